From an optimization exercise on the open Yosys and OpenROAD flow, aimed at small area, a short achievable clock period and few clock cycles per item; shortcuts taken in it are not production practice. Function was checked by simulation only, so behaviour that the tests miss may differ from the original. Runs are listed by start time; runs that overlapped did not see each other's results, and the first one shown may already differ from the original design. Not every run is shown, and edits may drop behaviour that the tests do not exercise. Power and IR drop assume default switching activity.

## flow/constraint.sdc

```tcl
create_clock -name core_clock -period 12.5 [get_ports {clk_i}]
set_input_delay 2.5000 -clock core_clock [delete_from_list [all_inputs] [get_ports {clk_i}]]
set_output_delay 2.5000 -clock core_clock [all_outputs]
set_load 0.01 [all_outputs]
```

## flow/run.sh

```bash
#!/bin/bash
# synth_recipe.tcl (not shown) runs the flow's synth.tcl, then flattens the netlist and writes it again
# the make line also repeats each setting of config.mk as NAME=value (left out here)
make -C /OpenROAD-flow-scripts/flow DESIGN_CONFIG=/design/flow/config.mk WORK_HOME=/design/flow/orfs CLKGATE_MAP_FILE= SYNTH_SCRIPT=/design/flow/synth_recipe.tcl finish
```

## flow/config.mk

```make
export PLATFORM = sky130hd
export DESIGN_NAME = md5_ctl
export DESIGN_NICKNAME = md5_ctl
export VERILOG_FILES = /design/flow/design.v
export SDC_FILE = /design/flow/constraint.sdc
export NUM_CORES = 4
export LEC_CHECK = 0
export CAP_MARGIN = 20
export CORE_MARGIN = 2
export CORE_UTILIZATION = 30
export SLEW_MARGIN = 20
```

## flow/design.v

```verilog
module md5_core(a_i, b_i, c_i, d_i, round_i, m_i, s_i, t_i, a_o);
	input [0:31] a_i, b_i, c_i, d_i;
	input [0:1] round_i;	 
	input [0:31] m_i;	 
	input [0:4] s_i;	 
	input [0:31] t_i;	 
	output [0:31] a_o;	 
	wire [0:31] a_i, b_i, c_i, d_i;
	wire [0:1] round_i;
	wire [0:31] a_o, tmp;
	reg [0:31] f;
	function [0:31] F;
	input [0:31] x, y, z;
	begin
		F = (x & y) | ((~x) & z);
	end
	endfunction
	function [0:31] G;
	input [0:31] x, y, z;
	begin
		G = (x & z) | ((~z) & y);
	end
	endfunction
	function [0:31] H;
	input [0:31] x, y, z;
	begin
		H = (x ^ y ^ z);
	end
	endfunction
	function [0:31] I;
	input [0:31] x, y, z;
	begin
		I = (y ^ (x | (~z)));
	end
	endfunction
	assign tmp = a_i + f + m_i + t_i;
	assign a_o = b_i + ((tmp << s_i) | (tmp >> (32 - s_i)));
	always @ (a_i, b_i, c_i, d_i, round_i, m_i, s_i, t_i)
	begin
		case (round_i)
		2'b00:
		begin
			f = F(b_i, c_i, d_i);
		end
		2'b01:
		begin
			f = G(b_i, c_i, d_i);
		end
		2'b10:
		begin
			f = H(b_i, c_i, d_i);
		end
		2'b11:
		begin
			f = I(b_i, c_i, d_i);
		end
		endcase
	end
endmodule
module slut(round_i, s_o);
	input [0:5] round_i;	 
	output [0:4] s_o;	 
	reg [0:4] s_o;
	always @ (round_i)
	begin
		case (round_i)
		00: s_o = 5'd7;
		01: s_o = 5'd12;
		02: s_o = 5'd17;
		03: s_o = 5'd22;
		04: s_o = 5'd7;
		05: s_o = 5'd12;
		06: s_o = 5'd17;
		07: s_o = 5'd22;
		08: s_o = 5'd7;
		09: s_o = 5'd12;
		10: s_o = 5'd17;
		11: s_o = 5'd22;
		12: s_o = 5'd7;
		13: s_o = 5'd12;
		14: s_o = 5'd17;
		15: s_o = 5'd22;
		16: s_o = 5'd5;
		17: s_o = 5'd9;
		18: s_o = 5'd14;
		19: s_o = 5'd20;
		20: s_o = 5'd5;
		21: s_o = 5'd9;
		22: s_o = 5'd14;
		23: s_o = 5'd20;
		24: s_o = 5'd5;
		25: s_o = 5'd9;
		26: s_o = 5'd14;
		27: s_o = 5'd20;
		28: s_o = 5'd5;
		29: s_o = 5'd9;
		30: s_o = 5'd14;
		31: s_o = 5'd20;
		32: s_o = 5'd4;
		33: s_o = 5'd11;
		34: s_o = 5'd16;
		35: s_o = 5'd23;
		36: s_o = 5'd4;
		37: s_o = 5'd11;
		38: s_o = 5'd16;
		39: s_o = 5'd23;
		40: s_o = 5'd4;
		41: s_o = 5'd11;
		42: s_o = 5'd16;
		43: s_o = 5'd23;
		44: s_o = 5'd4;
		45: s_o = 5'd11;
		46: s_o = 5'd16;
		47: s_o = 5'd23;
		48: s_o = 5'd6;
		49: s_o = 5'd10;
		50: s_o = 5'd15;
		51: s_o = 5'd21;
		52: s_o = 5'd6;
		53: s_o = 5'd10;
		54: s_o = 5'd15;
		55: s_o = 5'd21;
		56: s_o = 5'd6;
		57: s_o = 5'd10;
		58: s_o = 5'd15;
		59: s_o = 5'd21;
		60: s_o = 5'd6;
		61: s_o = 5'd10;
		62: s_o = 5'd15;
		63: s_o = 5'd21;
		endcase
	end
endmodule
module tlut(round_i, t_o);
	input [0:5] round_i;	 
	output [0:31] t_o;	 
	reg [0:31] t_o;
	always @ (round_i)
	begin
		case (round_i)
		00: t_o = 32'hd76aa478  ;
		01: t_o = 32'he8c7b756  ;
		02: t_o = 32'h242070db  ;
		03: t_o = 32'hc1bdceee  ;
		04: t_o = 32'hf57c0faf  ;
		05: t_o = 32'h4787c62a  ;
		06: t_o = 32'ha8304613  ;
		07: t_o = 32'hfd469501  ;
		08: t_o = 32'h698098d8  ;
		09: t_o = 32'h8b44f7af  ;
		10: t_o = 32'hffff5bb1  ;
		11: t_o = 32'h895cd7be  ;
		12: t_o = 32'h6b901122  ;
		13: t_o = 32'hfd987193  ;
		14: t_o = 32'ha679438e  ;
		15: t_o = 32'h49b40821  ;
		16: t_o = 32'hf61e2562  ;
		17: t_o = 32'hc040b340  ;
		18: t_o = 32'h265e5a51  ;
		19: t_o = 32'he9b6c7aa  ;
		20: t_o = 32'hd62f105d  ;
		21: t_o = 32'h02441453  ;
		22: t_o = 32'hd8a1e681  ;
		23: t_o = 32'he7d3fbc8  ;
		24: t_o = 32'h21e1cde6  ;
		25: t_o = 32'hc33707d6  ;
		26: t_o = 32'hf4d50d87  ;
		27: t_o = 32'h455a14ed  ;
		28: t_o = 32'ha9e3e905  ;
		29: t_o = 32'hfcefa3f8  ;
		30: t_o = 32'h676f02d9  ;
		31: t_o = 32'h8d2a4c8a  ;
		32: t_o = 32'hfffa3942  ;
		33: t_o = 32'h8771f681  ;
		34: t_o = 32'h6d9d6122  ;
		35: t_o = 32'hfde5380c  ;
		36: t_o = 32'ha4beea44  ;
		37: t_o = 32'h4bdecfa9  ;
		38: t_o = 32'hf6bb4b60  ;
		39: t_o = 32'hbebfbc70  ;
		40: t_o = 32'h289b7ec6  ;
		41: t_o = 32'heaa127fa  ;
		42: t_o = 32'hd4ef3085  ;
		43: t_o = 32'h04881d05  ;
		44: t_o = 32'hd9d4d039  ;
		45: t_o = 32'he6db99e5  ;
		46: t_o = 32'h1fa27cf8  ;
		47: t_o = 32'hc4ac5665  ;
		48: t_o = 32'hf4292244  ;
		49: t_o = 32'h432aff97  ;
		50: t_o = 32'hab9423a7  ;
		51: t_o = 32'hfc93a039  ;
		52: t_o = 32'h655b59c3  ;
		53: t_o = 32'h8f0ccc92  ;
		54: t_o = 32'hffeff47d  ;
		55: t_o = 32'h85845dd1  ;
		56: t_o = 32'h6fa87e4f  ;
		57: t_o = 32'hfe2ce6e0  ;
		58: t_o = 32'ha3014314  ;
		59: t_o = 32'h4e0811a1  ;
		60: t_o = 32'hf7537e82  ;
		61: t_o = 32'hbd3af235  ;
		62: t_o = 32'h2ad7d2bb  ;
		63: t_o = 32'heb86d391  ;
		endcase
	end
endmodule
module ilut(round_i, i_o);
	input [0:5] round_i;	 
	output [0:3] i_o;	 
	reg [0:3] i_o;
	always @*
	begin
		case (round_i)
		00: i_o = 00;
		01: i_o = 01;
		02: i_o = 02;
		03: i_o = 03;
		04: i_o = 04;
		05: i_o = 05;
		06: i_o = 06;
		07: i_o = 07;
		08: i_o = 08;
		09: i_o = 09;
		10: i_o = 10;
		11: i_o = 11;
		12: i_o = 12;
		13: i_o = 13;
		14: i_o = 14;
		15: i_o = 15;
		16: i_o = 01;
		17: i_o = 06;
		18: i_o = 11;
		19: i_o = 00;
		20: i_o = 05;
		21: i_o = 10;
		22: i_o = 15;
		23: i_o = 04;
		24: i_o = 09;
		25: i_o = 14;
		26: i_o = 03;
		27: i_o = 08;
		28: i_o = 13;
		29: i_o = 02;
		30: i_o = 07;
		31: i_o = 12;
		32: i_o = 05;
		33: i_o = 08;
		34: i_o = 11;
		35: i_o = 14;
		36: i_o = 01;
		37: i_o = 04;
		38: i_o = 07;
		39: i_o = 10;
		40: i_o = 13;
		41: i_o = 00;
		42: i_o = 03;
		43: i_o = 06;
		44: i_o = 09;
		45: i_o = 12;
		46: i_o = 15;
		47: i_o = 02;
		48: i_o = 00;
		49: i_o = 07;
		50: i_o = 14;
		51: i_o = 05;
		52: i_o = 12;
		53: i_o = 03;
		54: i_o = 10;
		55: i_o = 01;
		56: i_o = 08;
		57: i_o = 15;
		58: i_o = 06;
		59: i_o = 13;
		60: i_o = 04;
		61: i_o = 11;
		62: i_o = 02;
		63: i_o = 09;
		endcase
	end
endmodule
module sram(clk_i, rst_i, en_i, we_i, addr_i, data_i, data_o);
	parameter aw = 6;	 
	parameter dw = 32;	 
	parameter readdelay = 1;	 
	parameter writedelay = 1;	 
	input clk_i;
	input rst_i;
	input en_i;		 
	input we_i;		 
	input [0:aw - 1] addr_i;
	input [0:dw - 1] data_i;
	output [0:dw - 1] data_o;
	wire clk_i, rst_i, en_i, we_i;
	wire [0:aw - 1] addr_i;
	wire [0:dw - 1] data_o, data_i;
	reg [0:dw - 1] mem [0:(1 << aw) - 1];
	reg [0:dw - 1] out;
	reg [0:dw - 1] wrbuf0;
	reg [0:aw - 1] wraddr0;
	reg wr;
	assign data_o = out;
	always @ (posedge clk_i)
	begin
		if (rst_i == 1) begin
			wr <= 0;
		end else if (en_i != 0) begin
			out <= mem[addr_i];
			if (we_i != 0)
			begin
				wrbuf0 <= data_i;
				wraddr0 <= addr_i;
				wr <= 1;
			end else begin
				wr <= 0;
			end
		   if (wr != 0) begin
				mem[wraddr0] <= wrbuf0;
		   end
		end
	end
	task dump;
		input [0:aw - 1] from;
		input [0:aw - 1] to;
		integer i;
		begin
			for (i = from; i <= to; i = i + 1)
			begin
				$display("%h:\t%h", i, mem[i]);
			end
		end
	endtask
endmodule
module md5_fsm(clk_i, rdy_i, msg_i, rst_i, hash_o);
	input clk_i;
	input rdy_i;
	input [0:31] msg_i;
	input rst_i;
	output [0:127] hash_o;
	wire clk_i;
	wire rdy_i, rst_i;
	wire [0:31] msg_i;
	wire [0:127] hash_o;
	reg [0:31] core_a, core_b, core_c, core_d;
	reg [0:1] core_round;
	wire [0:31] core_m, core_t;
	wire [0:4] core_s;
	wire [0:31] core_out;
	reg [0:5] round;
	wire [0:4] s_o;
	wire [0:31] t_o;
	reg [0:31] h0, h1, h2, h3;
	reg [0:31] a;
	reg [0:31] b;
	reg [0:31] c;
	reg [0:31] d;
	assign core_m = {msg_i[24:31], msg_i[16:23], msg_i[8:15], msg_i[0:7]};
	assign core_s = s_o;
	assign core_t = t_o;
	assign hash_o = {h0[24:31], h0[16:23], h0[8:15], h0[0:7],
	    h1[24:31], h1[16:23], h1[8:15], h1[0:7],
	    h2[24:31], h2[16:23], h2[8:15], h2[0:7],
	    h3[24:31], h3[16:23], h3[8:15], h3[0:7]};  
	always @ (posedge clk_i)
	begin
		if (rst_i == 1) begin
			round <= 0;
			h0 <= 32'h67452301;
			h1 <= 32'hefcdab89;
			h2 <= 32'h98badcfe;
			h3 <= 32'h10325476;
			a <= 32'h67452301;
			b <= 32'hefcdab89;
			c <= 32'h98badcfe;
			d <= 32'h10325476;
		end else begin
			if (rdy_i == 1) begin
				round <= round + 1;
				case (round)
				0: begin
					a <= core_out;
				end
				1: begin
					d <= core_out;
				end
				2: begin
					c <= core_out;
				end
				3: begin
					b <= core_out;
				end
				4: begin
					a <= core_out;
				end
				5: begin
					d <= core_out;
				end
				6: begin
					c <= core_out;
				end
				7: begin
					b <= core_out;
				end
				8: begin
					a <= core_out;
				end
				9: begin
					d <= core_out;
				end
				10: begin
					c <= core_out;
				end
				11: begin
					b <= core_out;
				end
				12: begin
					a <= core_out;
				end
				13: begin
					d <= core_out;
				end
				14: begin
					c <= core_out;
				end
				15: begin
					b <= core_out;
				end
				16: begin
					a <= core_out;
				end
				17: begin
					d <= core_out;
				end
				18: begin
					c <= core_out;
				end
				19: begin
					b <= core_out;
				end
				20: begin
					a <= core_out;
				end
				21: begin
					d <= core_out;
				end
				22: begin
					c <= core_out;
				end
				23: begin
					b <= core_out;
				end
				24: begin
					a <= core_out;
				end
				25: begin
					d <= core_out;
				end
				26: begin
					c <= core_out;
				end
				27: begin
					b <= core_out;
				end
				28: begin
					a <= core_out;
				end
				29: begin
					d <= core_out;
				end
				30: begin
					c <= core_out;
				end
				31: begin
					b <= core_out;
				end
				32: begin
					a <= core_out;
				end
				33: begin
					d <= core_out;
				end
				34: begin
					c <= core_out;
				end
				35: begin
					b <= core_out;
				end
				36: begin
					a <= core_out;
				end
				37: begin
					d <= core_out;
				end
				38: begin
					c <= core_out;
				end
				39: begin
					b <= core_out;
				end
				40: begin
					a <= core_out;
				end
				41: begin
					d <= core_out;
				end
				42: begin
					c <= core_out;
				end
				43: begin
					b <= core_out;
				end
				44: begin
					a <= core_out;
				end
				45: begin
					d <= core_out;
				end
				46: begin
					c <= core_out;
				end
				47: begin
					b <= core_out;
				end
				48: begin
					a <= core_out;
				end
				49: begin
					d <= core_out;
				end
				50: begin
					c <= core_out;
				end
				51: begin
					b <= core_out;
				end
				52: begin
					a <= core_out;
				end
				53: begin
					d <= core_out;
				end
				54: begin
					c <= core_out;
				end
				55: begin
					b <= core_out;
				end
				56: begin
					a <= core_out;
				end
				57: begin
					d <= core_out;
				end
				58: begin
					c <= core_out;
				end
				59: begin
					b <= core_out;
				end
				60: begin
					a <= core_out;
				end
				61: begin
					d <= core_out;
				end
				62: begin
					c <= core_out;
				end
				63: begin
					h0 <= h0 + a;
					h1 <= h1 + core_out;
					h2 <= h2 + c;
					h3 <= h3 + d;
					a <= h0 + a;
					b <= h1 + core_out;
					c <= h2 + c;
					d <= h3 + d;
				end
				endcase
			end
		end
	end
	always @*
	begin
		case (round)
		0: begin
			core_a = a;
			core_b = b;
			core_c = c;
			core_d = d;
		end
		1: begin
			core_a = d;
			core_b = a;
			core_c = b;
			core_d = c;
		end
		2: begin
			core_a = c;
			core_b = d;
			core_c = a;
			core_d = b;
		end
		3: begin
			core_a = b;
			core_b = c;
			core_c = d;
			core_d = a;
		end
		4: begin
			core_a = a;
			core_b = b;
			core_c = c;
			core_d = d;
		end
		5: begin
			core_a = d;
			core_b = a;
			core_c = b;
			core_d = c;
		end
		6: begin
			core_a = c;
			core_b = d;
			core_c = a;
			core_d = b;
		end
		7: begin
			core_a = b;
			core_b = c;
			core_c = d;
			core_d = a;
		end
		8: begin
			core_a = a;
			core_b = b;
			core_c = c;
			core_d = d;
		end
		9: begin
			core_a = d;
			core_b = a;
			core_c = b;
			core_d = c;
		end
		10: begin
			core_a = c;
			core_b = d;
			core_c = a;
			core_d = b;
		end
		11: begin
			core_a = b;
			core_b = c;
			core_c = d;
			core_d = a;
		end
		12: begin
			core_a = a;
			core_b = b;
			core_c = c;
			core_d = d;
		end
		13: begin
			core_a = d;
			core_b = a;
			core_c = b;
			core_d = c;
		end
		14: begin
			core_a = c;
			core_b = d;
			core_c = a;
			core_d = b;
		end
		15: begin
			core_a = b;
			core_b = c;
			core_c = d;
			core_d = a;
		end
		16: begin
			core_a = a;
			core_b = b;
			core_c = c;
			core_d = d;
		end
		17: begin
			core_a = d;
			core_b = a;
			core_c = b;
			core_d = c;
		end
		18: begin
			core_a = c;
			core_b = d;
			core_c = a;
			core_d = b;
		end
		19: begin
			core_a = b;
			core_b = c;
			core_c = d;
			core_d = a;
		end
		20: begin
			core_a = a;
			core_b = b;
			core_c = c;
			core_d = d;
		end
		21: begin
			core_a = d;
			core_b = a;
			core_c = b;
			core_d = c;
		end
		22: begin
			core_a = c;
			core_b = d;
			core_c = a;
			core_d = b;
		end
		23: begin
			core_a = b;
			core_b = c;
			core_c = d;
			core_d = a;
		end
		24: begin
			core_a = a;
			core_b = b;
			core_c = c;
			core_d = d;
		end
		25: begin
			core_a = d;
			core_b = a;
			core_c = b;
			core_d = c;
		end
		26: begin
			core_a = c;
			core_b = d;
			core_c = a;
			core_d = b;
		end
		27: begin
			core_a = b;
			core_b = c;
			core_c = d;
			core_d = a;
		end
		28: begin
			core_a = a;
			core_b = b;
			core_c = c;
			core_d = d;
		end
		29: begin
			core_a = d;
			core_b = a;
			core_c = b;
			core_d = c;
		end
		30: begin
			core_a = c;
			core_b = d;
			core_c = a;
			core_d = b;
		end
		31: begin
			core_a = b;
			core_b = c;
			core_c = d;
			core_d = a;
		end
		32: begin
			core_a = a;
			core_b = b;
			core_c = c;
			core_d = d;
		end
		33: begin
			core_a = d;
			core_b = a;
			core_c = b;
			core_d = c;
		end
		34: begin
			core_a = c;
			core_b = d;
			core_c = a;
			core_d = b;
		end
		35: begin
			core_a = b;
			core_b = c;
			core_c = d;
			core_d = a;
		end
		36: begin
			core_a = a;
			core_b = b;
			core_c = c;
			core_d = d;
		end
		37: begin
			core_a = d;
			core_b = a;
			core_c = b;
			core_d = c;
		end
		38: begin
			core_a = c;
			core_b = d;
			core_c = a;
			core_d = b;
		end
		39: begin
			core_a = b;
			core_b = c;
			core_c = d;
			core_d = a;
		end
		40: begin
			core_a = a;
			core_b = b;
			core_c = c;
			core_d = d;
		end
		41: begin
			core_a = d;
			core_b = a;
			core_c = b;
			core_d = c;
		end
		42: begin
			core_a = c;
			core_b = d;
			core_c = a;
			core_d = b;
		end
		43: begin
			core_a = b;
			core_b = c;
			core_c = d;
			core_d = a;
		end
		44: begin
			core_a = a;
			core_b = b;
			core_c = c;
			core_d = d;
		end
		45: begin
			core_a = d;
			core_b = a;
			core_c = b;
			core_d = c;
		end
		46: begin
			core_a = c;
			core_b = d;
			core_c = a;
			core_d = b;
		end
		47: begin
			core_a = b;
			core_b = c;
			core_c = d;
			core_d = a;
		end
		48: begin
			core_a = a;
			core_b = b;
			core_c = c;
			core_d = d;
		end
		49: begin
			core_a = d;
			core_b = a;
			core_c = b;
			core_d = c;
		end
		50: begin
			core_a = c;
			core_b = d;
			core_c = a;
			core_d = b;
		end
		51: begin
			core_a = b;
			core_b = c;
			core_c = d;
			core_d = a;
		end
		52: begin
			core_a = a;
			core_b = b;
			core_c = c;
			core_d = d;
		end
		53: begin
			core_a = d;
			core_b = a;
			core_c = b;
			core_d = c;
		end
		54: begin
			core_a = c;
			core_b = d;
			core_c = a;
			core_d = b;
		end
		55: begin
			core_a = b;
			core_b = c;
			core_c = d;
			core_d = a;
		end
		56: begin
			core_a = a;
			core_b = b;
			core_c = c;
			core_d = d;
		end
		57: begin
			core_a = d;
			core_b = a;
			core_c = b;
			core_d = c;
		end
		58: begin
			core_a = c;
			core_b = d;
			core_c = a;
			core_d = b;
		end
		59: begin
			core_a = b;
			core_b = c;
			core_c = d;
			core_d = a;
		end
		60: begin
			core_a = a;
			core_b = b;
			core_c = c;
			core_d = d;
		end
		61: begin
			core_a = d;
			core_b = a;
			core_c = b;
			core_d = c;
		end
		62: begin
			core_a = c;
			core_b = d;
			core_c = a;
			core_d = b;
		end
		63: begin
			core_a = b;
			core_b = c;
			core_c = d;
			core_d = a;
		end
		endcase
	end
	always @* begin
		if (round < 16) begin
			core_round = 0;
		end else if (round < 32) begin
			core_round = 1;
		end else if (round < 48) begin
			core_round = 2;
		end else begin
			core_round = 3;
		end
	end
	md5_core md5_core0(core_a, core_b, core_c, core_d, core_round, core_m,
	    core_s, core_t, core_out);
	slut slut0(round, s_o);
	tlut tlut0(round, t_o);
endmodule
module md5_ctl(clk_i, rdy_i, msg_i, rst_i, hash_o, rdy_o, busy_o);
	input clk_i;
	input rdy_i;
	input [0:31] msg_i;
	input rst_i;
	output [0:127] hash_o;
	output rdy_o;
	output busy_o;
	wire clk_i;
	wire rdy_i, rst_i;
	wire [0:31] msg_i;
	wire [0:127] hash_o;
	reg busy_o;
	reg rdy_o;
	reg msgram0_en;
	reg msgram0_we;
	reg [0:3] msgram0_addr;
	wire [0:31] msgram0_data_i, msgram0_data_o;
	reg [0:31] rambuf, msgreg;
	reg md5fsm_rdy;
	reg [0:31] md5fsm_msg;
	wire [0:127] md5fsm_hash;
	wire [0:3] i_o;
	reg [0:5] md5_round;
	reg [0:5] ilut_md5_round;
	reg rrr;
	assign msgram0_data_i = rambuf;
	assign hash_o = md5fsm_hash;
	always @ (posedge clk_i)
	begin
		if (rst_i == 1) begin
			md5_round <= 0;
			ilut_md5_round <= 0;
			msgram0_addr <= 0;
			msgram0_we <= 0;
			msgram0_en <= 1;
			rrr <= 0;
			rdy_o <= 0;
			busy_o <= 0;
			md5fsm_rdy <= 0;
		end else begin
			if (md5_round == 0)
				rdy_o <= 1;
			else if (md5_round == 1)
				rdy_o <= 0;
			if (md5_round < 15)
				busy_o <= 0;
			else
				busy_o <= 1;
			if (md5_round < 16) begin
				if (rdy_i == 1) begin
					msgram0_we <= 1;
					msgram0_addr <= i_o;
					rambuf <= msg_i;
					msgreg <= msg_i;
					md5fsm_rdy <= 1;
					md5_round <= md5_round + 1;
					ilut_md5_round <= ilut_md5_round + 1;
				end else begin
					msgram0_we <= 0;
					md5fsm_rdy <= 0;
				end
			end else if (md5_round == 16 && rrr == 0) begin
					msgram0_addr <= i_o;
					msgram0_we <= 0;
					md5fsm_rdy <= 0;
					rrr <= 1;
					ilut_md5_round <= ilut_md5_round + 1;
			end else begin
					msgram0_addr <= i_o;
					md5fsm_rdy <= 1;
					msgreg <= msgram0_data_o;
					md5_round <= md5_round + 1;
					ilut_md5_round <= ilut_md5_round + 1;
			end
			if (md5_round == 63)
					ilut_md5_round <= 0;
			if (md5_round == 0)
					rrr <= 0;
		end
	end
	always @*
	begin
		if (rrr == 0)
			md5fsm_msg = msgreg;
		else
			md5fsm_msg = msgram0_data_o;
	end
	md5_fsm md5_fsm0(clk_i, md5fsm_rdy, md5fsm_msg, rst_i, md5fsm_hash);
	sram msgram0(clk_i, rst_i, msgram0_en, msgram0_we, msgram0_addr, msgram0_data_i, msgram0_data_o);
	defparam msgram0.aw = 4;
	ilut ilut0(ilut_md5_round, i_o);
endmodule
```

==> flow_metrics.py, run 1 <==
metrics = {
    "status": {
        "outcome": "timing/DRC/antenna clean",
    },
    "synthesis": {
        "synth_nets": 5861,
        "synth_area_mm2": 0.05716,
        "yosysWarningCount": 7,
        "netlist_top_cells_area": "edfxtp_1 (34%), dfxtp_1 (11%), mux4_2 (6.5%), a21oi_1 (4.9%), ha_1 (4.8%)",
        "yosysTopAreaCell": "edfxtp_1",
        "synth_top_area_share_pct": 33.83,
        "synth-edff-count": 644,
        "synth_top_flop_cell": "edfxtp_1",
        "synth_common_cells": "edfxtp_1 (644), a21oi_1 (565), nor2_1 (523)",
        "avgSynthCellArea_um2": 10.32,
        "ys_seq_area_share_pct": 45.22,
        "synth_most_common_cell": "edfxtp_1",
        "ys_async_sr_fraction_pct": 0,
        "ys_ff_latch": 969,
        "synth_cells": 5541,
        "synth.distinct_cells": 92,
    },
    "setup_path": {
        "worst_path_max_delay_cell": "or3_4",
        "crit_type": "reg2reg",
        "crit_fanout": 48,
        "worstPathArrival_ns": 12.71,
        "r2r_start": "md5_fsm0.round[5]",
        "endpoint_kind": "flop",
        "start_kind": "flop",
        "path_common_cell": "inv_1",
        "worst_path_largest_cell_delay_ns": 0.51,
        "worstPathRequired_ns": 13.16,
        "reg2regPathDepth": 49,
        "crit_start": "md5_fsm0.round[5]",
    },
    "timing": {
        "fin_skew_ns": 0.03726,
        "tightest_slew_ns": 1.038,
        "max-slew-margin-rel_pct": 28.83,
        "period_share_pct": 96.37,
        "slew_violations": 0,
        "holdWs_ns": 0.4107,
        "finalSetupViolations": 0,
        "fmax_mhz": 83.02,
        "period_minus_slack_ns": 12.05,
        "hold_viol_final": 0,
    },
    "floorplan": {
        "die_area_mm2": 0.1940,
        "ios": 165,
        "core_region_area_mm2": 0.1898,
        "std_cell_rows": 160,
        "start_util_pct": 30.12,
        "die_x_um": 440.5,
        "dieHeight_um": 440.5,
    },
    "worst_hold_path": {
        "hold_start": "rambuf[28]",
        "min_path_type": "reg2reg",
        "hold-path-cell-count": 0,
    },
    "route": {
        "drtAntennaViolNets": 0,
        "drt_wl_total_mm": 200.6,
        "firstDrtPassIters": 15,
        "drc": 0,
        "vias": 46540,
        "routedWlPerCell_um": 24.47,
        "drtIter0Drc": 6389,
        "via_per_inst": 5.678,
    },
    "cells_and_area": {
        "fin_util_pct": 34.65,
        "area_delta_synth_final_pct": 15.03,
        "nFillCells": 18880,
        "drive_gt1_share_pct": 12.39,
        "nNetsFinal": 5918,
    },
    "place": {
        "place_congestion": 0.9654,
        "dp_hpwl_mm": 141.7,
        "portBuffers": 164,
    },
    "clock_network": {
        "clk_latency_ns": 0.75,
        "cts_made_buffers": 97,
        "cts_tree": "done",
        "htreeDepth": 3,
        "clock_sinks": 969,
        "cts_buffer_depth": 3,
        "cts.reportedPaths.clkPinSlew_ns": 0.06,
        "clockRootBuffer": "clkbuf_16",
    },
    "global_route": {
        "grt_max_degree": 133,
        "grt-ovfl-total": 0,
        "antenna_found_initial": 9,
        "grt_usage_pct": 19.95,
        "grt_pass1_vias": 43170,
        "grt_pass1_wl_mm": 290.9,
    },
    "flow_run": {
        "maxCapViolations": 0,
    },
}
## per-layer routing
layer / GRT usage [%] / routed length (um) / vias up
met5: 0 / 34 / -
met4: 8.323 / 9362 / 4
li1: - / - / 21060
met3: 3.299 / 16760 / 360
met1: 26.67 / 82940 / 22880
met2: 31.95 / 91460 / 2242
## cell families after synthesis
logic type / after synthesis / share of synthesized area (%)
compound gates: 1665 / 19.33
simple gates: 1439 / 10.93
flops: 969 / 45.22
buf+inv: 604 / 3.982
mux: 324 / 9.428
fa+ha+maj: 316 / 7.662
xor+xnor: 224 / 3.446
## cell type report
cell class	instances	area [um^2]	share of cell area, %
clock buffer	124	2610	3.970
clock inverter	60	784.5	1.193
multi-input combinational	3969	29470	44.82
tap	2511	3142	4.778
sequential	969	25860	39.34
antenna	2	5.005	0.007612
inverter	229	864.6	1.315
timing repair buffer	332	3012	4.580
## worst max-delay path, delay by kind of cell (launching register included)
kind | cells | cell delay [ns]
mux | 3 | 0.79
simple gates | 11 | 2.40
compound gates | 20 | 4.70
xor+xnor | 2 | 0.33
fa+ha+maj | 7 | 2.59
flops | 1 | 0.40
buf+inv | 6 | 0.69
## layout by cell type, fill, tap and decap left out, types with 23 or more instances in the layout
cell type and n:
o21bai_1 25, o211ai_1 116, mux2i_1 101, o21ai_0 289, xnor2_1 120, ha_1 215
a21o_1 61, o221a_2 34, a21oi_2 38, and3_1 34, clkbuf_16 98, o22a_1 34
mux4_2 166, mux2_2 55, a211oi_1 72, dfxtp_1 316, nor2b_1 27, nand3_1 106
a311oi_1 26, nor2_1 508, nand2_1 498, nor3_1 84, clkdlybuf4s50_1 163, o21a_1 47
inv_1 221, xor2_1 100, nand2b_1 42, a21oi_1 527, or3_1 23, buf_4 159
a31oi_1 70, and2_1 32, edfxtp_1 644, fa_1 67, maj3_1 31, a222oi_1 129
## what timing repair did
| action | 4_1_cts | 5_1_grt |
|---|---|---|
| buffers inserted | 0 | 4 |
| endpoints found under the hold margin | 0 | 0 |
| hold buffers | 0 | 0 |
| resized for setup | 0 | 58 |
| endpoints found under the setup margin | 0 | 19 |
## final timing paths
| check | to | slack, ns |
|---|---|---|
| worst min register to register | msgram0.wrbuf0[28] | 0.41 |
| worst min-delay path | msgram0.wrbuf0[28] | 0.41 |
| worst max register to register | md5_fsm0.b[0] | 0.45 |
| worst max-delay path | md5_fsm0.b[0] | 0.45 |
## registers in the layout, indices dropped and copies added, names as in the netlist, 5 cells and up
register / count
md5_fsm0.md5_core0.t_i: 32
md5_fsm0.md5_core0.s_i: 5
msgram0.mem: 512
md5_fsm0.h1: 32
md5_fsm0.h3: 32
msgram0.out: 32
msgram0.wrbuf0: 32
md5_fsm0.b: 32
md5_fsm0.h0: 32
rambuf: 32
md5_fsm0.a: 32
ilut_md5_round: 6
md5_round: 6
msgreg: 32
md5_fsm0.d: 32
md5_fsm0.h2: 32
md5_fsm0.round: 6
md5_fsm0.c: 32
## metrics by stage
stage                     setup WS [ns]  setup TNS, ns  cells  area, um^2
after floorplan                   1.166              0   5541       57160
after global placement           0.3580              0   8004       62060
after detailed placement         0.1283              0   8004       62060
after CTS                       0.07578              0   8188       65450
after global routing            -0.1173        -0.2935   8196       65750
final                            0.4540              0   8196       65750
Testbench counts, summed over its fixed seeds: cycles 30,084, blocks 450.
Power of run 1 is not shown: default switching activity piles up to over one toggle a cycle in this logic, so the estimate is an artifact.
==> inputs of run 2 (changes only) <==
==> flow/design.v (replaced) <==
module md5_ctl(clk_i, rdy_i, msg_i, rst_i, hash_o, rdy_o, busy_o);
	input clk_i;
	input rdy_i;
	input [0:31] msg_i;
	input rst_i;
	output [0:127] hash_o;
	output rdy_o;
	output busy_o;
	reg idle, run, last, fin;
	reg [5:0] k;		 
	reg go;			 
	reg [4:0] sh;		 
	reg [2:0] rsel;		 
	reg [31:0] pre;
	reg [31:0] a, b, c, d;
	reg [31:0] h0, h1, h2, h3;
	reg [511:0] mq;		 
	wire [31:0] msg = msg_i;
	wire [31:0] m_in = {msg[7:0], msg[15:8], msg[23:16], msg[31:24]};
	wire accept = rdy_i & ~run & ~last & ~fin;
	wire do_pre = accept | run;
	wire [5:0] k_n = do_pre ? k + 6'd1 : k;
	wire shift = accept | (run & (k != 6'd47));
	wire [63:0] kdec = 64'd1 << k;
	wire [31:0] tk;
	assign tk[0] = |(kdec & 64'he9debc225c74a6d4);
	assign tk[1] = |(kdec & 64'h5136030587297a7e);
	assign tk[2] = |(kdec & 64'h2547ad181f104a1a);
	assign tk[3] = |(kdec & 64'h41485228e8984b3d);
	assign tk[4] = |(kdec & 64'he4ea528062342d47);
	assign tk[5] = |(kdec & 64'h6a4cf2e429099e39);
	assign tk[6] = |(kdec & 64'h03d1e3d16bb7010f);
	assign tk[7] = |(kdec & 64'hdab66722efc86f1c);
	assign tk[8] = |(kdec & 64'h8c962a65378b7e92);
	assign tk[9] = |(kdec & 64'hf707837262ce4e7a);
	assign tk[10] = |(kdec & 64'h13e2cba28f690afb);
	assign tk[11] = |(kdec & 64'h11b269f995848518);
	assign tk[12] = |(kdec & 64'hf9d2fd8b08b63f86);
	assign tk[13] = |(kdec & 64'h334f479f30c32207);
	assign tk[14] = |(kdec & 64'hf7f2d17691cc6e6c);
	assign tk[15] = |(kdec & 64'he26a30b231ca0bab);
	assign tk[16] = |(kdec & 64'h545927ce77d0442a);
	assign tk[17] = |(kdec & 64'hf05a65f1fa9d04a3);
	assign tk[18] = |(kdec & 64'hc2e494bc663d8eba);
	assign tk[19] = |(kdec & 64'h2b73adf5e8156c19);
	assign tk[20] = |(kdec & 64'h701c31f70e8dfc58);
	assign tk[21] = |(kdec & 64'h2343c6dbf358c45d);
	assign tk[22] = |(kdec & 64'h5050342b7da64e93);
	assign tk[23] = |(kdec & 64'hc1ccfffd35c8b52a);
	assign tk[24] = |(kdec & 64'hb5f6502fdb88bfb9);
	assign tk[25] = |(kdec & 64'hdf6662e342b55621);
	assign tk[26] = |(kdec & 64'h3bf9ecdfec9564b5);
	assign tk[27] = |(kdec & 64'heb6c53adb048bfc2);
	assign tk[28] = |(kdec & 64'h324954c924512491);
	assign tk[29] = |(kdec & 64'hf75d23dd758d75d6);
	assign tk[30] = |(kdec & 64'h9b5bb66d6edbb5bb);
	assign tk[31] = |(kdec & 64'hb6edb6dbb6db6edb);
	reg [2:0] rn;
	always @* begin
		case (k_n)
		6'd0: rn = 3'd0;
		6'd1: rn = 3'd0;
		6'd2: rn = 3'd0;
		6'd3: rn = 3'd0;
		6'd4: rn = 3'd0;
		6'd5: rn = 3'd0;
		6'd6: rn = 3'd0;
		6'd7: rn = 3'd0;
		6'd8: rn = 3'd0;
		6'd9: rn = 3'd0;
		6'd10: rn = 3'd0;
		6'd11: rn = 3'd0;
		6'd12: rn = 3'd0;
		6'd13: rn = 3'd0;
		6'd14: rn = 3'd0;
		6'd15: rn = 3'd0;
		6'd16: rn = 3'd0;
		6'd17: rn = 3'd2;
		6'd18: rn = 3'd4;
		6'd19: rn = 3'd6;
		6'd20: rn = 3'd0;
		6'd21: rn = 3'd2;
		6'd22: rn = 3'd4;
		6'd23: rn = 3'd6;
		6'd24: rn = 3'd0;
		6'd25: rn = 3'd2;
		6'd26: rn = 3'd4;
		6'd27: rn = 3'd6;
		6'd28: rn = 3'd0;
		6'd29: rn = 3'd2;
		6'd30: rn = 3'd4;
		6'd31: rn = 3'd6;
		6'd32: rn = 3'd2;
		6'd33: rn = 3'd3;
		6'd34: rn = 3'd4;
		6'd35: rn = 3'd5;
		6'd36: rn = 3'd6;
		6'd37: rn = 3'd7;
		6'd38: rn = 3'd0;
		6'd39: rn = 3'd1;
		6'd40: rn = 3'd2;
		6'd41: rn = 3'd3;
		6'd42: rn = 3'd4;
		6'd43: rn = 3'd5;
		6'd44: rn = 3'd6;
		6'd45: rn = 3'd7;
		6'd46: rn = 3'd0;
		6'd47: rn = 3'd1;
		6'd48: rn = 3'd0;
		6'd49: rn = 3'd3;
		6'd50: rn = 3'd6;
		6'd51: rn = 3'd1;
		6'd52: rn = 3'd4;
		6'd53: rn = 3'd7;
		6'd54: rn = 3'd2;
		6'd55: rn = 3'd5;
		6'd56: rn = 3'd0;
		6'd57: rn = 3'd3;
		6'd58: rn = 3'd6;
		6'd59: rn = 3'd1;
		6'd60: rn = 3'd4;
		6'd61: rn = 3'd7;
		6'd62: rn = 3'd2;
		6'd63: rn = 3'd5;
		endcase
	end
	reg [4:0] sk;
	always @* begin
		case ({k[5:4], k[1:0]})
		4'd0: sk = 5'd7;
		4'd1: sk = 5'd12;
		4'd2: sk = 5'd17;
		4'd3: sk = 5'd22;
		4'd4: sk = 5'd5;
		4'd5: sk = 5'd9;
		4'd6: sk = 5'd14;
		4'd7: sk = 5'd20;
		4'd8: sk = 5'd4;
		4'd9: sk = 5'd11;
		4'd10: sk = 5'd16;
		4'd11: sk = 5'd23;
		4'd12: sk = 5'd6;
		4'd13: sk = 5'd10;
		4'd14: sk = 5'd15;
		4'd15: sk = 5'd21;
		endcase
	end
	reg [31:0] mr;
	always @* begin
		case (rsel)
		3'd0: mr = mq[63:32];
		3'd1: mr = mq[127:96];
		3'd2: mr = mq[191:160];
		3'd3: mr = mq[255:224];
		3'd4: mr = mq[319:288];
		3'd5: mr = mq[383:352];
		3'd6: mr = mq[447:416];
		3'd7: mr = mq[511:480];
		endcase
	end
	wire [31:0] msel = run ? mr : m_in;
	wire [31:0] asel = go ? d : a;
	wire [31:0] pre_n = asel + msel + tk;
	reg [31:0] x1, x0;
	reg [31:0] x1_n, x0_n;
	wire [31:0] c_n, d_n;
	always @* begin
		case (k[5:4])
		2'd0: begin x1_n = c_n; x0_n = d_n; end
		2'd1: begin x1_n = c_n | d_n; x0_n = c_n & ~d_n; end
		2'd2: begin x1_n = ~(c_n ^ d_n); x0_n = c_n ^ d_n; end
		default: begin x1_n = ~c_n; x0_n = ~(c_n ^ d_n); end
		endcase
	end
	wire [31:0] f = (b & x1) | (~b & x0);
	wire [31:0] x = pre + f;
	wire [31:0] r0 = sh[0] ? {x[30:0], x[31]} : x;
	wire [31:0] r1 = sh[1] ? {r0[29:0], r0[31:30]} : r0;
	wire [31:0] r2 = sh[2] ? {r1[27:0], r1[31:28]} : r1;
	wire [31:0] r3 = sh[3] ? {r2[23:0], r2[31:24]} : r2;
	wire [31:0] r4 = sh[4] ? {r3[15:0], r3[31:16]} : r3;
	wire [31:0] nb = b + r4;
	wire hstep = (run & (k[5:1] == 5'b11111)) | last | fin;
	wire [31:0] hsum = h0 + b;
	always @(posedge clk_i) begin
		if (shift)
			mq <= {run ? mq[31:0] : m_in, mq[511:32]};
	end
	always @(posedge clk_i) begin
		if (rst_i) begin
			idle <= 1'b1;
			run <= 1'b0;
			last <= 1'b0;
			fin <= 1'b0;
			k <= 6'd0;
			go <= 1'b0;
		end else begin
			if (accept)
				idle <= 1'b0;
			else if (fin)
				idle <= 1'b1;
			if (accept && k == 6'd15)
				run <= 1'b1;
			else if (k == 6'd63)
				run <= 1'b0;
			last <= run && k == 6'd63;
			fin <= last;
			go <= do_pre;
			k <= k_n;
		end
	end
	always @(posedge clk_i) begin
		pre <= pre_n;
		sh <= sk;
		rsel <= rn;
	end
	assign c_n = rst_i ? 32'h98badcfe : go ? b : fin ? h3 : c;
	assign d_n = rst_i ? 32'h10325476 : go ? c : fin ? h2 : d;
	always @(posedge clk_i) begin
		if (rst_i) begin
			a <= 32'h67452301;
			b <= 32'hefcdab89;
		end else if (go) begin
			a <= d;
			b <= nb;
		end else if (fin) begin
			a <= h1;
			b <= hsum;
		end
		c <= c_n;
		d <= d_n;
		x1 <= x1_n;
		x0 <= x0_n;
	end
	always @(posedge clk_i) begin
		if (rst_i) begin
			h0 <= 32'h67452301;
			h1 <= 32'h10325476;
			h2 <= 32'h98badcfe;
			h3 <= 32'hefcdab89;
		end else if (hstep) begin
			h0 <= h1;
			h1 <= h2;
			h2 <= h3;
			h3 <= hsum;
		end
	end
	assign hash_o = {h0[7:0], h0[15:8], h0[23:16], h0[31:24],
	    h3[7:0], h3[15:8], h3[23:16], h3[31:24],
	    h2[7:0], h2[15:8], h2[23:16], h2[31:24],
	    h1[7:0], h1[15:8], h1[23:16], h1[31:24]};
	assign rdy_o = idle;
	assign busy_o = ~idle;
endmodule
--- a/flow/config.mk
+++ b/flow/config.mk
@@ -5,7 +5,9 @@
 export SDC_FILE = /design/flow/constraint.sdc
 export NUM_CORES = 4
 export LEC_CHECK = 0
+export ABC_AREA = 1
 export CAP_MARGIN = 20
 export CORE_MARGIN = 2
 export CORE_UTILIZATION = 30
+export SETUP_SLACK_MARGIN = 5
 export SLEW_MARGIN = 20
==> run 2 against run 1 <==
Effect of this change: setup slack better by 5.8 ns; fmax increased by 92%; register-to-register slack improved by 5.8 ns; critical path depth down 33; hold slack lost 0.021 ns; wire length down 10%; first-iteration DRC count shrank 30%; non-clock buffer count is 98 lower; critical path type unchanged; critical endpoint is now pre[30]; largest cell class is now flip-flops and latches.
==> flow_metrics.py, run 2 <==
metrics = {
    "status": {
        "outcome": "timing/DRC/antenna clean",
    },
    "setup_path": {
        "crit_fanout": 54,
        "crit_type": "reg2reg",
        "r2r_start": "k[5]",
        "start_kind": "flop",
        "worst_path_largest_cell_delay_ns": 1.00,
        "worstPathRequired_ns": 13.10,
        "critical_path.top_delay_family": "simple AND/OR/NAND/NOR gates",
        "worstPathArrival_ns": 6.89,
        "worst_path_max_delay_cell": "nor4b_1",
        "critPathBufInv": 3,
        "endpoint_kind": "flop",
        "r2r-end": "pre[30]",
        "reg2regPathDepth": 16,
        "path_common_cell": "inv_1",
        "path_depth": 16,
        "crit_chain": "nand2_4 -> inv_2 -> nand2_2 -> inv_1 -> nor2_1 -> nand3_1 -> nor4b_1 -> nand4_1 -> fa_1 -> ha_1 -> inv_1 -> nor3_1 -> nor3b_1 -> nand2_1 -> o21ai_0 -> xor2_1",
        "rrSetupSlack_ns": 6.21,
    },
    "synthesis": {
        "ys_async_sr_fraction_pct": 0,
        "synth-edff-count": 512,
        "synth_most_common_cell": "nand2_1",
        "synth_common_cells": "nand2_1 (1290), inv_1 (561), edfxtp_1 (512)",
        "ys_seq_area_share_pct": 49.66,
        "synth_top_area_share_pct": 33.49,
        "netlist_top_cells_area": "edfxtp_1 (33%), dfxtp_1 (16%), nand2_1 (11%), ha_1 (5.4%), inv_1 (4.6%)",
        "synth_area_mm2": 0.04592,
        "synth_nets": 5596,
        "synth.distinct_cells": 67,
        "ys_ff_latch": 883,
        "avgSynthCellArea_um2": 8.619,
        "synth_cells": 5327,
        "yosysTopAreaCell": "edfxtp_1",
        "yosysWarningCount": 1,
        "synth_top_flop_cell": "edfxtp_1",
    },
    "place": {
        "placed_area_mm2": 0.04986,
        "portBuffers": 164,
        "place_ws_ns": 6.161,
        "dp_hpwl_mm": 132.4,
        "place_congestion": 1.002,
    },
    "worst_hold_path": {
        "hold_start": "mq[394]",
        "min_path_type": "reg2reg",
        "hold-path-cell-count": 0,
        "holdPathEnd": "mq[362]",
    },
    "timing": {
        "period_minus_slack_ns": 6.288,
        "setup_tns_ns": 0,
        "max-slew-margin-rel_pct": 19.19,
        "finalSetupViolations": 0,
        "fin_skew_ns": 0.08136,
        "tightest_slew_ns": 1.195,
        "grt_setup_unrepaired": "false",
        "hold_viol_final": 0,
        "fmax_mhz": 159.0,
        "period_share_pct": 50.30,
        "setup_ws_ns": 6.212,
        "slew_violations": 0,
    },
    "cells_and_area": {
        "drive_gt1_share_pct": 7.368,
        "final_area_mm2": 0.05326,
        "nFillCells": 15540,
        "largest_reg_flops": 512,
        "max_flop_register": "mq",
        "nNetsFinal": 5710,
        "antenna_cells": 0,
        "final_common_cell": "nand2_1",
        "final_cell_mix": "nand2_1 (1289), inv_1 (557), edfxtp_1 (512)",
        "area_delta_synth_final_pct": 16.00,
    },
    "clock_network": {
        "cts_buffer_depth": 3,
        "cts_made_buffers": 96,
        "clk_latency_ns": 0.75,
        "ctsResizeCount": 0,
        "cts.reportedPaths.clkPinSlew_ns": 0.07,
        "clockRootBuffer": "clkbuf_16",
        "cts_tree": "done",
        "post_cts_buffers": 0,
        "clock_sinks": 883,
        "htreeDepth": 3,
        "cts_hold_buf": 0,
    },
    "route": {
        "via_per_inst": 5.233,
        "vias": 39530,
        "firstDrtPassIters": 6,
        "drc": 0,
        "drtIter0Drc": 4469,
        "drtAntennaViolNets": 0,
        "routedWlPerCell_um": 23.79,
        "drt_wl_total_mm": 179.7,
    },
    "global_route": {
        "grt_pass1_vias": 37050,
        "grt-ovfl-total": 0,
        "antenna_found_initial": 3,
        "grt_pass1_wl_mm": 258.1,
        "grt_max_degree": 188,
        "grt_usage_pct": 22.27,
    },
    "floorplan": {
        "dieHeight_um": 395.2,
        "std_cell_rows": 143,
        "ios": 165,
        "die_area_mm2": 0.1562,
        "core_region_area_mm2": 0.1519,
        "die_x_um": 395.2,
        "start_util_pct": 30.23,
    },
    "power": {
        "power.leakage_nw": 23.00,
        "vdd_drop_max_uv": 127.4,
        "power_density_mw_per_mm2": 190.9,
    },
    "flow_run": {
        "maxCapViolations": 0,
    },
}
[run 2: changes by cell type after synthesis, sizes merged, moves of 129 or more]
cell	delta
a222oi	-129
inv	+352
edfxtp	-132
clkbuf	-169
nand2	+822
a21oi	-341
nand3	+307
mux4	-166
[run 2: worst max path at each step]
stage,start,endpoint
CTS,b[17],b[28]
floorplan,rdy_i,mq[0]
detailed placement,msg_i[6],pre[27]
finish,k[5],pre[30]
global route,b[17],b[28]
global placement,msg_i[6],pre[27]
[run 2: layout make-up]
cell class | instances | area [um^2] | share of cell area (%)
Clock inverter | 57 | 747.0 | 1.402
Multi-Input combinational cell | 3643 | 20110 | 37.76
Tap cell | 2030 | 2540 | 4.769
Timing Repair Buffer | 234 | 2187 | 4.106
Clock buffer | 124 | 2658 | 4.990
Inverter | 583 | 2206 | 4.142
Sequential cell | 883 | 22810 | 42.83
[run 2: cells by family (layout without fill, tap and decap cells)]
| group | count (synthesis) | after routing | share of synthesized area [%] |
|---|---|---|---|
| buffers and inverters | 801 | 998 | 6.714 |
| multiplexers | 36 | 36 | 0.8529 |
| flip-flops | 883 | 883 | 49.66 |
| adder cells (fa/ha/maj) | 234 | 234 | 6.949 |
| AND/OR/NAND/NOR | 2466 | 2466 | 23.14 |
| XOR/XNOR | 82 | 82 | 1.581 |
| AO/OA/AOI/OAI | 825 | 825 | 11.11 |
[run 2: layer usage]
metal,routed length [um],up-vias,track usage [%]
met4,8219,4,9.508
met2,79580,1674,34.38
li1,-,18360,-
met1,79190,19160,30.76
met3,12710,324,3.621
met5,25,-,0
[run 2: power by group]
part	internal (mW)	leakage, nW	switching [mW]	total (mW)
sequential	3.31	8.06	0.154	3.46
clock	1.77	1.66	1.27	3.04
combinational	1.17	13.3	2.49	3.66
[run 2: through the flow]
| step | total power, mW | instances | util, % | hold WS [ns] |
|---|---|---|---|---|
| floorplan | 5.970 | 5327 | - | 0.4003 |
| global placement | 7.074 | 7373 | 32.82 | 0.4011 |
| detailed placement | 7.075 | 7373 | 32.82 | 0.4045 |
| CTS | 10.14 | 7554 | 35.06 | 0.3875 |
| global route | 10.70 | 7554 | 35.06 | 0.3995 |
| finish | 10.17 | 7554 | 35.06 | 0.3896 |
Testbench counts for the RTL of run 2, summed over its fixed seeds: cycles 29,892, blocks 450.
==> inputs of run 3 (changes only) <==
==> flow/flow/run.sh (new file) <==
#!/bin/bash
set -euo pipefail
bash standard.sh SETUP_SLACK_MARGIN=8 finish > make_finish.log 2>&1
==> flow/standard.sh (new file) <==
#!/bin/bash
# synth_recipe.tcl (not shown) runs the flow's synth.tcl, then flattens the netlist and writes it again
# the make line also repeats each setting of config.mk as NAME=value (left out here)
make -C /OpenROAD-flow-scripts/flow DESIGN_CONFIG=/design/flow/config.mk WORK_HOME=/design/flow/orfs CLKGATE_MAP_FILE= SYNTH_SCRIPT=/design/flow/synth_recipe.tcl "${@:-finish}"
--- a/flow/config.mk
+++ b/flow/config.mk
@@ -9,5 +9,4 @@
 export CAP_MARGIN = 20
 export CORE_MARGIN = 2
 export CORE_UTILIZATION = 30
-export SETUP_SLACK_MARGIN = 5
 export SLEW_MARGIN = 20
removed: flow/run.sh
==> run 3 against run 2 <==
Effect of this change: synthesized area did not move; largest cell class is now multi-input gates; critical endpoint is now b[12]; final area is 12% higher; critical path depth grew 20; clock-buffer cell count shrank 6; fmax grew 26%; still clean on timing, DRC and antenna.
==> flow_metrics.py, run 3 <==
metrics = {
    "global_route": {
        "grt_usage_pct": 23.64,
        "grt_pass1_wl_mm": 272.3,
        "antenna_found_initial": 8,
        "grt-ovfl-total": 0,
        "grt_max_degree": 99,
        "grt_pass1_vias": 38830,
    },
    "synthesis": {
        "synth_area_mm2": 0.04592,
        "ys_ff_latch": 883,
        "synth.distinct_cells": 67,
        "yosysWarningCount": 1,
        "synth_common_cells": "nand2_1 (1290), inv_1 (561), edfxtp_1 (512)",
        "ys_seq_area_share_pct": 49.66,
        "synth-edff-count": 512,
        "synth_cells": 5327,
        "synth_nets": 5596,
        "synth_top_flop_cell": "edfxtp_1",
        "netlist_top_cells_area": "edfxtp_1 (33%), dfxtp_1 (16%), nand2_1 (11%), ha_1 (5.4%), inv_1 (4.6%)",
        "avgSynthCellArea_um2": 8.619,
        "ys_async_sr_fraction_pct": 0,
        "synth_top_area_share_pct": 33.49,
        "synth_most_common_cell": "nand2_1",
        "yosysTopAreaCell": "edfxtp_1",
    },
    "worst_hold_path": {
        "min_path_type": "reg2reg",
        "holdPathEnd": "mq[358]",
        "hold_start": "mq[390]",
        "hold-path-cell-count": 0,
    },
    "clock_network": {
        "clock_sinks": 883,
        "cts_buffer_depth": 3,
        "cts_made_buffers": 95,
        "clockRootBuffer": "clkbuf_16",
        "cts.reportedPaths.clkPinSlew_ns": 0.06,
        "clk_latency_ns": 0.78,
        "htreeDepth": 3,
        "cts_tree": "done",
        "cts_hold_buf": 0,
    },
    "place": {
        "placed_area_mm2": 0.05001,
        "portBuffers": 164,
        "place_congestion": 1.033,
        "dp_hpwl_mm": 136.1,
    },
    "cells_and_area": {
        "nNetsFinal": 5907,
        "area_delta_synth_final_pct": 29.68,
        "multi_input_area_mm2": 0.02442,
        "nFillCells": 14920,
        "max_flop_register": "mq",
        "largest_reg_flops": 512,
        "drive_gt1_share_pct": 22.62,
        "final_cell_mix": "nand2_1 (1111), inv_1 (514), edfxtp_1 (512)",
        "final_area_mm2": 0.05954,
        "seq_area_mm2": 0.02293,
        "final_common_cell": "nand2_1",
    },
    "floorplan": {
        "die_x_um": 395.2,
        "die_area_mm2": 0.1562,
        "dieHeight_um": 395.2,
        "start_util_pct": 30.23,
        "std_cell_rows": 143,
        "core_region_area_mm2": 0.1519,
        "ios": 165,
    },
    "timing": {
        "period_minus_slack_ns": 4.976,
        "period_share_pct": 39.81,
        "fin_skew_ns": 0.1026,
        "fmax_mhz": 201.0,
        "slew_violations": 0,
        "setup_tns_ns": 0,
        "finalSetupViolations": 0,
        "hold_viol_final": 0,
        "tightest_slew_ns": 1.084,
        "max-slew-margin-rel_pct": 27.64,
        "grt_setup_unrepaired": "true",
    },
    "setup_path": {
        "critical_path.top_delay_family": "simple AND/OR/NAND/NOR gates",
        "start_kind": "flop",
        "crit_fanout": 3,
        "worstPathRequired_ns": 13.11,
        "worstPathArrival_ns": 5.59,
        "reg2regPathDepth": 36,
        "rrSetupSlack_ns": 7.52,
        "worst_path_max_delay_cell": "fa_2",
        "crit_type": "reg2reg",
        "r2r-end": "b[12]",
        "critPathBufInv": 4,
        "r2r_start": "b[0]",
        "worst_path_largest_cell_delay_ns": 0.39,
        "endpoint_kind": "flop",
        "path_common_cell": "nand2_1",
    },
    "route": {
        "vias": 41590,
        "firstDrtPassIters": 7,
        "routedWlPerCell_um": 24.94,
        "drtIter0Drc": 4648,
        "drc": 0,
        "via_per_inst": 5.369,
        "drtAntennaViolNets": 0,
        "drt_wl_total_mm": 193.2,
    },
    "power": {
        "combPwrFrac_pct": 45.8,
        "power.leakage_nw": 24.98,
        "power_density_mw_per_mm2": 199.0,
        "vdd_drop_max_uv": 124.4,
        "pwr-share-seq_pct": 29.4,
        "pwr-share-clk_pct": 24.8,
        "switching_share_pct": 39.98,
        "switching_power_mw": 4.738,
        "p_int_mw": 7.113,
    },
    "status": {
        "outcome": "timing/DRC/antenna clean",
    },
    "flow_run": {
        "maxCapViolations": 0,
    },
}
-- run 3: cell types whose count changed in the layout (fill, tap and decap cells not counted), moves of 60 or more --
cell     change
buf_4      +140
ha_1        -88
ha_4        +80
nand2_1    -178
nand2_2    +112
nand2_4     +61
nor2_1     -113
nor2_4      +60
o21ai_0     -66
-- run 3: logic make-up (layout without fill, tap and decap cells) --
logic type                 after synthesis  count (layout)  share of synthesized area (%)
and+or+nand+nor                       2466            2471                          23.14
xor gates and xnor gates                82              82                          1.581
buffers and inverters                  801            1182                          6.714
AOI/OAI and AO/OA                      825             825                          11.11
other                                    0               4                              0
DFF                                    883             883                          49.66
adders and majority gates              234             234                          6.949
muxes                                   36              36                         0.8529
-- run 3: how the worst max path moves through the flow --
stage	to	cells after the start	startpoint
global route	b[29]	34	b[4]
finish	b[12]	36	b[0]
detailed placement	mq[169]	8	rdy_i
floorplan	mq[0]	4	rdy_i
global placement	mq[105]	8	rdy_i
CTS	b[28]	35	b[0]
-- run 3: area by class of cell --
type / count / area share (%)
clock inverters: 54 / 1.227
flip-flops and latches: 883 / 38.52
repair buffers: 427 / 6.941
clock buffers: 118 / 4.224
multi-input cells: 3648 / 41.02
diodes: 4 / 0.01681
inverters: 583 / 3.791
well taps: 2030 / 4.266
-- run 3: worst register-to-register path: cells and delay by family (launching register included) --
family,cells,cell delay (ns)
multiplexers,1,0.25
buffers and inverters,4,0.35
adder cells (fa/ha/maj),4,1.07
XOR/XNOR,1,0.15
AO/OA/AOI/OAI,7,0.87
flip-flops,1,0.35
AND/OR/NAND/NOR,19,1.82
-- run 3: metrics by stage --
stage               worst slack (ns)  power, mW  utilization, %  instances  hold WS, ns
floorplan                     0.5054      5.990               -       5327       0.4003
global placement               6.106      7.157           32.92       7377       0.4003
detailed placement             6.040      7.145           32.92       7377       0.4045
CTS                            7.607      10.98           37.44       7639       0.3663
global route                   7.302      12.37           39.19       7743       0.3790
finish                         7.524      11.85           39.20       7747       0.3725
-- run 3: power groups by stage --
stage / clock (mW) / combinational (mW) / sequential [mW]
final: 2.94 / 5.43 / 3.48
after global routing: 3.10 / 5.78 / 3.49
after CTS: 2.99 / 4.51 / 3.48
after detailed placement: 0 / 3.64 / 3.51
after global placement: 0 / 3.65 / 3.50
after floorplan: 0 / 2.52 / 3.47
-- run 3: routing by layer --
metal | wire length [um] | global-route usage [%] | vias up
met1 | 81080 | 31.99 | 20230
met4 | 12510 | 12.69 | 4
met2 | 84380 | 35.97 | 2055
met3 | 15200 | 4.000 | 540
li1 | - | - | 18760
met5 | 26 | 0 | -
-- run 3: timing repair --
action | 4_1_cts | 5_1_grt
pin swaps | 142 | 229
cloned | 12 | 1
endpoints found under the setup margin | 407 | 289
gates resized for setup | 698 | 451
buffers inserted | 78 | 102
==> inputs of run 4 (changes only) <==
==> flow/flow/run.sh (replaced) <==
#!/bin/bash
# The standard layout (standard.sh: the standard synthesis and ORFS flow) with three
# changes to how the layout is made; the clock period and constraints are the design's:
#  - the clock tree is built from clkbuf_16 with up to 25 sinks per cluster and no dummy loads;
#  - every input and output port still gets its own buffer, a buf_1.
set -euo pipefail
bash standard.sh SETUP_SLACK_MARGIN=8 \
  "CTS_ARGS=-sink_clustering_enable -repair_clock_nets -dont_use_dummy_load -buf_list sky130_fd_sc_hd__clkbuf_16 -sink_clustering_size 25 -sink_clustering_max_diameter 80" \
  "BUFFER_PORTS_ARGS=-buffer_cell sky130_fd_sc_hd__buf_1" \
  finish > make_finish.log 2>&1
==> run 4 against run 3 <==
Effect of this change: still clean on timing, DRC and antenna; sequential power is essentially flat; total power shrank 11%; hold slack lost 0.0095 ns; non-clock buffer count grew 8; register-to-register slack gained 0.09 ns; global-route usage shrank 0.89 points; synthesized cell count is the same; utilization shrank 2.3 points; setup slack gained 0.086 ns; first-iteration DRC count shrank 7.7%; critical endpoint is now b[20]; largest cell class unchanged; highest routed layer unchanged.
==> flow_metrics.py, run 4 <==
metrics = {
    "status": {
        "outcome": "timing/DRC/antenna clean",
    },
    "route": {
        "wl_met2_mm": 82.41,
        "route.met3.wl_mm": 14.07,
        "drt_wl_total_mm": 185.1,
        "via_per_inst": 5.324,
        "vias": 40660,
        "drtAntennaViolNets": 0,
        "drc": 0,
        "routedWlPerCell_um": 24.24,
        "firstDrtPassIters": 6,
        "drtIter0Drc": 4288,
        "maxUsedRoutingLayer": "met5",
        "met1Wirelength_mm": 78.91,
    },
    "power": {
        "vdd_drop_max_uv": 144.6,
        "power_density_mw_per_mm2": 187.0,
        "power.leakage_nw": 23.56,
        "finalPower_mw": 10.49,
    },
    "place": {
        "place_congestion": 1.035,
        "placed_cells": 7385,
        "dp_hpwl_mm": 132.8,
        "portBuffers": 164,
    },
    "clock_network": {
        "cts_made_buffers": 55,
        "cts.reportedPaths.clkPinSlew_ns": 0.10,
        "htreeDepth": 2,
        "clk_latency_ns": 0.75,
        "clockRootBuffer": "clkbuf_16",
        "cts_buffer_depth": 3,
        "cts_tree": "done",
        "clock_sinks": 883,
    },
    "cells_and_area": {
        "nNetsFinal": 5876,
        "finalNonFillerCells": 7636,
        "largest_reg_flops": 512,
        "drive_gt1_share_pct": 20.11,
        "final_common_cell": "nand2_1",
        "nFillCells": 15380,
        "max_flop_register": "mq",
        "area_delta_synth_final_pct": 22.20,
        "final_cell_mix": "nand2_1 (1155), inv_1 (516), edfxtp_1 (512)",
    },
    "global_route": {
        "grt_usage_pct": 22.75,
        "grt_max_degree": 104,
        "grt_pass1_vias": 37940,
        "antenna_found_initial": 10,
        "grt-ovfl-total": 0,
        "grt_pass1_wl_mm": 264.1,
    },
    "worst_hold_path": {
        "hold_start": "mq[89]",
        "min_path_type": "reg2reg",
        "hold-path-cell-count": 0,
        "holdPathEnd": "mq[57]",
    },
    "timing": {
        "fin_skew_ns": 0.1787,
        "max-slew-margin-rel_pct": 22.43,
        "period_share_pct": 39.12,
        "hold_viol_final": 0,
        "tightest_slew_ns": 1.162,
        "setup_tns_ns": 0,
        "slew_violations": 0,
        "finalSetupViolations": 0,
        "fmax_mhz": 204.5,
        "period_minus_slack_ns": 4.890,
        "grt_setup_unrepaired": "true",
    },
    "synthesis": {
        "yosysWarningCount": 1,
        "synth-edff-count": 512,
        "ys_ff_latch": 883,
        "synth_area_mm2": 0.04592,
        "synth_top_flop_cell": "edfxtp_1",
        "synth_most_common_cell": "nand2_1",
        "synth_nets": 5596,
        "avgSynthCellArea_um2": 8.619,
        "ys_async_sr_fraction_pct": 0,
        "synth_top_area_share_pct": 33.49,
        "ys_seq_area_share_pct": 49.66,
        "yosysTopAreaCell": "edfxtp_1",
        "synth.distinct_cells": 67,
        "synth_common_cells": "nand2_1 (1290), inv_1 (561), edfxtp_1 (512)",
        "synth_cells": 5327,
        "netlist_top_cells_area": "edfxtp_1 (33%), dfxtp_1 (16%), nand2_1 (11%), ha_1 (5.4%), inv_1 (4.6%)",
    },
    "setup_path": {
        "crit_fanout": 6,
        "r2r_start": "b[2]",
        "path_common_cell": "nand2_2",
        "reg2regPathDepth": 37,
        "worst_path_max_delay_cell": "mux2_4",
        "r2r-end": "b[20]",
        "worst_path_largest_cell_delay_ns": 0.37,
        "worstPathArrival_ns": 5.52,
        "worstPathRequired_ns": 13.13,
        "start_kind": "flop",
        "crit_type": "reg2reg",
        "rrSetupSlack_ns": 7.61,
        "endpoint_kind": "flop",
    },
    "floorplan": {
        "std_cell_rows": 143,
        "ios": 165,
        "dieHeight_um": 395.2,
        "die_area_mm2": 0.1562,
        "start_util_pct": 30.23,
        "core_region_area_mm2": 0.1519,
        "die_x_um": 395.2,
    },
    "flow_run": {
        "maxCapViolations": 0,
    },
}
==> run 4: worst max path at each step <==
stage	to	depth (start not counted)	start	slack, ns
finish	b[20]	37	b[2]	7.61
global route	b[20]	37	b[17]	7.39
CTS	b[28]	35	b[14]	7.70
detailed placement	pre[27]	20	k[5]	5.98
global placement	pre[27]	20	k[5]	6.01
floorplan	mq[0]	4	rdy_i	0.51
==> run 4: report_power, final <==
group,switching [mW],internal [mW]
Sequential,0.157,3.31
Clock,0.955,0.775
Combinational,3.18,2.11
==> run 4: cell families (layout without fill, tap and decap cells) <==
logic type      Yosys count  after routing  share of synthesized area (%)
mux                      36             36                         0.8529
buf+inv                 801           1073                          6.714
xor+xnor                 82             82                          1.581
fa+ha+maj               234            234                          6.949
compound gates          825            826                          11.11
simple gates           2466           2471                          23.14
flops                   883            883                          49.66
other cells               0              1                              0
==> run 4: cell type report <==
cell class / instances / area [um^2] / area share [%]
diodes: 1 / 2.502 / 0.004460
inverters: 583 / 2251 / 4.012
clock buffers: 55 / 1376 / 2.453
flip-flops and latches: 883 / 22900 / 40.82
multi-input cells: 3649 / 23920 / 42.63
well taps: 2030 / 2540 / 4.527
repair buffers: 435 / 3115 / 5.553
==> run 4: stage by stage <==
step,hold WS (ns),cell area (um^2),setup WS (ns),util (%)
floorplan,0.4003,46080,0.5054,-
global placement,0.4003,49050,6.008,32.29
detailed placement,0.4045,49050,5.979,32.29
CTS,0.3639,54200,7.704,35.68
global route,0.3663,56100,7.392,36.93
finish,0.3630,56110,7.610,36.94
==> run 4: worst max-delay path, delay by kind of cell (launching register included) <==
kind                       cells  cell delay (ns)
adders and majority gates      3             0.90
buffers and inverters          3             0.32
and+or+nand+nor               23             2.02
AOI/OAI and AO/OA              7             0.81
muxes                          1             0.37
DFF                            1             0.33
==> run 4: repair_timing <==
action,CTS,global route
hold buffers,0,0
pin swaps,140,156
buffers inserted,125,60
setup endpoints to repair,503,72
resized for setup,638,346
gates cloned,10,0
==> run 4: metal layers <==
layer / track usage, % / vias to the layer above
li1: - / 18670
met1: 31.22 / 19920
met2: 35.60 / 1666
met3: 3.378 / 392
met4: 9.746 / 6
met5: 0 / -
==> inputs of run 5 (changes only) <==
--- a/flow/design.v
+++ b/flow/design.v
@@ -7,9 +7,11 @@
 	output rdy_o;
 	output busy_o;
 	reg idle, run, last, fin;
+	reg rst_d;		 
 	reg [5:0] k;		 
 	reg go;			 
-	reg [4:0] sh;		 
+	reg [3:0] rr;		 
+	reg [5:0] rq;		 
 	reg [2:0] rsel;		 
 	reg [31:0] pre;
 	reg [31:0] a, b, c, d;
@@ -124,25 +126,44 @@
 		6'd63: rn = 3'd5;
 		endcase
 	end
-	reg [4:0] sk;
+	reg [3:0] rrn;
+	reg [5:0] rqn;
 	always @* begin
 		case ({k[5:4], k[1:0]})
-		4'd0: sk = 5'd7;
-		4'd1: sk = 5'd12;
-		4'd2: sk = 5'd17;
-		4'd3: sk = 5'd22;
-		4'd4: sk = 5'd5;
-		4'd5: sk = 5'd9;
-		4'd6: sk = 5'd14;
-		4'd7: sk = 5'd20;
-		4'd8: sk = 5'd4;
-		4'd9: sk = 5'd11;
-		4'd10: sk = 5'd16;
-		4'd11: sk = 5'd23;
-		4'd12: sk = 5'd6;
-		4'd13: sk = 5'd10;
-		4'd14: sk = 5'd15;
-		4'd15: sk = 5'd21;
+		4'd0: rrn = 4'd8;
+		4'd1: rrn = 4'd1;
+		4'd2: rrn = 4'd2;
+		4'd3: rrn = 4'd4;
+		4'd4: rrn = 4'd2;
+		4'd5: rrn = 4'd2;
+		4'd6: rrn = 4'd4;
+		4'd7: rrn = 4'd1;
+		4'd8: rrn = 4'd1;
+		4'd9: rrn = 4'd8;
+		4'd10: rrn = 4'd1;
+		4'd11: rrn = 4'd8;
+		4'd12: rrn = 4'd4;
+		4'd13: rrn = 4'd4;
+		4'd14: rrn = 4'd8;
+		4'd15: rrn = 4'd2;
+		endcase
+		case ({k[5:4], k[1:0]})
+		4'd0: rqn = 6'd2;
+		4'd1: rqn = 6'd8;
+		4'd2: rqn = 6'd16;
+		4'd3: rqn = 6'd32;
+		4'd4: rqn = 6'd2;
+		4'd5: rqn = 6'd4;
+		4'd6: rqn = 6'd8;
+		4'd7: rqn = 6'd32;
+		4'd8: rqn = 6'd2;
+		4'd9: rqn = 6'd4;
+		4'd10: rqn = 6'd16;
+		4'd11: rqn = 6'd32;
+		4'd12: rqn = 6'd2;
+		4'd13: rqn = 6'd4;
+		4'd14: rqn = 6'd8;
+		4'd15: rqn = 6'd32;
 		endcase
 	end
 	reg [31:0] mr;
@@ -159,7 +180,7 @@
 		endcase
 	end
 	wire [31:0] msel = run ? mr : m_in;
-	wire [31:0] asel = go ? d : a;
+	wire [31:0] asel = go ? d : idle ? h0 : a;
 	wire [31:0] pre_n = asel + msel + tk;
 	reg [31:0] x1, x0;
 	reg [31:0] x1_n, x0_n;
@@ -174,12 +195,18 @@
 	end
 	wire [31:0] f = (b & x1) | (~b & x0);
 	wire [31:0] x = pre + f;
-	wire [31:0] r0 = sh[0] ? {x[30:0], x[31]} : x;
-	wire [31:0] r1 = sh[1] ? {r0[29:0], r0[31:30]} : r0;
-	wire [31:0] r2 = sh[2] ? {r1[27:0], r1[31:28]} : r1;
-	wire [31:0] r3 = sh[3] ? {r2[23:0], r2[31:24]} : r2;
-	wire [31:0] r4 = sh[4] ? {r3[15:0], r3[31:16]} : r3;
-	wire [31:0] nb = b + r4;
+	wire [31:0] y1 = ({32{rr[0]}} & x) |
+	    ({32{rr[1]}} & {x[30:0], x[31:31]}) |
+	    ({32{rr[2]}} & {x[29:0], x[31:30]}) |
+	    ({32{rr[3]}} & {x[28:0], x[31:29]});
+	wire [31:0] r4 = ({32{rq[0]}} & y1) |
+	    ({32{rq[1]}} & {y1[27:0], y1[31:28]}) |
+	    ({32{rq[2]}} & {y1[23:0], y1[31:24]}) |
+	    ({32{rq[3]}} & {y1[19:0], y1[31:20]}) |
+	    ({32{rq[4]}} & {y1[15:0], y1[31:16]}) |
+	    ({32{rq[5]}} & {y1[11:0], y1[31:12]});
+	wire [31:0] bq = rst_d ? 32'hefcdab89 : b;
+	wire [31:0] nb = bq + r4;
 	wire hstep = (run & (k[5:1] == 5'b11111)) | last | fin;
 	wire [31:0] hsum = h0 + b;
 	always @(posedge clk_i) begin
@@ -210,27 +237,22 @@
 		end
 	end
 	always @(posedge clk_i) begin
-		pre <= pre_n;
-		sh <= sk;
+		pre <= rst_i ? 32'd0 : do_pre ? pre_n : last ? h1 : 32'd0;
+		rr <= last ? 4'd1 : rrn;
+		rq <= last ? 6'd1 : rqn;
 		rsel <= rn;
 	end
-	assign c_n = rst_i ? 32'h98badcfe : go ? b : fin ? h3 : c;
-	assign d_n = rst_i ? 32'h10325476 : go ? c : fin ? h2 : d;
-	always @(posedge clk_i) begin
-		if (rst_i) begin
-			a <= 32'h67452301;
-			b <= 32'hefcdab89;
-		end else if (go) begin
+	assign c_n = go ? b : idle ? h2 : c;
+	assign d_n = go ? c : idle ? h1 : d;
+	always @(posedge clk_i) begin
+		if (go)
 			a <= d;
-			b <= nb;
-		end else if (fin) begin
-			a <= h1;
-			b <= hsum;
-		end
+		b <= nb;
 		c <= c_n;
 		d <= d_n;
-		x1 <= x1_n;
-		x0 <= x0_n;
+		x1 <= do_pre & ~rst_i ? x1_n : 32'd0;
+		x0 <= do_pre & ~rst_i ? x0_n : 32'd0;
+		rst_d <= rst_i;
 	end
 	always @(posedge clk_i) begin
 		if (rst_i) begin
==> run 5 against run 4 <==
Effect of this change: sequential power rose by 5%; highest routed layer unchanged; largest cell class unchanged; non-clock buffer count increased by 26; wire length increased by 3.3%; synthesized area grew 0.15%; clock power decreased by 3%; critical path depth decreased by 7; register-to-register slack better by 0.23 ns; via count is 3.2% higher; still clean on timing, DRC and antenna; combinational power decreased by 25%.
==> flow_metrics.py, run 5 <==
metrics = {
    "clock_network": {
        "cts_made_buffers": 52,
        "cts_tree": "done",
        "clock_sinks": 889,
        "cts_buffer_depth": 3,
        "clockRootBuffer": "clkbuf_16",
        "cts.reportedPaths.clkPinSlew_ns": 0.10,
        "htreeDepth": 2,
        "clk_latency_ns": 0.71,
    },
    "route": {
        "wl_met2_mm": 85.12,
        "route.met3.wl_mm": 16.91,
        "drtIter0Drc": 4799,
        "firstDrtPassIters": 6,
        "maxUsedRoutingLayer": "met5",
        "vias": 41960,
        "drtAntennaViolNets": 0,
        "drt_wl_total_mm": 191.2,
        "met1Wirelength_mm": 78.38,
        "via_per_inst": 5.425,
        "drc": 0,
        "routedWlPerCell_um": 24.71,
    },
    "synthesis": {
        "yosysTopAreaCell": "edfxtp_1",
        "synth_top_family_by_area": "simple AND/OR/NAND/NOR gates",
        "synthMuxAreaShare_pct": 0.02449,
        "synth-edff-count": 544,
        "ys_ff_latch": 889,
        "synth_area_mm2": 0.04598,
        "synth-compound-area-share_pct": 11.28,
        "yosysWarningCount": 1,
        "netlist_top_cells_area": "edfxtp_1 (36%), dfxtp_1 (15%), nand2_1 (11%), ha_1 (5.3%), nor2_1 (4.4%)",
        "synthAdderAreaFrac_pct": 6.830,
        "synth_nets": 5653,
        "synth_common_cells": "nand2_1 (1370), edfxtp_1 (544), nor2_1 (534)",
        "synth_top_flop_cell": "edfxtp_1",
        "yosys.area_share.simple_pct": 23.85,
        "synth-xor-area-share_pct": 1.181,
        "ys_seq_area_share_pct": 50.55,
        "avgSynthCellArea_um2": 8.534,
        "ys_async_sr_fraction_pct": 0,
        "synth_top_area_share_pct": 35.53,
        "synth.distinct_cells": 62,
        "synth_most_common_cell": "nand2_1",
        "synth_cells": 5388,
    },
    "global_route": {
        "grt_max_degree": 101,
        "grt_usage_pct": 23.24,
        "grt-ovfl-total": 0,
        "antenna_found_initial": 5,
        "grt_pass1_vias": 39310,
        "grt_pass1_wl_mm": 270.7,
    },
    "timing": {
        "grt_setup_unrepaired": "true",
        "holdWs_ns": 0.3822,
        "period_share_pct": 37.26,
        "fmax_mhz": 214.7,
        "setup_tns_ns": 0,
        "period_minus_slack_ns": 4.657,
        "max-slew-margin-rel_pct": 23.11,
        "tightest_slew_ns": 1.152,
        "setup_ws_ns": 7.843,
        "fin_skew_ns": 0.1270,
        "finalSetupViolations": 0,
        "slew_violations": 0,
        "hold_viol_final": 0,
    },
    "cells_and_area": {
        "final_common_cell": "nand2_1",
        "area_delta_synth_final_pct": 23.58,
        "fin_util_pct": 37.36,
        "nFillCells": 15400,
        "nNetsFinal": 5968,
        "drive_gt1_share_pct": 20.82,
        "largest_reg_flops": 512,
        "max_flop_register": "mq",
        "final_cell_mix": "nand2_1 (1182), edfxtp_1 (544), inv_1 (459)",
    },
    "setup_path": {
        "worst_path_max_delay_cell": "dfxtp_4",
        "crit_type": "reg2reg",
        "reg2regPathDepth": 30,
        "start_kind": "flop",
        "worst_path_largest_cell_delay_ns": 0.40,
        "worstPathArrival_ns": 5.15,
        "worstPathRequired_ns": 12.99,
        "crit_fanout": 5,
        "r2r_start": "b[2]",
        "rrSetupSlack_ns": 7.84,
        "endpoint_kind": "flop",
        "path_common_cell": "nand2_1",
        "r2r-end": "b[27]",
    },
    "place": {
        "place_congestion": 1.021,
        "portBuffers": 164,
        "dp_hpwl_mm": 137.5,
        "place_ws_ns": 6.495,
    },
    "floorplan": {
        "dieHeight_um": 395.5,
        "die_area_mm2": 0.1564,
        "start_util_pct": 30.24,
        "core_region_area_mm2": 0.1521,
        "die_x_um": 395.5,
        "std_cell_rows": 143,
        "ios": 165,
    },
    "worst_hold_path": {
        "hold-path-cell-count": 0,
        "min_path_type": "reg2reg",
        "holdPathEnd": "mq[254]",
        "hold_start": "mq[286]",
    },
    "power": {
        "power_density_mw_per_mm2": 163.6,
        "vdd_drop_max_uv": 125.7,
        "power.leakage_nw": 23.68,
    },
    "status": {
        "outcome": "timing/DRC/antenna clean",
    },
    "flow_run": {
        "maxCapViolations": 0,
    },
}
## run 5: cell families (layout without fill, tap and decap cells)
kind of cell / count (synthesis) / in the layout
other cells: 0 / 4
flops: 889 / 889
compound gates: 866 / 866
fa+ha+maj: 230 / 230
mux: 1 / 1
buf+inv: 754 / 1065
xor+xnor: 62 / 62
simple gates: 2586 / 2588
## run 5: report_power, final
group	switching (mW)	leakage [nW]	internal, mW	total (mW)
Combinational	2.41	14.9	1.57	3.98
Clock	0.948	0.641	0.735	1.68
Sequential	0.242	8.15	3.40	3.64
Total	3.60	23.7	5.70	9.30
## run 5: critical path, delay by kind of cell (launching register included)
kind                       cells  cell delay (ns)
DFF                            1             0.40
adders and majority gates      2             0.57
buffers and inverters          5             0.82
xor gates and xnor gates       1             0.15
AOI/OAI and AO/OA              6             0.84
and+or+nand+nor               16             1.72
## run 5: layout make-up
class / instances / area, um^2 / share of cell area [%]
Multi-Input combinational cell: 3747 / 24070 / 42.36
Clock buffer: 52 / 1301 / 2.290
Sequential cell: 889 / 23380 / 41.14
Antenna cell: 4 / 10.01 / 0.01761
Inverter: 550 / 2246 / 3.952
Timing Repair Buffer: 461 / 3263 / 5.742
Timing Repair inverter: 2 / 17.52 / 0.03083
Tap cell: 2030 / 2540 / 4.470
## run 5: what timing repair did
item                                   CTS  global route
hold buffers                             0             0
pin swaps                              139           209
endpoints found under the hold margin    0             0
gates resized for setup                586           482
setup endpoints to repair              543           419
buffers inserted                       144           102
cloned                                   6             3
## run 5: stage by stage
| stage | cells | power (mW) | cell area, um^2 |
|---|---|---|---|
| floorplan | 5388 | 5.405 | 46280 |
| global placement | 7424 | 6.420 | 49010 |
| detailed placement | 7424 | 6.410 | 49010 |
| CTS | 7626 | 8.789 | 54010 |
| global route | 7731 | 9.710 | 56820 |
| finish | 7735 | 9.297 | 56830 |
## run 5: per-layer routing
layer / track usage, % / up-vias
met5: 0 / -
met4: 11.50 / 4
met3: 5.001 / 523
met2: 35.90 / 2010
met1: 30.71 / 20510
li1: - / 18920
## run 5: how the worst max path moves through the flow
stage	from	to	slack (ns)	cells after the start
after floorplan	rdy_i	mq[0]	1.59	6
after global placement	k[4]	pre[27]	6.51	22
after detailed placement	k[4]	pre[25]	6.50	18
after CTS	rdy_i	mq[178]	7.64	9
after global routing	b[3]	b[31]	7.65	31
final	b[2]	b[27]	7.84	30
Testbench counts for the RTL of run 5, summed over its fixed seeds: cycles 29,892, blocks 450.
==> inputs of run 6 (changes only) <==
--- a/flow/config.mk
+++ b/flow/config.mk
@@ -9,4 +9,6 @@
 export CAP_MARGIN = 20
 export CORE_MARGIN = 2
 export CORE_UTILIZATION = 30
+export GPL_ROUTABILITY_DRIVEN = 0
+export PLACE_DENSITY = 0.45
 export SLEW_MARGIN = 20
==> run 6 against run 5 <==
Effect of this change: clock-buffer cell count is 5 higher; die area stayed put; first-iteration DRC count is 0.52% higher; critical path type is now in2reg; global-route usage is 0.76 points lower; final area is 0.30% higher; clock skew hardly changed; wire length is 2.3% lower; total power is 1.5% higher.
==> flow_metrics.py, run 6 <==
metrics = {
    "status": {
        "outcome": "timing/DRC/antenna clean",
    },
    "synthesis": {
        "synth_nets": 5653,
        "synth.distinct_cells": 62,
        "yosysTopAreaCell": "edfxtp_1",
        "avgSynthCellArea_um2": 8.534,
        "synth_top_area_share_pct": 35.53,
        "ys_seq_area_share_pct": 50.55,
        "yosysWarningCount": 1,
        "synth-edff-count": 544,
        "synth_most_common_cell": "nand2_1",
        "netlist_top_cells_area": "edfxtp_1 (36%), dfxtp_1 (15%), nand2_1 (11%), ha_1 (5.3%), nor2_1 (4.4%)",
        "synth_common_cells": "nand2_1 (1370), edfxtp_1 (544), nor2_1 (534)",
        "synth_cells": 5388,
        "ys_ff_latch": 889,
        "ys_async_sr_fraction_pct": 0,
        "synth_top_flop_cell": "edfxtp_1",
        "synth_area_mm2": 0.04598,
    },
    "route": {
        "vias": 41300,
        "drtIter0Drc": 4824,
        "drtAntennaViolNets": 0,
        "drc": 0,
        "routedWlPerCell_um": 24.17,
        "firstDrtPassIters": 20,
        "via_per_inst": 5.344,
        "drt_wl_total_mm": 186.7,
    },
    "clock_network": {
        "cts.reportedPaths.clkPinSlew_ns": 0.08,
        "cts_hold_buf": 0,
        "clockRootBuffer": "clkbuf_16",
        "clock_sinks": 889,
        "htreeDepth": 2,
        "clk_latency_ns": 0.72,
        "cts_tree": "done",
        "cts_made_buffers": 57,
        "cts_buffer_depth": 3,
    },
    "global_route": {
        "grt_max_degree": 88,
        "antenna_found_initial": 5,
        "grt_usage_pct": 22.48,
        "grt_pass1_vias": 38280,
        "grt_pass1_wl_mm": 262.5,
        "grt-ovfl-total": 0,
    },
    "setup_path": {
        "worst_path_largest_cell_delay_ns": 0.48,
        "path_common_cell": "nand2_1",
        "endpoint_kind": "flop",
        "crit_fanout": 5,
        "worstPathArrival_ns": 5.22,
        "worstPathRequired_ns": 13.04,
        "start_kind": "input pin",
        "crit_type": "in2reg",
        "crit_chain": "buf_1 -> nand2_1 -> nand2_2 -> fa_1 -> ha_4 -> nand2_1 -> nor2_1 -> inv_1 -> o21ai_2 -> a21oi_4 -> buf_4 -> xnor2_1 -> a22o_1",
        "worst_path_max_delay_cell": "fa_1",
    },
    "floorplan": {
        "std_cell_rows": 143,
        "core_region_area_mm2": 0.1521,
        "dieHeight_um": 395.5,
        "start_util_pct": 30.24,
        "ios": 165,
        "die_area_mm2": 0.1564,
        "die_x_um": 395.5,
    },
    "cells_and_area": {
        "max_flop_register": "mq",
        "area_delta_synth_final_pct": 23.95,
        "final_common_cell": "nand2_1",
        "final_cell_mix": "nand2_1 (1148), edfxtp_1 (544), inv_1 (457)",
        "largest_reg_flops": 512,
        "nNetsFinal": 5963,
        "drive_gt1_share_pct": 21.28,
    },
    "timing": {
        "finalSetupViolations": 0,
        "slew_violations": 0,
        "tightest_slew_ns": 1.019,
        "period_share_pct": 37.41,
        "fmax_mhz": 213.8,
        "setup_tns_ns": 0,
        "max-slew-margin-rel_pct": 32.06,
        "grt_setup_unrepaired": "true",
        "hold_viol_final": 0,
        "period_minus_slack_ns": 4.677,
        "fin_skew_ns": 0.1269,
        "setup_ws_ns": 7.823,
    },
    "flow_run": {
        "maxCapViolations": 0,
    },
    "place": {
        "place_ws_ns": 6.459,
        "dp_hpwl_mm": 129.3,
        "portBuffers": 164,
    },
    "worst_hold_path": {
        "min_path_type": "reg2reg",
    },
    "power": {
        "power.leakage_nw": 23.85,
        "vdd_drop_max_uv": 130.2,
        "power_density_mw_per_mm2": 165.5,
    },
}
## run 6: cell count changes in the layout (fill, tap and decap cells not counted), moves of 7 or more
cell	change
nand2_1	-34
nand2_4	+20
a21oi_4	+19
nand2_2	+19
a21oi_1	-14
inv_2	+14
clkinvlp_4	-11
nor2_1	+8
nor2_4	-8
nor4_1	+8
clkbuf_16	+7
nor4_4	-7
## run 6: metrics by stage
stage | power (mW) | cell area (um^2) | util, % | cells | hold slack (ns)
2_1_floorplan | 5.405 | 46280 | - | 5388 | 0.4003
3_3_place_gp | 6.407 | 49060 | 32.26 | 7432 | 0.4004
3_5_place_dp | 6.389 | 49060 | 32.26 | 7432 | 0.4045
4_1_cts | 8.714 | 53600 | 35.24 | 7593 | 0.3311
5_1_grt | 9.869 | 56990 | 37.48 | 7726 | 0.3353
6_report | 9.433 | 57000 | 37.48 | 7727 | 0.3616
## run 6: worst paths after layout
check | from | end | slack (ns) | cells after the start
min | d[31] | a[31] | 0.36 | 0
min reg2reg | d[31] | a[31] | 0.36 | 0
max reg2reg | k[0] | pre[16] | 7.85 | 20
max | msg_i[8] | pre[16] | 7.82 | 13
## run 6: layout make-up
| class | instances | area (um^2) |
|---|---|---|
| Clock buffer | 57 | 1426 |
| Antenna cell | 1 | 2.502 |
| Timing Repair inverter | 2 | 17.52 |
| Multi-Input combinational cell | 3746 | 24240 |
| Fill cell | 15480 | 95090 |
| Timing Repair Buffer | 452 | 3186 |
| Sequential cell | 889 | 23390 |
| Inverter | 550 | 2198 |
| Tap cell | 2030 | 2540 |
## run 6: layer usage
metal	track usage, %	up-vias	wire [um]
met3	4.165	521	13000
met1	30.72	20200	80810
met2	35.09	1689	84120
met5	0.2463	-	75
li1	-	18880	-
met4	8.698	6	8726
## run 6: what timing repair did
action                     in CTS  in global routing
setup endpoints to repair     220                194
gates cloned                    4                  4
buffers inserted              100                129
pin swaps                     117                285
resized for setup             555                556
hold endpoints to repair        0                  0
## run 6: cell families after synthesis
group	after synthesis	synth area share (%)
adders and majority gates	230	6.830
muxes	1	0.02449
AOI/OAI and AO/OA	866	11.28
buffers and inverters	754	6.291
and+or+nand+nor	2586	23.85
DFF	889	50.55
xor gates and xnor gates	62	1.181
## run 6: where the power goes
group          switching [mW]  total [mW]  internal, mW
clock network           0.984        1.79         0.802
registers               0.179        3.58          3.40
logic                    2.48        4.07          1.59
## run 6: worst max-delay path: cells and delay by family
kind / cells / cell delay [ns]
AO/OA/AOI/OAI: 3 / 0.47
XOR/XNOR: 1 / 0.48
buffers and inverters: 3 / 0.33
adder cells (fa/ha/maj): 2 / 0.81
AND/OR/NAND/NOR: 4 / 0.62
==> inputs of run 7 (changes only) <==
--- a/flow/design.v
+++ b/flow/design.v
@@ -8,6 +8,8 @@
 	output busy_o;
 	reg idle, run, last, fin;
 	reg rst_d;		 
+	reg wpend;		 
+	reg [31:0] min;		 
 	reg [5:0] k;		 
 	reg go;			 
 	reg [3:0] rr;		 
@@ -20,9 +22,9 @@
 	wire [31:0] msg = msg_i;
 	wire [31:0] m_in = {msg[7:0], msg[15:8], msg[23:16], msg[31:24]};
 	wire accept = rdy_i & ~run & ~last & ~fin;
-	wire do_pre = accept | run;
+	wire do_pre = wpend | run;
 	wire [5:0] k_n = do_pre ? k + 6'd1 : k;
-	wire shift = accept | (run & (k != 6'd47));
+	wire shift = wpend | (run & (k != 6'd47));
 	wire [63:0] kdec = 64'd1 << k;
 	wire [31:0] tk;
 	assign tk[0] = |(kdec & 64'he9debc225c74a6d4);
@@ -179,8 +181,8 @@
 		3'd7: mr = mq[511:480];
 		endcase
 	end
-	wire [31:0] msel = run ? mr : m_in;
-	wire [31:0] asel = go ? d : idle ? h0 : a;
+	wire [31:0] msel = run ? mr : min;
+	wire [31:0] asel = go ? d : (k == 6'd0) ? h0 : a;
 	wire [31:0] pre_n = asel + msel + tk;
 	reg [31:0] x1, x0;
 	reg [31:0] x1_n, x0_n;
@@ -211,7 +213,7 @@
 	wire [31:0] hsum = h0 + b;
 	always @(posedge clk_i) begin
 		if (shift)
-			mq <= {run ? mq[31:0] : m_in, mq[511:32]};
+			mq <= {run ? mq[31:0] : min, mq[511:32]};
 	end
 	always @(posedge clk_i) begin
 		if (rst_i) begin
@@ -221,12 +223,14 @@
 			fin <= 1'b0;
 			k <= 6'd0;
 			go <= 1'b0;
+			wpend <= 1'b0;
 		end else begin
+			wpend <= accept;
 			if (accept)
 				idle <= 1'b0;
 			else if (fin)
 				idle <= 1'b1;
-			if (accept && k == 6'd15)
+			if (do_pre && k == 6'd15)
 				run <= 1'b1;
 			else if (k == 6'd63)
 				run <= 1'b0;
@@ -241,6 +245,7 @@
 		rr <= last ? 4'd1 : rrn;
 		rq <= last ? 6'd1 : rqn;
 		rsel <= rn;
+		min <= m_in;
 	end
 	assign c_n = go ? b : idle ? h2 : c;
 	assign d_n = go ? c : idle ? h1 : d;
--- a/flow/config.mk
+++ b/flow/config.mk
@@ -9,6 +9,4 @@
 export CAP_MARGIN = 20
 export CORE_MARGIN = 2
 export CORE_UTILIZATION = 30
-export GPL_ROUTABILITY_DRIVEN = 0
-export PLACE_DENSITY = 0.45
 export SLEW_MARGIN = 20
==> run 7 against run 6 <==
Effect of this change: still clean; non-clock buffer count decreased by 26; clock skew decreased by 0.033 ns; utilization decreased by 1.2 points; hold slack improved by 0.040 ns; critical path type is now reg2reg.
==> flow_metrics.py, run 7 <==
metrics = {
    "timing": {
        "fmax_mhz": 219.8,
        "finalSetupViolations": 0,
        "grt_setup_unrepaired": "true",
        "max-slew-margin-rel_pct": 18.67,
        "fin_skew_ns": 0.09363,
        "period_share_pct": 36.40,
        "setup_ws_ns": 7.950,
        "hold_viol_final": 0,
        "period_minus_slack_ns": 4.550,
        "slew_violations": 0,
        "tightest_slew_ns": 1.220,
        "setup_tns_ns": 0,
    },
    "global_route": {
        "grt_pass1_wl_mm": 274.9,
        "busiest_layer": "met2",
        "grt_max_degree": 209,
        "antenna_found_initial": 5,
        "grtUsageMet1_pct": 33.96,
        "use_met3_pct": 3.742,
        "grt_usage_pct": 23.49,
        "grt_pass1_vias": 38260,
        "global_route.usage.met2_pct": 34.97,
        "grt-ovfl-total": 0,
    },
    "setup_path": {
        "crit_start": "k[0]",
        "worstPathRequired_ns": 13.11,
        "start_kind": "flop",
        "rrSetupSlack_ns": 7.95,
        "crit_type": "reg2reg",
        "worstPathArrival_ns": 5.16,
        "critical_path.endpoint": "pre[27]",
        "endpoint_kind": "flop",
        "r2r_start": "k[0]",
        "r2r-end": "pre[27]",
        "crit_fanout": 6,
        "reg2regPathDepth": 23,
    },
    "route": {
        "vias": 41780,
        "drt_wl_total_mm": 195.3,
        "firstDrtPassIters": 8,
        "drc": 0,
        "routedWlPerCell_um": 25.03,
        "drtAntennaViolNets": 0,
        "via_per_inst": 5.355,
        "drtIter0Drc": 4827,
    },
    "synthesis": {
        "yosysWarningCount": 1,
        "yosysTopAreaCell": "edfxtp_1",
        "ys_seq_area_share_pct": 50.87,
        "netlist_top_cells_area": "edfxtp_1 (35%), dfxtp_1 (16%), nand2_1 (10%), ha_1 (5.2%), nor2_1 (4.4%)",
        "synth_common_cells": "nand2_1 (1312), nor2_1 (557), inv_1 (552)",
        "synth-edff-count": 544,
        "synth.distinct_cells": 64,
        "synth_cells": 5464,
        "synth_top_flop_cell": "edfxtp_1",
        "avgSynthCellArea_um2": 8.600,
        "synth_area_mm2": 0.04699,
        "synth_top_area_share_pct": 34.76,
        "synth_nets": 5731,
        "ys_ff_latch": 922,
        "synth_most_common_cell": "nand2_1",
        "ys_async_sr_fraction_pct": 0,
    },
    "worst_hold_path": {
        "hold-path-cell-count": 0,
        "min_path_type": "reg2reg",
    },
    "floorplan": {
        "core_region_area_mm2": 0.1558,
        "dieHeight_um": 399.8,
        "die_area_mm2": 0.1598,
        "ios": 165,
        "die_x_um": 399.8,
        "start_util_pct": 30.15,
        "std_cell_rows": 145,
    },
    "power": {
        "power.leakage_nw": 23.38,
        "power_density_mw_per_mm2": 136.1,
        "vdd_drop_max_uv": 105.8,
    },
    "cells_and_area": {
        "final_common_cell": "nand2_1",
        "nFillCells": 15970,
        "final_cell_mix": "nand2_1 (1219), edfxtp_1 (544), inv_1 (512)",
        "area_delta_synth_final_pct": 20.27,
        "nNetsFinal": 6012,
        "drive_gt1_share_pct": 18.06,
        "max_flop_register": "mq",
        "largest_reg_flops": 512,
        "antenna_cells": 0,
    },
    "clock_network": {
        "cts.reportedPaths.clkPinSlew_ns": 0.10,
        "cts_buffer_depth": 3,
        "clockRootBuffer": "clkbuf_16",
        "clock_sinks": 922,
        "cts_tree": "done",
        "clk_latency_ns": 0.70,
        "cts_made_buffers": 53,
        "htreeDepth": 2,
    },
    "place": {
        "portBuffers": 164,
        "place_congestion": 1.002,
        "dp_hpwl_mm": 141.8,
        "place_ws_ns": 6.268,
    },
    "status": {
        "outcome": "timing/DRC/antenna clean",
    },
    "flow_run": {
        "maxCapViolations": 0,
    },
}
## run 7: final cells by class
| cell class | instances | area [um^2] | area share (%) |
|---|---|---|---|
| Sequential cell | 922 | 24040 | 42.54 |
| Timing Repair Buffer | 426 | 2874 | 5.085 |
| Clock buffer | 53 | 1326 | 2.347 |
| Multi-Input combinational cell | 3761 | 23440 | 41.48 |
| Inverter | 581 | 2260 | 3.998 |
| Tap cell | 2058 | 2575 | 4.556 |
## run 7: cell families (layout without fill, tap and decap cells)
| group | count (synthesis) | count (layout) | synth area share (%) |
|---|---|---|---|
| compound gates | 881 | 881 | 11.20 |
| xor+xnor | 55 | 55 | 1.025 |
| fa+ha+maj | 232 | 232 | 6.736 |
| buf+inv | 788 | 1060 | 6.518 |
| flops | 922 | 922 | 50.87 |
| mux | 2 | 2 | 0.04792 |
| simple gates | 2584 | 2591 | 23.60 |
## run 7: layer usage
metal | up-vias | part of all wire (%)
met2 | 1901 | 43
li1 | 19080 | -
met1 | 20450 | 44
met4 | 6 | 4.4
met5 | - | 0.018
met3 | 346 | 8.5
## run 7: critical path, cell delays in order (launching register included)
cell and delay, ns:
dfxtp_4 0.43, inv_6 0.06, ha_4 0.19, inv_4 0.08
nor2_4 0.04, inv_4 0.08, nor2_4 0.05, nor2_4 0.18
clkinvlp_4 0.23, buf_6 0.18, nor4_4 0.40, nand4_1 0.40
fa_2 0.72, ha_4 0.24, a21oi_2 0.13, inv_2 0.07
a21oi_2 0.13, inv_1 0.07, a21oi_2 0.18, nand3_4 0.13
a21o_1 0.19, xor2_1 0.13, nand2_1 0.08, a21oi_2 0.15
## run 7: how the worst min path moves through the flow
stage,to,start
6_report,mq[474],mq[506]
3_3_place_gp,mq[167],mq[199]
5_1_grt,mq[474],mq[506]
4_1_cts,mq[474],mq[506]
2_1_floorplan,mq[100],mq[132]
3_5_place_dp,mq[233],mq[265]
## run 7: metrics by stage
stage          power (mW)  cells  utilization (%)  instance area [um^2]  hold slack (ns)
2_1_floorplan       4.773   5464                -                 47050           0.4003
3_3_place_gp        5.420   7535            31.98                 49840           0.4001
3_5_place_dp        5.417   7535            31.98                 49840           0.4045
4_1_cts             7.433   7699            34.77                 54180           0.3971
5_1_grt             8.005   7801            36.26                 56510           0.4091
6_report            7.690   7801            36.26                 56510           0.4015
## run 7: timing repair
action,in CTS,in global routing
buffers inserted,104,98
endpoints found under the hold margin,0,0
gates cloned,7,3
hold buffers,0,0
gates resized for setup,520,361
endpoints found under the setup margin,59,47
pin swaps,116,164
## run 7: report_power, final
group,total [mW],internal [mW],switching (mW)
clock network,1.73,0.751,0.980
logic,2.36,0.882,1.48
registers,3.60,3.42,0.179
total,7.69,5.05,2.64
Testbench counts for the RTL of run 7, summed over its fixed seeds: cycles 30,342, blocks 450.

[re-timing with driven ports]
The flow's constraints put no driver on any port. The routed layouts listed below were extracted and timed again, unchanged, in two steps. Step 1 (the two cells are an assumption about what drives the block):
set clk [get_ports {clk_i}]
set_driving_cell -lib_cell sky130_fd_sc_hd__clkbuf_16 $clk
set_driving_cell -lib_cell sky130_fd_sc_hd__buf_2 [delete_from_list [all_inputs] $clk]
Step 2 adds t to the input delays and takes it off the output delays; t is the mean of the earliest and latest rising clock arrival at the registers after step 1. Input paths then give back, and output paths get back, about the clock's delay inside the block. Slacks: ideal ports / drivers / drivers and shift; pairs: ideal ports / drivers.
| run | shift t [ns] | setup slack, ns | hold WS [ns] | cell pins on the clock port's net |
|---|---|---|---|---|
| run 1 | 0.807 | 0.454 / 0.454 / 0.454 | 0.411 / 0.411 / 0.411 | 1 |
| run 2 | 0.794 | 6.212 / 6.212 / 6.031 | 0.390 / 0.390 / 0.390 | 1 |
| run 3 | 0.811 | 7.524 / 7.524 / 7.036 | 0.373 / 0.373 / 0.373 | 1 |
| run 4 | 0.740 | 7.610 / 7.610 / 6.948 | 0.363 / 0.363 / 0.363 | 1 |
| run 5 | 0.721 | 7.843 / 7.843 / 7.322 | 0.382 / 0.382 / 0.382 | 1 |
| run 6 | 0.738 | 7.823 / 7.849 / 7.145 | 0.362 / 0.362 / 0.362 | 1 |
| run 7 | 0.726 | 7.950 / 7.950 / 7.588 | 0.402 / 0.402 / 0.402 | 1 |
After both steps setup and hold are still met in every run listed. For run 6, which loses most, drivers alone change the setup slack by +0.026 ns; drivers and shift together by -0.678 ns.
